From an optimization exercise on the open Yosys and OpenROAD flow, aimed at small area and a short achievable clock period; shortcuts taken in it are not production practice. Only simulation tests tie the RTL to the original design; equivalence was not proved. Runs are listed by start time; runs that overlapped did not see each other's results, and the first one shown may already differ from the original design. Not every run is shown, and edits may drop behaviour that the tests do not exercise. In runs 11 to 16 the design's own scripts or RTL, not TritonCTS, make the clock network. The flow treats the clock pin as an ideal source. Dropping or thinning the clock tree relies on that and would not hold on a real chip.

==> flow/design.v <==
`timescale 1ns / 1ps
module Fdiv #(
    parameter [31:0] DIV = 32'd4
) (
    input  wire reset,
    input  wire clk_50ns,
    output wire tick_1s
);
  reg [31:0] counter;
  reg clk_1s;
  assign tick_1s = (counter == DIV) && !clk_1s;
  always @(posedge reset or posedge clk_50ns) begin
    if (reset) begin
      counter <= 32'd0;
      clk_1s  <= 1'b0;
    end else if (counter == DIV) begin
      counter <= 32'd0;
      clk_1s <= ~clk_1s;
    end else counter <= counter + 1'b1;
  end
endmodule
`timescale 1ns / 1ps
module Dis (
    input wire reset,
    input wire start,
    input wire pause,
    input wire waitt,
    input wire clk_50ns,
    input wire tick_1s,
    input wire [1:0] speedup,
    output reg [15:0] distance
);
  reg start_ff;
  always @(posedge reset or posedge clk_50ns) begin
    if (reset) begin
      distance <= 16'd0;
      start_ff <= 1'b0;
    end else if (tick_1s) begin
      if ((start || start_ff) && !pause && !waitt) begin
        case (speedup)
          2'b00: distance <= distance + 16'd1;
          2'b01: distance <= distance + 16'd2;
          2'b10: distance <= distance + 16'd4;
          2'b11: distance <= distance + 16'd6;
        endcase
        if (start) start_ff <= start;
      end
    end
  end
endmodule
`timescale 1ns / 1ps
module Traffic (
    input  wire reset,
    input  wire pause,
    input  wire waitt,
    input  wire clk_50ns,
    input  wire tick_1s,
    output reg  addition
);
  reg [3:0] count;
  always @(posedge reset or posedge clk_50ns) begin
    if (reset) begin
      count <= 4'd0;
      addition <= 1'b0;
    end else if (tick_1s) begin
      if (count == 4'd10) begin
        count <= 4'd0;
        addition <= 1'b1;
      end else if (!pause && waitt) begin
        count <= count + 4'd1;
        addition <= 1'b0;
      end
    end
  end
endmodule
`timescale 1ns / 1ps
module Fare (
    input wire reset,
    input wire start,
    input wire pause,
    input wire waitt,
    input wire clk_50ns,
    input wire tick_1s,
    input wire addition,
    input wire [15:0] distance,
    output reg [15:0] fare
);
  parameter s_fare = 16'd60;   
  reg start_ff;
  always @(posedge reset or posedge clk_50ns) begin
    if (reset) begin
      fare <= 16'd0;
      start_ff <= 1'b0;
    end else if (tick_1s) begin
      if ((start || start_ff) && !waitt && !pause) begin
        if (distance <= 16'd30) begin
          fare <= s_fare;
        end else if (fare <= 16'd200) begin
          fare <= s_fare + (12 * (distance - 30)) / 10;
        end else begin
          fare <= 16'd204 + (18 * (distance - 150)) / 10;
        end
        if (start) start_ff <= start;
      end else if (addition && waitt && !pause) begin
        fare <= fare + 16'd5;
      end
    end
  end
endmodule
`timescale 1ns / 1ps
module Delay #(
    parameter integer SCAN = 2
) (
    input wire reset,
    input wire clk_50ns,
    output reg [2:0] Bit_Sel
);
  integer cnt;
  always @(posedge reset or posedge clk_50ns) begin
    if (reset) begin
      cnt <= 0;
      Bit_Sel <= 3'b000;
    end else begin
      cnt <= cnt + 1;
      if (cnt == SCAN) begin
        Bit_Sel <= Bit_Sel + 3'b001;
        cnt <= 0;
      end
    end
  end
endmodule
`timescale 1ns / 1ps
module BcdCode (
    input  wire [15:0] bin,
    output reg  [15:0] bcd
);
  always @(*) begin
    bcd[3:0]   = bin % 10;
    bcd[7:4]   = bin / 10 % 10;
    bcd[11:8]  = bin / 100 % 10;
    bcd[15:12] = bin / 1000 % 10;
  end
endmodule
`timescale 1ns / 1ps
module SLed (
    input wire [15:0] distance_bcd,
    input wire [15:0] fare_bcd,
    input wire [2:0] Bit_Sel,
    output reg [3:0] AN,   
    output reg [7:0] Seg   
);
  reg [3:0] digit;
  always @(*) begin
    case (Bit_Sel)
      3'b000: AN <= 4'b1000;
      3'b001: AN <= 4'b1001;
      3'b010: AN <= 4'b1010;
      3'b011: AN <= 4'b1011;
      3'b100: AN <= 4'b1100;
      3'b101: AN <= 4'b1101;
      3'b110: AN <= 4'b1110;
      3'b111: AN <= 4'b1111;
    endcase
  end
  always @(*) begin
    case (Bit_Sel)
      3'b000: digit <= fare_bcd[15:12];
      3'b001: digit <= fare_bcd[11:8];
      3'b010: digit <= fare_bcd[7:4];
      3'b011: digit <= fare_bcd[3:0];
      3'b100: digit <= distance_bcd[15:12];
      3'b101: digit <= distance_bcd[11:8];
      3'b110: digit <= distance_bcd[7:4];
      3'b111: digit <= distance_bcd[3:0];
    endcase
  end
  always @(*) begin
    if (Bit_Sel == 3'b010 || Bit_Sel == 3'b110) begin
      case (digit)
        4'b0000: Seg <= 8'b0000_0010;
        4'b0001: Seg <= 8'b1001_1110;
        4'b0010: Seg <= 8'b0010_0100;
        4'b0011: Seg <= 8'b0000_1100;
        4'b0100: Seg <= 8'b1001_1000;
        4'b0101: Seg <= 8'b0100_1000;
        4'b0110: Seg <= 8'b0100_0000;
        4'b0111: Seg <= 8'b0001_1110;
        4'b1000: Seg <= 8'b0000_0000;
        4'b1001: Seg <= 8'b0000_1000;
        default: Seg <= 8'b1111_1110;
      endcase
    end else begin
      case (digit)
        4'b0000: Seg <= 8'b0000_0011;
        4'b0001: Seg <= 8'b1001_1111;
        4'b0010: Seg <= 8'b0010_0101;
        4'b0011: Seg <= 8'b0000_1101;
        4'b0100: Seg <= 8'b1001_1001;
        4'b0101: Seg <= 8'b0100_1001;
        4'b0110: Seg <= 8'b0100_0001;
        4'b0111: Seg <= 8'b0001_1111;
        4'b1000: Seg <= 8'b0000_0001;
        4'b1001: Seg <= 8'b0000_1001;
        default: Seg <= 8'b1111_1111;
      endcase
    end
  end
endmodule
`timescale 1ns / 1ps
module Top(reset,start,pause,waitt,clk_50ns,speedup,AN,Seg);
  input reset;
  input start;
  input pause;
  input waitt;
  input clk_50ns;
  input [1:0]speedup;
  output [3:0]AN;
  output [7:0]Seg;
  wire tick_1s;
  wire addition;
  wire [2:0]Bit_Sel;
  wire [15:0]fare;
  wire [15:0]fare_bcd;
  wire [15:0]distance;
  wire [15:0]distance_bcd;
  Fdiv u1(reset,clk_50ns,tick_1s);
  Dis  u2(reset,start,pause,waitt,clk_50ns,tick_1s,speedup,distance);
  Traffic u3(reset,pause,waitt,clk_50ns,tick_1s,addition);
  Fare u4(reset,start,pause,waitt,clk_50ns,tick_1s,addition,distance,fare);
  Delay u5(reset,clk_50ns,Bit_Sel);
  BcdCode u6(distance,distance_bcd);
  BcdCode u7(fare,fare_bcd);
  SLed  u8(distance_bcd,fare_bcd,Bit_Sel,AN,Seg);
endmodule
==> flow/run.sh <==
#!/bin/bash
# synth_recipe.tcl (not shown) runs the flow's synth.tcl, then flattens the netlist and writes it again
# the make line also repeats each setting of config.mk as NAME=value (left out here)
make -C /OpenROAD-flow-scripts/flow DESIGN_CONFIG=/design/flow/config.mk WORK_HOME=/design/flow/orfs CLKGATE_MAP_FILE= SYNTH_SCRIPT=/design/flow/synth_recipe.tcl finish
==> flow/config.mk <==
export PLATFORM = sky130hd
export DESIGN_NAME = Top
export DESIGN_NICKNAME = Top
export VERILOG_FILES = /design/flow/design.v
export SDC_FILE = /design/flow/constraint.sdc
export NUM_CORES = 4
export LEC_CHECK = 0
export CAP_MARGIN = 20
export CORE_MARGIN = 2
export CORE_UTILIZATION = 40
export SLEW_MARGIN = 20
==> flow/constraint.sdc <==
create_clock -name core_clock -period 120.0 [get_ports {clk_50ns}]
set_input_delay 24.0000 -clock core_clock [delete_from_list [all_inputs] [get_ports {clk_50ns}]]
set_output_delay 24.0000 -clock core_clock [all_outputs]
set_load 0.01 [all_outputs]
==> run summary, run 1 <==
PortBufs=17; vias in the first global route=65.13k; # setup viols final=0; CTS tree=yes; Reg clk slew, reported paths=90 ps; largest net degree at the start of global routing=59; RSZ-0062 raised after global routing=no; Worst-Margin Slew=1166 ps; antenna violations before repair=5; Yosys cell types=160; CTS Buffer Depth=2; Yosys reg bits=107; fillcell total=16.13k; Hold Fails Final Rpt=0; Finished Cell Area=64560 sq um; Hold Path Class=reg -> reg; setup TNS=0 ps; Final Max Slew Viols=0; share of post-route cells with drive strength above 1=0.06771; die width=396.9 microns; Mean Syn Cell Area=6.814 sq um; ys flop type=dfrtp_1; outcome=no timing/DRC/antenna violations; post-DP HPWL=179000 microns; Yosys warning count=7; drt drc=0; ys async rst share=1.000; data arrival time of the worst path=89190 ps; Crit Path Class=reg -> out; Core Area=153700 sq um; initial core utilization=0.4018; Critical Path Source Type=flip-flop; Skew-Pair Late Insertion Delay=390 ps; DR pass1 iterations=8; Synth area leader=ha_1; # Max-Cap Violations=0; number of top-level pins=19; total gr overflow=0; Post-Route Utilization=0.4200; Crit-path slowest cell=a2111oi_0; Worst EP required=96000 ps; GP Congestion=0.9865; Cells after Synth=9064; first-pass GRT wire length=355700 microns; minimum clock period=113190 ps; Worst Setup End Kind=output port; final net count=9433; DRT iter0 DRCs=6551; CTS H-tree depth=3; Slew headroom=0.2174; cell repeated most along the worst path=ha_1; DP Area=64160 sq um; synthesized area=61760 sq um; clock skew=23.76 ps; part of the Yosys area used for sequential elements=0.04335; die height=396.9 microns; Die ar.=157600 sq um; register area=2678 sq um; CTS root buffer=clkbuf_16; Area Overhead vs Synth=4.528%; vias per cell=6.443; CTS Hold Bufs=0; area of the multi-input gates=56950 sq um; CP peak stage delay=810 ps; CTS Buf Count=9; Yosys top cell area share=0.1031; routed wire length=223900 microns; Post-DRT Antenna Nets=0; Final Cycle Share=0.9433; Core Rows=144; crit path max fanout=27; wire per inst=20.42 microns; GRT Overall Usage=0.2689; number of synthesized flops with an enable pin=0; Max Freq=8.834 MHz; via count=70.65k; Clock Sinks=107; synth top area cells=ha_1 (10%), xnor2_1 (7.7%), nor2_1 (5.7%), nand2_1 (5.2%), a21oi_1 (4.9%)
==> final cells by class <==
cell class,count,share of cell area
clock inverters,7,0.001744
well taps,2044,0.03962
flip-flops and latches,107,0.04148
clock buffers,9,0.003489
inverters,257,0.01502
multi-input cells,8406,0.8823
diodes,1,0.00003876
repair buffers,134,0.01636
==> metal layers <==
layer,up-vias,routed length (microns),global-route usage,share of wire
met5,-,51,0,0.00023
met4,8,6885,0.07734,0.031
met3,392,13960,0.02265,0.062
met2,2475,100400,0.4426,0.45
met1,33594,102600,0.3723,0.46
li1,34180,-,-,-
==> path summary, 6_finish.rpt <==
path | from | endpoint | slack [ps] | cells past startpoint
setup / recovery | u5.Bit_Sel[1] | Seg[3] | 6810 | 322
hold / removal | u2.start_ff | u2.start_ff | 470 | 1
setup reg to reg | u2.distance[2] | u4.fare[0] | 81100 | 110
hold reg to reg | u2.start_ff | u2.start_ff | 470 | 1
max in group asynchronous | reset | u4.fare[4] | 94680 | 3
min in group asynchronous | reset | u1.counter[6] | 24090 | 2
==> worst max-delay path, delay by kind of cell (launching register included) <==
| family | cells | cell delay, ps |
|---|---|---|
| AOI/OAI and AO/OA | 136 | 36940 |
| and+or+nand+nor | 126 | 33640 |
| adders and majority gates | 31 | 10030 |
| muxes | 10 | 3680 |
| buffers and inverters | 15 | 2470 |
| xor gates and xnor gates | 4 | 1400 |
| DFF | 1 | 410 |
==> synthesized netlist by cell type, drive strengths merged, types with 34 or more instances <==
cell     instances
nor3           365
and3           140
o21a           159
a22oi           47
a211oi         127
nor2b          122
or3            110
a2111oi         54
a41oi           36
and2           124
o22ai           48
a311oi          37
a21o           196
xor2           241
nor3b           41
a211o           47
nand4          168
and4            52
o2111ai         45
o21bai          45
dfrtp          107
mux2i          128
nand2b         172
nand2          870
o31ai          101
inv            256
o211ai         117
a31oi          154
a21oi          618
nor4           131
nand3          350
or2            101
xnor2          547
clkbuf         223
nor2           945
ha             509
a31o            34
mux2            98
o31a            51
or4             58
a21boi          64
buf            102
o21ai          593
==> placed cells by master, fill, tap and decap left out, types with 126 or more instances in the layout <==
cell and instances:
a21o_1 195, a21oi_1 602, a31oi_1 148, and3_1 137, ha_1 509, inv_1 243
mux2i_1 126, nand2_1 861, nand2b_1 170, nand3_1 345, nand4_1 162, nor2_1 932
nor3_1 342, o21a_1 158, o21ai_0 500, xnor2_1 544, xor2_1 239
==> stage by stage <==
step | setup WS [ps] | cells | hold slack [ps]
floorplan | 25400 | 9095 | 435.5
global placement | 6486 | 10943 | 456.3
detailed placement | 6661 | 10944 | 455.1
CTS | 5934 | 10960 | 476.7
global route | 52.17 | 10964 | 501.8
finish | 6807 | 10965 | 471.9
==> cell families after synthesis <==
group | count (synthesis) | synth area share
buf+inv | 582 | 0.03825
other cells | 2 | 0.0001216
compound gates | 2952 | 0.3363
mux | 228 | 0.03947
simple gates | 3883 | 0.3247
xor+xnor | 788 | 0.1122
fa+ha+maj | 522 | 0.1056
flops | 107 | 0.04335
==> timing repair <==
action | CTS | global route
setup endpoints to repair | 0 | 7
gates resized for setup | 0 | 4
setup buffers | 0 | 3
==> state kept, by name, indices dropped and copies added, names as in the netlist <==
signal,cells
u1.clk_1s,1
u2.distance,16
u4.fare,16
u4.start_ff,1
u5.Bit_Sel,3
u3.addition,1
u1.counter,32
u2.start_ff,1
u3.count,4
u5.cnt,32
Power of run 1 is not shown: the default activity estimate is doubtful for this run.
==> run 2, diff against run 1 <==
==> flow/design.v (replaced) <==
`timescale 1ns / 1ps
module Fdiv (
    input  wire reset,
    input  wire clk_50ns,
    output reg  [3:0] phase,
    output wire tick_1s
);
  assign tick_1s = (phase == 4'd4);
  always @(posedge reset or posedge clk_50ns) begin
    if (reset) phase <= 4'd0;
    else if (phase == 4'd9) phase <= 4'd0;
    else phase <= phase + 4'd1;
  end
endmodule
`timescale 1ns / 1ps
module Dis (
    input wire reset,
    input wire start,
    input wire pause,
    input wire waitt,
    input wire clk_50ns,
    input wire tick_1s,
    input wire [1:0] speedup,
    output reg [18:0] distance,
    output wire drive
);
  reg start_ff;
  assign drive = (start || start_ff) && !pause && !waitt;
  wire en = tick_1s && drive;
  wire [3:0] d0 = distance[3:0];
  wire [3:0] d1 = distance[7:4];
  wire [3:0] d2 = distance[11:8];
  wire [3:0] d3 = distance[15:12];
  wire [2:0] d4 = distance[18:16];
  wire [3:0] inc = en ? {1'b0, speedup[1], speedup[0], ~(speedup[0] | speedup[1])} : 4'd0;
  wire [4:0] u = d0 + inc;
  wire c0 = (u >= 5'd10);
  wire [3:0] n0 = c0 ? u[3:0] - 4'd10 : u[3:0];
  wire c1 = c0 && (d1 == 4'd9);
  wire [3:0] n1 = c0 ? (c1 ? 4'd0 : d1 + 4'd1) : d1;
  wire c2 = c1 && (d2 == 4'd9);
  wire [3:0] n2 = c1 ? (c2 ? 4'd0 : d2 + 4'd1) : d2;
  wire c3 = c2 && (d3 == 4'd9);
  wire [3:0] n3 = c2 ? (c3 ? 4'd0 : d3 + 4'd1) : d3;
  wire [2:0] n4 = c3 ? d4 + 3'd1 : d4;
  wire wrap = (d4 == 3'd6) && (d3 == 4'd5) && (d2 == 4'd5) && (d1 == 4'd3) && (u >= 5'd6);
  wire [3:0] w0 = u[3:0] - 4'd6;
  always @(posedge reset or posedge clk_50ns) begin
    if (reset) begin
      distance <= 19'd0;
      start_ff <= 1'b0;
    end else begin
      distance <= wrap ? {15'd0, w0} : {n4, n3, n2, n1, n0};
      if (en && start) start_ff <= 1'b1;
    end
  end
endmodule
`timescale 1ns / 1ps
module Traffic (
    input  wire reset,
    input  wire pause,
    input  wire waitt,
    input  wire clk_50ns,
    input  wire tick_1s,
    output reg  addition
);
  reg [3:0] count;
  always @(posedge reset or posedge clk_50ns) begin
    if (reset) begin
      count <= 4'd0;
      addition <= 1'b0;
    end else if (tick_1s) begin
      if (count == 4'd10) begin
        count <= 4'd0;
        addition <= 1'b1;
      end else if (!pause && waitt) begin
        count <= count + 4'd1;
        addition <= 1'b0;
      end
    end
  end
endmodule
`timescale 1ns / 1ps
module Fare (
    input wire reset,
    input wire drive,
    input wire pause,
    input wire waitt,
    input wire clk_50ns,
    input wire tick_1s,
    input wire [3:0] phase,
    input wire addition,
    input wire [18:0] distance,
    output reg [18:0] fare
);
  wire [3:0] f0 = fare[3:0];
  wire [3:0] f1 = fare[7:4];
  wire [3:0] f2 = fare[11:8];
  wire [3:0] f3 = fare[15:12];
  wire [2:0] f4 = fare[18:16];
  wire le200 = (fare <= 19'h00200);   
  wire [18:0] calc;
  BcdCode u_calc (
      .reset(reset),
      .clk_50ns(clk_50ns),
      .phase(phase),
      .d(distance),
      .le200(le200),
      .fare_new(calc)
  );
  wire en5 = tick_1s && addition && waitt && !pause;
  wire [4:0] u = f0 + (en5 ? 4'd5 : 4'd0);
  wire c0 = (u >= 5'd10);
  wire [3:0] n0 = c0 ? u[3:0] - 4'd10 : u[3:0];
  wire c1 = c0 && (f1 == 4'd9);
  wire [3:0] n1 = c0 ? (c1 ? 4'd0 : f1 + 4'd1) : f1;
  wire c2 = c1 && (f2 == 4'd9);
  wire [3:0] n2 = c1 ? (c2 ? 4'd0 : f2 + 4'd1) : f2;
  wire c3 = c2 && (f3 == 4'd9);
  wire [3:0] n3 = c2 ? (c3 ? 4'd0 : f3 + 4'd1) : f3;
  wire [2:0] n4 = c3 ? f4 + 3'd1 : f4;
  wire wrap = en5 && (f4 == 3'd6) && (f3 == 4'd5) && (f2 == 4'd5) && (f1 == 4'd3) && (f0 != 4'd0);
  wire [3:0] w0 = f0 - 4'd1;
  always @(posedge reset or posedge clk_50ns) begin
    if (reset) fare <= 19'd0;
    else if (tick_1s && drive) fare <= calc;
    else fare <= wrap ? {15'd0, w0} : {n4, n3, n2, n1, n0};
  end
endmodule
`timescale 1ns / 1ps
module Delay (
    input wire reset,
    input wire clk_50ns,
    output reg [2:0] Bit_Sel
);
  reg [1:0] cnt;
  always @(posedge reset or posedge clk_50ns) begin
    if (reset) begin
      cnt <= 2'd0;
      Bit_Sel <= 3'b000;
    end else if (cnt == 2'd2) begin
      cnt <= 2'd0;
      Bit_Sel <= Bit_Sel + 3'b001;
    end else begin
      cnt <= cnt + 2'd1;
    end
  end
endmodule
`timescale 1ns / 1ps
module BcdCode (
    input  wire        reset,
    input  wire        clk_50ns,
    input  wire [3:0]  phase,
    input  wire [18:0] d,         
    input  wire        le200,     
    output wire [18:0] fare_new   
);
  wire le30 = (d <= 19'h00030);
  wire ge150 = (d >= 19'h00150);
  wire geA = (d >= 19'h54594);
  wire geB = (d >= 19'h36446);
  reg  [19:0] cst;   
  always @(*) begin
    if (le30) cst = 20'h00060;
    else if (le200) cst = geA ? 20'h34488 : 20'h00024;
    else if (ge150) cst = geB ? 20'h34398 : 20'h99934;
    else cst = 20'h39255;
  end
  wire k8 = !le200;   
  wire [4:0] c0 = (!le30 && !le200 && !ge150) ? 5'd6 : 5'd0;
  reg  [3:0] dj;   
  reg  [3:0] cj;   
  always @(*) begin
    case (phase)
      4'd9: begin dj = d[3:0];   cj = 4'd0; end
      4'd0: begin dj = d[7:4];   cj = cst[3:0]; end
      4'd1: begin dj = d[11:8];  cj = cst[7:4]; end
      4'd2: begin dj = d[15:12]; cj = cst[11:8]; end
      4'd3: begin dj = {1'b0, d[18:16]}; cj = cst[15:12]; end
      default: begin dj = 4'd0;  cj = cst[19:16]; end
    endcase
    if (le30) dj = 4'd0;
  end
  reg  [4:0] carry;
  wire [4:0] cin = (phase == 4'd9) ? c0 : carry;
  wire [6:0] t = (k8 ? {dj, 3'b000} : {2'b00, dj, 1'b0}) + cj + cin;   
  wire [3:0] tq = t / 7'd10;
  wire [3:0] q = t % 7'd10;
  wire [4:0] cout = dj + tq;
  reg  [15:0] sr;
  always @(posedge reset or posedge clk_50ns) begin
    if (reset) carry <= 5'd0;
    else carry <= cout;
  end
  always @(posedge clk_50ns) sr <= {q, sr[15:4]};
  assign fare_new = {q[2:0], sr};
endmodule
`timescale 1ns / 1ps
module SLed (
    input wire [15:0] distance_bcd,
    input wire [15:0] fare_bcd,
    input wire [2:0] Bit_Sel,
    output wire [3:0] AN,   
    output reg [7:0] Seg   
);
  reg [3:0] digit;
  assign AN = {1'b1, Bit_Sel};
  always @(*) begin
    case (Bit_Sel)
      3'b000: digit = fare_bcd[15:12];
      3'b001: digit = fare_bcd[11:8];
      3'b010: digit = fare_bcd[7:4];
      3'b011: digit = fare_bcd[3:0];
      3'b100: digit = distance_bcd[15:12];
      3'b101: digit = distance_bcd[11:8];
      3'b110: digit = distance_bcd[7:4];
      default: digit = distance_bcd[3:0];
    endcase
  end
  always @(*) begin
    case (digit)
      4'd0: Seg[7:1] = 7'b0000001;
      4'd1: Seg[7:1] = 7'b1001111;
      4'd2: Seg[7:1] = 7'b0010010;
      4'd3: Seg[7:1] = 7'b0000110;
      4'd4: Seg[7:1] = 7'b1001100;
      4'd5: Seg[7:1] = 7'b0100100;
      4'd6: Seg[7:1] = 7'b0100000;
      4'd7: Seg[7:1] = 7'b0001111;
      4'd8: Seg[7:1] = 7'b0000000;
      4'd9: Seg[7:1] = 7'b0000100;
      default: Seg[7:1] = 7'b1111111;
    endcase
    Seg[0] = (Bit_Sel[1:0] != 2'b10);
  end
endmodule
`timescale 1ns / 1ps
module Top(reset,start,pause,waitt,clk_50ns,speedup,AN,Seg);
  input reset;
  input start;
  input pause;
  input waitt;
  input clk_50ns;
  input [1:0]speedup;
  output [3:0]AN;
  output [7:0]Seg;
  wire tick_1s;
  wire [3:0]phase;
  wire addition;
  wire drive;
  wire [2:0]Bit_Sel;
  wire [18:0]fare;
  wire [18:0]distance;
  Fdiv u1(reset,clk_50ns,phase,tick_1s);
  Dis  u2(reset,start,pause,waitt,clk_50ns,tick_1s,speedup,distance,drive);
  Traffic u3(reset,pause,waitt,clk_50ns,tick_1s,addition);
  Fare u4(reset,drive,pause,waitt,clk_50ns,tick_1s,phase,addition,distance,fare);
  Delay u5(reset,clk_50ns,Bit_Sel);
  SLed  u8(distance[15:0],fare[15:0],Bit_Sel,AN,Seg);
endmodule
==> run 2 against run 1 <==
  * Global-route usage shrank 7.9 points
  * Routed wire length is 94% lower
  * Critical endpoint is now u2.distance[18]
  * Die area fell by 90%
  * Highest routed layer is now met4
  * Area after synthesis fell by 90%
  * Design area down 90%
  * Final cell count is 92% lower
  * Register-to-register slack improved by 31000 ps
  * Count of clock-buffer cells in the layout did not move
  * Clock skew down 14 ps
  * Sequential share of layout area up 23 points
==> run summary, run 2 <==
diodes inserted=0; hold path startpoint=u4.u_calc.sr[6]; setup TNS=0 ps; Area Overhead vs Synth=10.97%; Critical Path Source Type=primary input; Skew-Pair Late Insertion Delay=350 ps; number of top-level pins=19; vias in the first global route=4943; Mean Syn Cell Area=8.444 sq um; count leader, synth=ha_1; synthesized area=5953 sq um; crit path max fanout=9; number of synthesized flops with an enable pin=0; synth top area cells=dfrtp_1 (24%), ha_1 (12%), dfxtp_1 (5.4%), o21ai_0 (4.4%), nand2_1 (3.6%); Final Max Slew Viols=0; routed wire length=14440 microns; reg-to-reg setup timing slack=112450 ps; vias per cell=5.704; first-pass GRT wire length=24760 microns; CTS Buf Count=9; Max Freq=35.76 MHz; most frequent cells in the layout=ha_1 (59), dfrtp_1 (58), nand2_1 (57), nor2_1 (55), inv_1 (55); data arrival time of the worst path=28240 ps; Regs by FF count=u2.distance: 19 flops, u4.fare: 19 flops, u4.u_calc.sr: 16 flops; post-DP HPWL=10730 microns; final net count=773; die height=126.0 microns; CTS Hold Bufs=0; critical path, cell by cell=clkdlybuf4s50_1, or4_1, nor3_1, ha_1, fa_1, xnor2_1, ha_1, a21boi_0, o21a_1, nand2b_1, nor4_1, nand2_1, xor2_1, nor2_1; antenna violations before repair=0; Hold Fails Final Rpt=0; Crit-path slowest cell=nor4_1; Slew headroom=0.3294; # setup viols final=0; CTS tree=yes; Yosys reg bits=74; share of post-route cells with drive strength above 1=0.07365; worst hold path stage count=0; Die ar.=15870 sq um; Core Rows=44; Crit Path Class=in -> reg; ys async rst share=0.7838; CTS resizes=0; WHS Endpoint=u4.u_calc.sr[2]; Post-CTS Setup Bufs=0; CTS Buffer Depth=2; Synth area leader=dfrtp_1; Met1 Routed Length=6861 microns; Hold Path Class=reg -> reg; synth cell count leaders=ha_1 (59), dfrtp_1 (58), nand2_1 (57), inv_1 (56), nor2_1 (55); CTS H-tree depth=3; CTS root buffer=clkbuf_16; drt drc=0; die width=126.0 microns; # Max-Cap Violations=0; part of the Yosys area used for sequential elements=0.2976; PortBufs=17; routed wl met2=6836 microns; total gr overflow=0; fillcell total=1390; cell repeated most along the worst path=ha_1; initial core utilization=0.4096; highest metal used=met4; RSZ-0062 raised after global routing=no; outcome=no timing/DRC/antenna violations; register area=1772 sq um; via count=5077; RR Endpoint=u4.u_calc.carry[4]; Worst-Margin Slew=1002 ps; DR pass1 iterations=5; reg2reg path depth=27; DRT iter0 DRCs=281; Worst Setup End Kind=flip-flop; wire per inst=16.22 microns; Final Cycle Share=0.2330; Yosys top cell area share=0.2438; wire length on met3=500 microns; clock skew=9.508 ps; GRT Overall Usage=0.1901; CP peak stage delay=810 ps; ys flop type=dfrtp_1; Cells after Synth=705; minimum clock period=27960 ps; Core Area=14530 sq um; Yosys cell types=82; Yosys warning count=7; Clock Sinks=74; largest net degree at the start of global routing=59; Post-DRT Antenna Nets=0; GP Congestion=0.8535; Reg clk slew, reported paths=60 ps; area of the multi-input gates=3824 sq um; commonest non-fill, non-tap cell in the layout=ha_1; R2R Path Start=u4.fare[0]; Worst EP required=120280 ps
## run 2: changes by cell type after synthesis, sizes merged, moves of 232 or more
cell / previous run / this run
a21oi: 618 / 41
nor2: 945 / 55
o21ai: 593 / 57
xor2: 241 / 9
nand3: 350 / 16
ha: 509 / 59
nand2: 870 / 57
nor3: 365 / 18
xnor2: 547 / 19
## run 2: logic make-up after synthesis
family	synth area share
AO/OA/AOI/OAI	0.2026
XOR/XNOR	0.04498
adder cells (fa/ha/maj)	0.1459
buffers and inverters	0.06221
flip-flops	0.2976
multiplexers	0.03615
other	0.0006299
AND/OR/NAND/NOR	0.2100
## run 2: worst max path at each step
stage | slack [ps] | depth (start not counted) | from | endpoint
floorplan | 92650 | 16 | waitt | u2.distance[18]
global placement | 91870 | 14 | waitt | u2.distance[18]
detailed placement | 91660 | 14 | waitt | u2.distance[18]
CTS | 92040 | 14 | waitt | u2.distance[18]
global route | 91770 | 14 | waitt | u2.distance[18]
finish | 92040 | 14 | waitt | u2.distance[18]
## run 2: final cells by class
class	count	area share
multi-input combinational	539	0.5788
sequential	74	0.2682
tap	184	0.03485
clock buffer	9	0.03409
inverter	57	0.03239
timing repair buffer	20	0.02917
clock inverter	7	0.02254
## run 2: layer usage
layer,up-vias,global-route usage
met1,2455,0.2494
met5,-,0
met2,103,0.3147
li1,2503,-
met4,0,0.06787
met3,16,0.03483
## run 2: per-stage QoR
step	std cells	util	area (sq um)	setup slack (ps)	hold WS, ps
final	890	0.4545	6606	92040	352.6
after detailed placement	874	0.4288	6232	91660	339.6
after CTS	890	0.4545	6606	92040	352.8
after global routing	890	0.4545	6606	91770	359.4
after global placement	874	0.4288	6232	91870	340.4
after floorplan	705	-	5953	92650	330.6
## run 2: critical path: cells and delay by family
family,cells,cell delay (ps)
buf+inv,1,470
compound gates,2,420
xor+xnor,2,320
fa+ha+maj,3,680
simple gates,6,2350
Power of run 2 is not shown: the default activity estimate is doubtful for this run.
==> run 3, diff against run 2 <==
==> flow/flow/run.sh (new file) <==
#!/bin/bash
# Layout flow: the standard synthesis, then its combinational logic
# re-mapped by ABC with an area-oriented script (flip-flops kept as they
# are, same cells and names), then the standard ORFS flow from the
# floorplan on, with a leaner clock tree.  Each tool's output goes to a
# log file of its own in this folder.
set -euo pipefail
R=orfs/results/${FLOW_PLATFORM}/Top/base
LIB=${FLOW_HOME}/platforms/${FLOW_PLATFORM}/lib/sky130_fd_sc_hd__tt_025C_1v80.lib

bash standard.sh synth > 1_standard_synth.log 2>&1

cp ${R}/1_2_yosys.v ${R}/1_2_yosys_standard.v
FFS=$(grep -oE "sky130_fd_sc_hd__(df|edf|sdf|dl)[a-z0-9_]+" ${R}/1_2_yosys_standard.v | sort -u | tr '\n' ' ')
sed -e "s#@LIB@#${LIB}#g" -e "s#@FFS@#${FFS}#g" -e "s#@IN@#${R}/1_2_yosys_standard.v#g" \
    -e "s#@OUT@#${R}/1_2_yosys.v#g" flow/remap.ys > remap.ys
yosys -s remap.ys > 2_remap_yosys.log 2>&1
rm -f ${R}/1_synth.odb ${R}/1_synth.sdc
touch ${R}/1_2_yosys.v ${R}/1_2_yosys.sdc

bash standard.sh \
  "CTS_ARGS=-sink_clustering_enable -repair_clock_nets -dont_use_dummy_load" \
  finish > 3_standard_finish.log 2>&1
==> flow/flow/remap.ys (new file) <==
# Re-map the combinational logic of the standard synthesis netlist.  The
# flip-flop cells are black boxes, so every register keeps its cell and name.
read_liberty -ignore_miss_func @LIB@
blackbox @FFS@
read_verilog @IN@
hierarchy -check -top Top
flatten
opt_clean -purge
abc -script +strash;&get,-n;&deepsyn,-T,60;&dch,-f;&nf,-R,1000;&put -liberty @LIB@ -dont_use *probe* -dont_use *lpflow* -D 120000
opt_clean -purge
splitnets
opt_clean -purge
hilomap -singleton -hicell sky130_fd_sc_hd__conb_1 HI -locell sky130_fd_sc_hd__conb_1 LO
insbuf -buf sky130_fd_sc_hd__buf_4 A X
check
stat -liberty @LIB@
write_verilog -noattr -nohex -nodec @OUT@
==> flow/standard.sh (new file) <==
#!/bin/bash
# synth_recipe.tcl (not shown) runs the flow's synth.tcl, then flattens the netlist and writes it again
# the make line also repeats each setting of config.mk as NAME=value (left out here)
make -C /OpenROAD-flow-scripts/flow DESIGN_CONFIG=/design/flow/config.mk WORK_HOME=/design/flow/orfs CLKGATE_MAP_FILE= SYNTH_SCRIPT=/design/flow/synth_recipe.tcl "${@:-finish}"
removed: flow/run.sh
==> run 3 against run 2 <==
  * Utilization decreased by 0.28 points
  * Critical endpoint unchanged
  * Worst setup slack improved by 320 ps
  * First-iteration DRC count increased by 20%
  * Fmax increased by 1.2%
  * Area after synthesis decreased by 26%
  * Via count decreased by 19%
  * Sequential share of layout area increased by 9.4 points
  * Design area decreased by 26%
  * Die area decreased by 25%
  * Hold slack got worse by 19 ps
  * Highest routed layer unchanged
  * Critical path depth increased by 2
  * Clock skew increased by 24 ps
==> run summary, run 3 <==
area of the multi-input gates=2574 sq um; Cells after Synth=555; worst setup margin=92360 ps; initial core utilization=0.4086; final net count=589; fillcell total=1071; CTS Hold Bufs=0; Reg clk slew, reported paths=70 ps; Die ar.=11930 sq um; RR Endpoint=u4.u_calc.carry[3]; Crit-path slowest cell=clkdlybuf4s50_1; PortBufs=17; Yosys warning count=7; Area Overhead vs Synth=10.57%; RSZ-0062 raised after global routing=no; vias per cell=5.740; reg-to-reg setup timing slack=112720 ps; wire per inst=15.37 microns; Max Freq=36.18 MHz; die width=109.2 microns; Core Area=10840 sq um; Final Cycle Share=0.2303; critical path, cell by cell=clkdlybuf4s50_1, nor4_2, buf_4, a21oi_1, o21ai_0, and2_0, and3_1, and2_0, nand2_1, nor3_1, and2_0, a21oi_1, and4_1, nand2_1, nand2_1, mux2i_1; post-DP HPWL=7949 microns; WHS Endpoint=u4.u_calc.sr[4]; worst hold path stage count=0; register area=1772 sq um; CTS Buffer Depth=2; Post-CTS Setup Bufs=0; R2R Path Start=u1.phase[0]; CTS resizes=0; Critical Path Source Type=primary input; diodes inserted=0; Worst Setup End Kind=flip-flop; Core Rows=38; # setup viols final=0; antenna violations before repair=0; CTS H-tree depth=3; DR pass1 iterations=5; Skew-Pair Late Insertion Delay=350 ps; first-pass GRT wire length=18650 microns; outcome=no timing/DRC/antenna violations; crit path max fanout=30; pre-CTS setup slack=92040 ps; GP Congestion=0.8924; synthesized area=4429 sq um; GRT Overall Usage=0.1974; Clock Sinks=74; # Max-Cap Violations=0; Slew headroom=0.4486; minimum clock period=27640 ps; DRT iter0 DRCs=336; Hold Fails Final Rpt=0; data arrival time of the worst path=27900 ps; Post-DRT Antenna Nets=0; largest net degree at the start of global routing=54; Crit Path Class=in -> reg; Regs by FF count=u2.distance: 19 flops, u4.fare: 19 flops, u4.u_calc.sr: 16 flops; reg2reg path depth=24; hold path startpoint=u4.u_calc.sr[8]; Worst EP required=120260 ps; commonest non-fill, non-tap cell in the layout=nor2_1; clock skew=33.67 ps; setup TNS=0 ps; vias in the first global route=3898; Hold Path Class=reg -> reg; total gr overflow=0; routed wire length=11070 microns; CP peak stage delay=520 ps; CTS Buf Count=9; number of top-level pins=19; Final Max Slew Viols=0; share of post-route cells with drive strength above 1=0.02586; via count=4133; drt drc=0; CTS tree=yes; Worst-Margin Slew=821.2 ps; Mean Syn Cell Area=7.981 sq um; CTS root buffer=clkbuf_8; die height=109.2 microns; most frequent cells in the layout=nor2_1 (89), nand2_1 (64), dfrtp_1 (58), a21oi_1 (49), o21ai_0 (42)
[run 3: changes by cell type in the layout (fill, tap and decap cells not counted), moves of 14 or more]
cell / delta
ha_1: -59
clkinv_1: +15
inv_1: -55
nor2_1: +34
nor3_1: +14
[run 3: routing by layer]
| metal | GRT usage | part of all wire |
|---|---|---|
| met1 | 0.2605 | 0.47 |
| met2 | 0.3336 | 0.47 |
| met3 | 0.03228 | 0.052 |
| met4 | 0.05696 | 0.010 |
| met5 | 0 | 0 |
[run 3: layout make-up]
type | instances | area share
multi-input combinational | 461 | 0.5255
sequential | 74 | 0.3618
timing repair buffer | 20 | 0.03935
tap | 140 | 0.03577
clock buffer | 9 | 0.02529
inverter | 16 | 0.01226
[run 3: critical path: cells and delay by family]
kind | cells | cell delay (ps)
compound gates | 3 | 720
buf+inv | 2 | 860
mux | 1 | 140
simple gates | 10 | 2160
[run 3: worst max-delay path by stage]
stage	start	end	slack [ps]	cells after the start
finish	waitt	u2.distance[18]	92360	16
global placement	waitt	u2.distance[18]	92210	16
detailed placement	waitt	u2.distance[18]	92040	16
global route	waitt	u2.distance[18]	91970	16
CTS	waitt	u2.distance[18]	92370	16
floorplan	waitt	u2.distance[18]	91110	14
[run 3: through the flow]
stage / instance area, sq um / instances / utilization / hold WS (ps)
after floorplan: 4429 / 555 / - / 330.6
after CTS: 4897 / 720 / 0.4518 / 337.3
after global routing: 4897 / 720 / 0.4518 / 348.1
after global placement: 4773 / 711 / 0.4403 / 338.4
after detailed placement: 4773 / 711 / 0.4403 / 338.2
final: 4897 / 720 / 0.4518 / 334.0
Power of run 3 is not shown: the default activity estimate is doubtful for this run.
==> run 4, diff against run 3 <==
==> flow/design.v (replaced) <==
`timescale 1ns / 1ps
module Fdiv (
    input  wire reset,
    input  wire clk_50ns,
    output reg  [3:0] phase,
    output wire tick_1s
);
  assign tick_1s = phase[2] & ~phase[1] & phase[0];
  always @(posedge reset or posedge clk_50ns) begin
    if (reset) phase <= 4'd1;
    else begin
      phase[0] <= ~phase[0];
      phase[1] <= phase[1] ^ (phase[0] & ~phase[3]);
      phase[2] <= phase[2] ^ (phase[1] & phase[0]);
      phase[3] <= phase[3] ^ (phase[0] & (phase[3] | (phase[2] & phase[1])));
    end
  end
endmodule
`timescale 1ns / 1ps
module Dis (
    input wire reset,
    input wire start,
    input wire pause,
    input wire waitt,
    input wire clk_50ns,
    input wire tick_1s,
    input wire [1:0] speedup,
    output reg [18:0] distance,
    output wire drive
);
  reg start_ff;
  assign drive = (start | start_ff) & ~pause & ~waitt;
  wire en = tick_1s & drive;
  wire [3:0] x  = distance[3:0];
  wire [3:0] d1 = distance[7:4];
  wire [3:0] d2 = distance[11:8];
  wire [3:0] d3 = distance[15:12];
  wire [2:0] d4 = distance[18:16];
  wire W = d4[2] & d4[1] & d3[2] & ~d3[1] & d3[0] & d2[2] & ~d2[1] & d2[0] & ~d1[2] & d1[1] & d1[0];
  wire n9_1 = d1[3] & d1[0];
  wire n9_2 = d2[3] & d2[0];
  wire n9_3 = d3[3] & d3[0];
  function [5:0] addu;   
    input [3:0] x;
    input [2:0] k;
    input w;
    reg [4:0] u;
    begin
      u = x + k;
      if (w && u >= 5'd6) addu = {2'b10, u[3:0] - 4'd6};
      else if (u >= 5'd10) addu = {2'b01, u[3:0] - 4'd10};
      else addu = {2'b00, u[3:0]};
    end
  endfunction
  wire [5:0] a0 = addu(x, 3'd1, W);
  wire [5:0] a1 = addu(x, 3'd2, W);
  wire [5:0] a2 = addu(x, 3'd4, W);
  wire [5:0] a3 = addu(x, 3'd6, W);
  reg  [5:0] a;
  always @(*) begin
    case (speedup)
      2'd0: a = a0;
      2'd1: a = a1;
      2'd2: a = a2;
      default: a = a3;
    endcase
  end
  wire z = en & a[5];    
  wire cc = en & a[4];   
  function [3:0] inc;
    input [3:0] d;
    begin
      inc[0] = ~d[0];
      inc[1] = d[1] ^ (d[0] & ~d[3]);
      inc[2] = d[2] ^ (d[1] & d[0]);
      inc[3] = d[3] ^ (d[0] & (d[3] | (d[2] & d[1])));
    end
  endfunction
  wire [3:0] n0 = en ? a[3:0] : x;
  wire [3:0] n1 = cc ? inc(d1) : d1;
  wire [3:0] n2 = (cc & n9_1) ? inc(d2) : d2;
  wire [3:0] n3 = (cc & n9_1 & n9_2) ? inc(d3) : d3;
  wire [2:0] n4 = (cc & n9_1 & n9_2 & n9_3) ? d4 + 3'd1 : d4;
  always @(posedge reset or posedge clk_50ns) begin
    if (reset) begin
      distance <= 19'd0;
      start_ff <= 1'b0;
    end else begin
      distance <= z ? {15'd0, n0} : {n4, n3, n2, n1, n0};
      if (tick_1s & start & ~pause & ~waitt) start_ff <= 1'b1;
    end
  end
endmodule
`timescale 1ns / 1ps
module Traffic (
    input  wire reset,
    input  wire pause,
    input  wire waitt,
    input  wire clk_50ns,
    input  wire tick_1s,
    output wire addition
);
  reg [3:0] s;
  wire t = tick_1s;
  wire c = ~pause & waitt;
  assign addition = s[3] & s[1] & s[0];
  always @(posedge reset or posedge clk_50ns) begin
    if (reset) s <= 4'd0;
    else begin
      s[3] <= (~t & s[3]) | (~c & s[3]) | (s[3] & ~s[1]) | (s[3] & ~s[0]) | (t & c & s[2] & s[1] & s[0]);
      s[2] <= (~t & s[2]) | (~c & s[2]) | (t & c & ~s[3] & ~s[2] & s[1] & s[0]) | (s[2] & ~s[1]) | (s[2] & ~s[0]);
      s[1] <= (~t & s[1]) | (~c & s[1]) | (t & c & ~s[1] & s[0]) | (s[1] & ~s[0]);
      s[0] <= (~t & s[0]) | (~c & s[0]) | (t & s[3] & s[1]) | (t & c & ~s[0]);
    end
  end
endmodule
`timescale 1ns / 1ps
module Fare (
    input wire reset,
    input wire drive,
    input wire pause,
    input wire waitt,
    input wire clk_50ns,
    input wire tick_1s,
    input wire [3:0] phase,
    input wire addition,
    input wire [18:0] distance,
    output reg [18:0] fare
);
  wire [3:0] x  = fare[3:0];
  wire [3:0] f1 = fare[7:4];
  wire [3:0] f2 = fare[11:8];
  wire [3:0] f3 = fare[15:12];
  wire [2:0] f4 = fare[18:16];
  wire le200 = ~f4[2] & ~f4[1] & ~f4[0] & ~f3[3] & ~f3[2] & ~f3[1] & ~f3[0] & ~f2[3] & ~f2[2] &
               (~f2[1] | (~f2[0] & ~f1[3] & ~f1[2] & ~f1[1] & ~f1[0] & ~x[3] & ~x[2] & ~x[1] & ~x[0]));
  wire [18:0] calc;
  BcdCode u_calc (
      .reset(reset),
      .clk_50ns(clk_50ns),
      .phase(phase),
      .d(distance),
      .le200(le200),
      .fare_new(calc)
  );
  wire load = tick_1s & drive;
  wire e = tick_1s & addition & waitt & ~pause;
  wire W = f4[2] & f4[1] & f3[2] & ~f3[1] & f3[0] & f2[2] & ~f2[1] & f2[0] & ~f1[2] & f1[1] & f1[0];
  wire [3:0] n0;
  assign n0[3] = (~W & ~x[2] & x[1] & x[0]) | (~W & x[2] & ~x[1] & ~x[0]);
  assign n0[2] = (W & x[2] & x[0]) | (~W & ~x[3] & ~x[2] & ~x[1]) | (x[3] & x[0]) |
                 (W & ~x[2] & ~x[1] & ~x[0]) | (~W & ~x[2] & x[1] & ~x[0]);
  assign n0[1] = (~W & ~x[3] & ~x[2] & ~x[1] & x[0]) | (~W & ~x[2] & x[1] & ~x[0]) |
                 (x[3] & ~x[0]) | (W & x[1] & x[0]) | (W & x[2] & ~x[0]) | (x[2] & x[1] & x[0]);
  assign n0[0] = ~x[0];
  wire c0 = (x[2] & x[0]) | x[3] | (x[2] & x[1]);
  wire z = W & (x[0] | x[1] | x[2]);
  function [4:0] inc;   
    input [3:0] d;
    input c;
    begin
      inc[0] = d[0] ^ c;
      inc[1] = d[1] ^ (c & d[0] & ~d[3]);
      inc[2] = d[2] ^ (c & d[1] & d[0]);
      inc[3] = d[3] ^ (c & d[0] & (d[3] | (d[2] & d[1])));
      inc[4] = c & d[3] & d[0];
    end
  endfunction
  wire [4:0] n1 = inc(f1, c0);
  wire [4:0] n2 = inc(f2, n1[4]);
  wire [4:0] n3 = inc(f3, n2[4]);
  wire c3 = n3[4];
  wire [2:0] n4 = {f4[2] ^ (c3 & f4[1] & f4[0]), f4[1] ^ (c3 & f4[0]), f4[0] ^ c3};
  wire [18:0] plus5 = {n4 & {3{~z}}, n3[3:0] & {4{~z}}, n2[3:0] & {4{~z}}, n1[3:0] & {4{~z}}, n0};
  always @(posedge reset or posedge clk_50ns) begin
    if (reset) fare <= 19'd0;
    else fare <= load ? calc : (e ? plus5 : fare);
  end
endmodule
`timescale 1ns / 1ps
module Delay (
    input wire reset,
    input wire clk_50ns,
    output reg [2:0] Bit_Sel
);
  reg [1:0] cnt;   
  always @(posedge reset or posedge clk_50ns) begin
    if (reset) begin
      cnt <= 2'd0;
      Bit_Sel <= 3'b000;
    end else begin
      cnt <= {cnt[0], ~cnt[1] & ~cnt[0]};
      Bit_Sel <= Bit_Sel + {2'b00, cnt[1]};
    end
  end
endmodule
`timescale 1ns / 1ps
module BcdCode (
    input  wire        reset,
    input  wire        clk_50ns,
    input  wire [3:0]  phase,
    input  wire [18:0] d,         
    input  wire        le200,     
    output wire [18:0] fare_new   
);
  wire le30 = (d <= 19'h00030);
  wire ge150 = (d >= 19'h00150);
  wire geA = (d >= 19'h54594);
  wire geB = (d >= 19'h36446);
  reg  [19:0] cst;   
  always @(*) begin
    if (le30) cst = 20'h00060;
    else if (le200) cst = geA ? 20'h34488 : 20'h00024;
    else if (ge150) cst = geB ? 20'h34398 : 20'h99934;
    else cst = 20'h39255;
  end
  wire k8 = ~le200;   
  wire [4:0] c0 = (~le30 & ~le200 & ~ge150) ? 5'd6 : 5'd0;
  wire [2:0] j = phase[2:0];   
  reg  [3:0] dj;   
  reg  [3:0] cj;   
  always @(*) begin
    case (j)
      3'd0: begin dj = d[3:0];   cj = 4'd0; end
      3'd1: begin dj = d[7:4];   cj = cst[3:0]; end
      3'd2: begin dj = d[11:8];  cj = cst[7:4]; end
      3'd3: begin dj = d[15:12]; cj = cst[11:8]; end
      3'd4: begin dj = {1'b0, d[18:16]}; cj = cst[15:12]; end
      default: begin dj = 4'd0; cj = cst[19:16]; end
    endcase
    if (le30) dj = 4'd0;
  end
  reg  [4:0] carry;
  wire [4:0] cin = (j == 3'd0) ? c0 : carry;
  wire [6:0] t = (k8 ? {dj, 3'b000} : {2'b00, dj, 1'b0}) + cj + cin;   
  wire [3:0] tq = t / 7'd10;
  wire [3:0] q = t % 7'd10;
  wire [4:0] cout = dj + tq;
  reg  [15:0] sr;
  always @(posedge reset or posedge clk_50ns) begin
    if (reset) carry <= 5'd0;
    else carry <= cout;
  end
  always @(posedge clk_50ns) sr <= {q, sr[15:4]};
  assign fare_new = {q[2:0], sr};
endmodule
`timescale 1ns / 1ps
module SLed (
    input wire [15:0] distance_bcd,
    input wire [15:0] fare_bcd,
    input wire [2:0] Bit_Sel,
    output wire [3:0] AN,   
    output wire [7:0] Seg   
);
  reg [3:0] x;
  assign AN = {1'b1, Bit_Sel};
  always @(*) begin
    case (Bit_Sel)
      3'b000: x = fare_bcd[15:12];
      3'b001: x = fare_bcd[11:8];
      3'b010: x = fare_bcd[7:4];
      3'b011: x = fare_bcd[3:0];
      3'b100: x = distance_bcd[15:12];
      3'b101: x = distance_bcd[11:8];
      3'b110: x = distance_bcd[7:4];
      default: x = distance_bcd[3:0];
    endcase
  end
  assign Seg[7] = (~x[3] & ~x[2] & ~x[1] & x[0]) | (x[2] & ~x[1] & ~x[0]);
  assign Seg[6] = (x[2] & ~x[1] & x[0]) | (x[2] & x[1] & ~x[0]);
  assign Seg[5] = ~x[2] & x[1] & ~x[0];
  assign Seg[4] = (~x[3] & ~x[2] & ~x[1] & x[0]) | (x[2] & ~x[1] & ~x[0]) | (x[2] & x[1] & x[0]);
  assign Seg[3] = x[0] | (x[2] & ~x[1]);
  assign Seg[2] = (~x[3] & ~x[2] & x[0]) | (~x[2] & x[1]) | (x[1] & x[0]);
  assign Seg[1] = (~x[3] & ~x[2] & ~x[1]) | (x[2] & x[1] & x[0]);
  assign Seg[0] = ~(Bit_Sel[1] & ~Bit_Sel[0]);
endmodule
`timescale 1ns / 1ps
module Top(reset,start,pause,waitt,clk_50ns,speedup,AN,Seg);
  input reset;
  input start;
  input pause;
  input waitt;
  input clk_50ns;
  input [1:0]speedup;
  output [3:0]AN;
  output [7:0]Seg;
  wire tick_1s;
  wire [3:0]phase;
  wire addition;
  wire drive;
  wire [2:0]Bit_Sel;
  wire [18:0]fare;
  wire [18:0]distance;
  Fdiv u1(reset,clk_50ns,phase,tick_1s);
  Dis  u2(reset,start,pause,waitt,clk_50ns,tick_1s,speedup,distance,drive);
  Traffic u3(reset,pause,waitt,clk_50ns,tick_1s,addition);
  Fare u4(reset,drive,pause,waitt,clk_50ns,tick_1s,phase,addition,distance,fare);
  Delay u5(reset,clk_50ns,Bit_Sel);
  SLed  u8(distance[15:0],fare[15:0],Bit_Sel,AN,Seg);
endmodule
--- a/flow/flow/run.sh
+++ b/flow/flow/run.sh
@@ -2,7 +2,7 @@
 # Layout flow: the standard synthesis, then its combinational logic
 # re-mapped by ABC with an area-oriented script (flip-flops kept as they
 # are, same cells and names), then the standard ORFS flow from the
-# floorplan on, with a leaner clock tree.  Each tool's output goes to a
+# floorplan on, with a leaner clock tree and plain buffers on the ports.  Each tool's output goes to a
 # log file of its own in this folder.
 set -euo pipefail
 R=orfs/results/${FLOW_PLATFORM}/Top/base
@@ -19,5 +19,6 @@
 touch ${R}/1_2_yosys.v ${R}/1_2_yosys.sdc
 
 bash standard.sh \
-  "CTS_ARGS=-sink_clustering_enable -repair_clock_nets -dont_use_dummy_load" \
+  "CTS_ARGS=-sink_clustering_enable -repair_clock_nets -dont_use_dummy_load -sink_clustering_size 25 -sink_clustering_max_diameter 60 -buf_list sky130_fd_sc_hd__clkbuf_8" \
+  "BUFFER_PORTS_ARGS=-buffer_cell sky130_fd_sc_hd__buf_2" \
   finish > 3_standard_finish.log 2>&1
==> run 4 against run 3 <==
  * Register-to-register slack got worse by 300 ps
  * Area after synthesis decreased by 3.4%
  * Sequential cell count decreased by 1
  * Routed wire length increased by 0.38%
  * Critical path type is now reg -> out
==> run summary, run 4 <==
vias in the first global route=3701; via count=4116; CTS tree=yes; post-DP HPWL=7968 microns; CTS Buffer Depth=2; Max Freq=37.33 MHz; Core Rows=37; crit path max fanout=13; Crit-path slowest cell=dfrtp_1; Most flops, register=u4.fare; max reg flops=19; pre-CTS setup slack=92900 ps; CTS H-tree depth=3; commonest non-fill, non-tap cell in the layout=nor2_1; vias per cell=5.939; most frequent cells in the layout=nor2_1 (67), nand2_1 (64), dfrtp_1 (56), a21oi_1 (52), o21ai_0 (49); first-pass GRT wire length=18290 microns; data arrival time of the worst path=2790 ps; outcome=no timing/DRC/antenna violations; drt drc=0; GP Congestion=0.8908; Area Overhead vs Synth=8.862%; Hold Path Class=reg -> reg; Die ar.=11540 sq um; Mean Syn Cell Area=8.056 sq um; Hold Fails Final Rpt=0; Clock Sinks=73; # setup viols final=0; DRT iter0 DRCs=403; setup TNS=0 ps; critical path, cell by cell=nor2b_1, a222oi_1, and3_1, a21oi_1, xnor2_1, nor2_1, o21a_1, or2_0, buf_2; clock skew=29.31 ps; worst setup margin=93210 ps; Finished Layout Cells=693; die width=107.4 microns; CTS resizes=0; number of top-level pins=19; Final Cycle Share=0.2232; minimum clock period=26790 ps; Slew headroom=0.4875; CTS Buf Count=9; Core Area=10370 sq um; initial core utilization=0.4125; Post-CTS Setup Bufs=0; wire per inst=16.03 microns; Crit Path Class=reg -> out; RSZ-0062 raised after global routing=no; Finished Cell Area=4657 sq um; routed wire length=11110 microns; Final Max Slew Viols=0; Worst-Margin Slew=768.7 ps; Reg clk slew, reported paths=90 ps; largest net degree at the start of global routing=58; fillcell total=1058; Critical Path Source Type=flip-flop; Post-DRT Antenna Nets=0; PortBufs=17; DR pass1 iterations=5; Yosys warning count=7; final net count=566; die height=107.4 microns; Worst EP required=96000 ps; DP Area=4533 sq um; Skew-Pair Late Insertion Delay=370 ps; diodes inserted=0; # Max-Cap Violations=0; CP peak stage delay=550 ps; total gr overflow=0; share of post-route cells with drive strength above 1=0.05745; synthesized area=4278 sq um; Worst Setup End Kind=output port; Cells after Synth=531; antenna violations before repair=0; CTS root buffer=clkbuf_8; Regs by FF count=u4.fare: 19 flops, u2.distance: 18 flops, u4.u_calc.sr: 16 flops; GRT Overall Usage=0.2008; # placed instances=684; CTS Hold Bufs=0
-- run 4: critical path: cells and delay by family, from the launching register on --
| kind | cells | cell delay [ps] |
|---|---|---|
| buf+inv | 1 | 140 |
| flops | 1 | 550 |
| simple gates | 4 | 860 |
| xor+xnor | 1 | 210 |
| compound gates | 3 | 670 |
-- run 4: cell type report --
type                       instances  area [sq um]  area share
multi-input combinational        440          2447      0.5255
tap                              136         170.2     0.03654
timing repair buffer              21         115.1     0.02472
sequential                        73          1748      0.3753
inverter                          14         52.55     0.01128
clock buffer                       9         123.9     0.02660
-- run 4: final timing paths --
| check | from | endpoint | slack, ps | cells after the start |
|---|---|---|---|---|
| worst max-delay path | u5.Bit_Sel[2] | Seg[4] | 93210 | 9 |
| worst min-delay path | u4.u_calc.sr[10] | u4.u_calc.sr[6] | 320 | 0 |
| worst max register to register | u2.distance[14] | u4.u_calc.carry[3] | 112420 | 32 |
| worst min register to register | u4.u_calc.sr[10] | u4.u_calc.sr[6] | 320 | 0 |
| max in group asynchronous | reset | u2.distance[16] | 95630 | 3 |
| min in group asynchronous | reset | u4.fare[17] | 23850 | 3 |
-- run 4: through the flow --
stage	utilization	hold slack (ps)
2_1_floorplan	-	325.9
3_3_place_gp	0.4371	337.3
3_5_place_dp	0.4371	340.0
4_1_cts	0.4491	328.9
5_1_grt	0.4491	330.0
6_report	0.4491	325.0
-- run 4: per-layer routing --
| layer | wire length, microns | global-route usage | share of wire | vias to the layer above |
|---|---|---|---|---|
| met5 | 0 | 0 | 0 | - |
| met2 | 5073 | 0.3241 | 0.46 | 119 |
| met4 | 181 | 0.06044 | 0.016 | 0 |
| met1 | 5262 | 0.2702 | 0.47 | 1989 |
| li1 | - | - | - | 1996 |
| met3 | 590 | 0.04358 | 0.053 | 12 |
Power of run 4 is not shown: the default activity estimate is doubtful for this run.
==> run 5, diff against run 4 <==
--- a/flow/flow/run.sh
+++ b/flow/flow/run.sh
@@ -19,6 +19,6 @@
 touch ${R}/1_2_yosys.v ${R}/1_2_yosys.sdc
 
 bash standard.sh \
-  "CTS_ARGS=-sink_clustering_enable -repair_clock_nets -dont_use_dummy_load -sink_clustering_size 25 -sink_clustering_max_diameter 60 -buf_list sky130_fd_sc_hd__clkbuf_8" \
+  "CTS_ARGS=-sink_clustering_enable -repair_clock_nets -dont_use_dummy_load -sink_clustering_size 40 -sink_clustering_max_diameter 200 -buf_list {sky130_fd_sc_hd__clkbuf_8 sky130_fd_sc_hd__clkbuf_16}" \
   "BUFFER_PORTS_ARGS=-buffer_cell sky130_fd_sc_hd__buf_2" \
   finish > 3_standard_finish.log 2>&1
==> run 5 against run 4 <==
  * Still clean
  * Fmax is the same
  * Highest routed layer unchanged
  * Worst setup slack unchanged
  * Critical path type unchanged
  * Synthesized cell count unchanged
  * Critical endpoint unchanged
==> run summary, run 5 <==
Yosys warning count=7; Crit Path Class=reg -> out; diodes inserted=0; Critical Path Source Type=flip-flop; Post-CTS Setup Bufs=0; # Max-Cap Violations=0; via count=4116; total gr overflow=0; commonest non-fill, non-tap cell in the layout=nor2_1; Die ar.=11540 sq um; GRT Overall Usage=0.2008; largest net degree at the start of global routing=58; critical path, cell by cell=nor2b_1, a222oi_1, and3_1, a21oi_1, xnor2_1, nor2_1, o21a_1, or2_0, buf_2; Max Freq=37.33 MHz; Most flops, register=u4.fare; max reg flops=19; Core Area=10370 sq um; CTS Hold Bufs=0; CTS Buf Count=9; Hold Fails Final Rpt=0; vias in the first global route=3701; most frequent cells in the layout=nor2_1 (67), nand2_1 (64), dfrtp_1 (56), a21oi_1 (52), o21ai_0 (49); synthesized area=4278 sq um; CP peak stage delay=550 ps; CTS tree=yes; RSZ-0062 raised after global routing=no; outcome=no timing/DRC/antenna violations; Cells after Synth=531; Regs by FF count=u4.fare: 19 flops, u2.distance: 18 flops, u4.u_calc.sr: 16 flops; DRT iter0 DRCs=403; post-DP HPWL=7968 microns; antenna violations before repair=0; Hold Path Class=reg -> reg; initial core utilization=0.4125; CTS Buffer Depth=2; Post-DRT Antenna Nets=0; Slew headroom=0.4875; wire per inst=16.03 microns; worst hold path stage count=0; Top Family by Delay on Critical Path=simple AND/OR/NAND/NOR gates; Worst-Margin Slew=768.7 ps; drt drc=0; Core Rows=37; CTS root buffer=clkbuf_8; Area Overhead vs Synth=8.862%; Mean Syn Cell Area=8.056 sq um; reg2reg path depth=32; Clock Sinks=73; CTS resizes=0; DR pass1 iterations=5; routed wire length=11110 microns; minimum clock period=26790 ps; CTS H-tree depth=3; Worst EP required=96000 ps; crit path max fanout=13; number of top-level pins=19; share of post-route cells with drive strength above 1=0.05745; PortBufs=17; vias per cell=5.939; Crit-path slowest cell=dfrtp_1; setup TNS=0 ps; final net count=566; Worst Setup End Kind=output port; die width=107.4 microns; Skew-Pair Late Insertion Delay=370 ps; data arrival time of the worst path=2790 ps; first-pass GRT wire length=18290 microns; clock skew=29.31 ps; # setup viols final=0; Reg clk slew, reported paths=90 ps; crit path buf inv count=1; CP Depth=9; GP Congestion=0.8908; Final Cycle Share=0.2232; die height=107.4 microns; Final Max Slew Viols=0
run 5: cell counts in the layout (fill, tap and decap cells not counted):
Identical to the previous run, type by type.
run 5: cell type report:
class | instances | area, sq um
well taps | 136 | 170.2
fillers | 1058 | 5713
repair buffers | 21 | 115.1
flip-flops and latches | 73 | 1748
inverters | 14 | 52.55
clock buffers | 9 | 123.9
multi-input cells | 440 | 2447
run 5: path summary, 6_finish.rpt:
path	from	slack [ps]	to
worst max-delay path	u5.Bit_Sel[2]	93210	Seg[4]
worst min-delay path	u4.u_calc.sr[10]	320	u4.u_calc.sr[6]
worst max register to register	u2.distance[14]	112420	u4.u_calc.carry[3]
worst min register to register	u4.u_calc.sr[10]	320	u4.u_calc.sr[6]
max in group asynchronous	reset	95630	u2.distance[16]
min in group asynchronous	reset	23850	u4.fare[17]
run 5: routing by layer:
metal | part of all wire | global-route usage
met2 | 0.46 | 0.3241
met1 | 0.47 | 0.2702
met5 | 0 | 0
met3 | 0.053 | 0.04358
met4 | 0.016 | 0.06044
run 5: stage by stage:
step           setup slack, ps  cells  hold WS [ps]  instance area, sq um    util
6_report                 93210    693         325.0                  4657  0.4491
3_3_place_gp             93020    684         337.3                  4533  0.4371
4_1_cts                  93250    693         328.9                  4657  0.4491
2_1_floorplan            93150    531         325.9                  4278       -
3_5_place_dp             92900    684         340.0                  4533  0.4371
5_1_grt                  92910    693         330.0                  4657  0.4491
Power of run 5 is not shown: the default activity estimate is doubtful for this run.
==> run 6, diff against run 5 <==
--- a/flow/design.v
+++ b/flow/design.v
@@ -36,58 +36,51 @@
   wire [3:0] d2 = distance[11:8];
   wire [3:0] d3 = distance[15:12];
   wire [2:0] d4 = distance[18:16];
+  wire s1 = speedup[1];
+  wire s0 = speedup[0];
   wire W = d4[2] & d4[1] & d3[2] & ~d3[1] & d3[0] & d2[2] & ~d2[1] & d2[0] & ~d1[2] & d1[1] & d1[0];
-  wire n9_1 = d1[3] & d1[0];
-  wire n9_2 = d2[3] & d2[0];
-  wire n9_3 = d3[3] & d3[0];
-  function [5:0] addu;   
-    input [3:0] x;
-    input [2:0] k;
-    input w;
-    reg [4:0] u;
+  wire [3:0] n0;
+  assign n0[3] = (en & s1 & ~s0 & ~W & x[2] & ~x[1]) | (en & s1 & s0 & ~W & ~x[2] & x[1]) |
+                 (en & ~s1 & s0 & x[2] & x[1]) | (en & ~s1 & x[2] & x[1] & x[0]) | (~en & x[3]) |
+                 (~s1 & ~s0 & x[3] & ~x[0]);
+  assign n0[2] = (~en & x[2]) | (~s1 & ~W & x[2] & ~x[1]) | (~s1 & ~s0 & x[2] & ~x[0]) |
+                 (en & ~s1 & s0 & ~x[2] & x[1]) | (s1 & s0 & W & x[2]) |
+                 (en & s1 & ~s0 & ~W & ~x[3] & ~x[2]) | (en & s1 & s0 & ~W & ~x[2] & ~x[1]) |
+                 (en & ~s1 & ~x[2] & x[1] & x[0]) | (en & s1 & ~s0 & ~x[3] & ~x[2] & ~x[1]);
+  assign n0[1] = (~en & x[1]) | (~s1 & ~s0 & x[1] & ~x[0]) | (s1 & ~s0 & ~W & ~x[2] & x[1]) |
+                 (en & s1 & ~s0 & x[3]) | (en & s0 & ~W & ~x[3] & ~x[2] & ~x[1]) | (s1 & s0 & x[2] & x[1]) |
+                 (s1 & s0 & W & x[1]) | (en & s1 & ~s0 & W & x[2]) | (en & ~s1 & ~W & ~x[3] & ~x[1] & x[0]) |
+                 (en & ~s1 & W & ~x[2] & ~x[1] & x[0]) | (en & ~s1 & s0 & ~W & x[2] & ~x[1]) |
+                 (en & ~s1 & s0 & W & ~x[2] & ~x[1]);
+  assign n0[0] = (~en & x[0]) | (en & ~s1 & ~s0 & ~x[0]) | (s0 & x[0]) | (s1 & x[0]);
+  wire c0 = (en & s1 & s0 & ~W & x[2]) | (en & s1 & x[2] & x[1]) | (en & s0 & x[3]) | (en & s1 & x[3]) | (en & x[3] & x[0]);
+  wire z = (en & s1 & s0 & W) | (en & s1 & W & x[1]) | (en & s1 & W & x[2]) | (en & s0 & W & x[2]) | (en & W & x[2] & x[0]);
+  function [4:0] inc;   
+    input [3:0] d;
+    input c;
     begin
-      u = x + k;
-      if (w && u >= 5'd6) addu = {2'b10, u[3:0] - 4'd6};
-      else if (u >= 5'd10) addu = {2'b01, u[3:0] - 4'd10};
-      else addu = {2'b00, u[3:0]};
+      inc[0] = d[0] ^ c;
+      inc[1] = d[1] ^ (c & d[0] & ~d[3]);
+      inc[2] = d[2] ^ (c & d[1] & d[0]);
+      inc[3] = d[3] ^ (c & d[0] & (d[3] | (d[2] & d[1])));
+      inc[4] = c & d[3] & d[0];
     end
   endfunction
-  wire [5:0] a0 = addu(x, 3'd1, W);
-  wire [5:0] a1 = addu(x, 3'd2, W);
-  wire [5:0] a2 = addu(x, 3'd4, W);
-  wire [5:0] a3 = addu(x, 3'd6, W);
-  reg  [5:0] a;
-  always @(*) begin
-    case (speedup)
-      2'd0: a = a0;
-      2'd1: a = a1;
-      2'd2: a = a2;
-      default: a = a3;
-    endcase
-  end
-  wire z = en & a[5];    
-  wire cc = en & a[4];   
-  function [3:0] inc;
-    input [3:0] d;
-    begin
-      inc[0] = ~d[0];
-      inc[1] = d[1] ^ (d[0] & ~d[3]);
-      inc[2] = d[2] ^ (d[1] & d[0]);
-      inc[3] = d[3] ^ (d[0] & (d[3] | (d[2] & d[1])));
-    end
-  endfunction
-  wire [3:0] n0 = en ? a[3:0] : x;
-  wire [3:0] n1 = cc ? inc(d1) : d1;
-  wire [3:0] n2 = (cc & n9_1) ? inc(d2) : d2;
-  wire [3:0] n3 = (cc & n9_1 & n9_2) ? inc(d3) : d3;
-  wire [2:0] n4 = (cc & n9_1 & n9_2 & n9_3) ? d4 + 3'd1 : d4;
+  wire [4:0] n1 = inc(d1, c0);
+  wire [4:0] n2 = inc(d2, n1[4]);
+  wire [4:0] n3 = inc(d3, n2[4]);
+  wire c3 = n3[4];
+  wire [2:0] n4 = {d4[2] ^ (c3 & d4[1] & d4[0]), d4[1] ^ (c3 & d4[0]), d4[0] ^ c3};
   always @(posedge reset or posedge clk_50ns) begin
     if (reset) begin
       distance <= 19'd0;
       start_ff <= 1'b0;
     end else begin
-      distance <= z ? {15'd0, n0} : {n4, n3, n2, n1, n0};
-      if (tick_1s & start & ~pause & ~waitt) start_ff <= 1'b1;
+      distance <= {n4[2] & ~z, n4[1] & ~z, n4[0],
+                   n3[3], n3[2] & ~z, n3[1], n3[0] & ~z,
+                   n2[3], n2[2] & ~z, n2[1], n2[0] & ~z,
+                   n1[3], n1[2], n1[1] & ~z, n1[0] & ~z, n0};
+      if (en && start) start_ff <= 1'b1;
     end
   end
 endmodule
@@ -147,14 +140,14 @@
   wire e = tick_1s & addition & waitt & ~pause;
   wire W = f4[2] & f4[1] & f3[2] & ~f3[1] & f3[0] & f2[2] & ~f2[1] & f2[0] & ~f1[2] & f1[1] & f1[0];
   wire [3:0] n0;
-  assign n0[3] = (~W & ~x[2] & x[1] & x[0]) | (~W & x[2] & ~x[1] & ~x[0]);
-  assign n0[2] = (W & x[2] & x[0]) | (~W & ~x[3] & ~x[2] & ~x[1]) | (x[3] & x[0]) |
-                 (W & ~x[2] & ~x[1] & ~x[0]) | (~W & ~x[2] & x[1] & ~x[0]);
-  assign n0[1] = (~W & ~x[3] & ~x[2] & ~x[1] & x[0]) | (~W & ~x[2] & x[1] & ~x[0]) |
-                 (x[3] & ~x[0]) | (W & x[1] & x[0]) | (W & x[2] & ~x[0]) | (x[2] & x[1] & x[0]);
-  assign n0[0] = ~x[0];
-  wire c0 = (x[2] & x[0]) | x[3] | (x[2] & x[1]);
-  wire z = W & (x[0] | x[1] | x[2]);
+  assign n0[3] = (~e & x[3]) | (e & ~W & ~x[2] & x[1] & x[0]) | (e & ~W & x[2] & ~x[1] & ~x[0]);
+  assign n0[2] = (~e & x[2]) | (W & x[2] & x[0]) | (e & ~W & ~x[3] & ~x[2] & ~x[1]) | (e & x[3] & x[0]) |
+                 (e & W & ~x[2] & ~x[1] & ~x[0]) | (e & ~W & ~x[2] & x[1] & ~x[0]);
+  assign n0[1] = (e & ~W & ~x[3] & ~x[2] & ~x[1] & x[0]) | (~e & x[1]) | (~W & ~x[2] & x[1] & ~x[0]) |
+                 (e & x[3] & ~x[0]) | (W & x[1] & x[0]) | (e & W & x[2] & ~x[0]) | (x[2] & x[1] & x[0]);
+  assign n0[0] = x[0] ^ e;
+  wire c0 = (e & ~W & x[2] & x[0]) | (e & x[3]) | (e & x[2] & x[1]);
+  wire z = (e & W & x[0]) | (e & W & x[1]) | (e & W & x[2]);
   function [4:0] inc;   
     input [3:0] d;
     input c;
@@ -171,10 +164,13 @@
   wire [4:0] n3 = inc(f3, n2[4]);
   wire c3 = n3[4];
   wire [2:0] n4 = {f4[2] ^ (c3 & f4[1] & f4[0]), f4[1] ^ (c3 & f4[0]), f4[0] ^ c3};
-  wire [18:0] plus5 = {n4 & {3{~z}}, n3[3:0] & {4{~z}}, n2[3:0] & {4{~z}}, n1[3:0] & {4{~z}}, n0};
+  wire [18:0] plus5 = {n4[2] & ~z, n4[1] & ~z, n4[0],
+                       n3[3], n3[2] & ~z, n3[1], n3[0] & ~z,
+                       n2[3], n2[2] & ~z, n2[1], n2[0] & ~z,
+                       n1[3], n1[2], n1[1] & ~z, n1[0] & ~z, n0};
   always @(posedge reset or posedge clk_50ns) begin
     if (reset) fare <= 19'd0;
-    else fare <= load ? calc : (e ? plus5 : fare);
+    else fare <= load ? calc : plus5;
   end
 endmodule
 `timescale 1ns / 1ps
--- a/flow/flow/run.sh
+++ b/flow/flow/run.sh
@@ -19,6 +19,6 @@
 touch ${R}/1_2_yosys.v ${R}/1_2_yosys.sdc
 
 bash standard.sh \
-  "CTS_ARGS=-sink_clustering_enable -repair_clock_nets -dont_use_dummy_load -sink_clustering_size 40 -sink_clustering_max_diameter 200 -buf_list {sky130_fd_sc_hd__clkbuf_8 sky130_fd_sc_hd__clkbuf_16}" \
+  "CTS_ARGS=-sink_clustering_enable -repair_clock_nets -dont_use_dummy_load -sink_clustering_size 25 -sink_clustering_max_diameter 60 -buf_list sky130_fd_sc_hd__clkbuf_8" \
   "BUFFER_PORTS_ARGS=-buffer_cell sky130_fd_sc_hd__buf_2" \
   finish > 3_standard_finish.log 2>&1
==> run 6 against run 5 <==
  * Non-clock buffer count unchanged
  * Design area shrank 0.54%
  * Worst setup slack improved by 71 ps
  * Utilization about the same
  * Critical path type unchanged
==> run summary, run 6 <==
outcome=no timing/DRC/antenna violations; Worst EP required=96000 ps; DRT iter0 DRCs=299; reg2reg path depth=36; Area Overhead vs Synth=9.043%; Crit Path Class=reg -> out; largest net degree at the start of global routing=58; Crit-path slowest cell=dfrtp_1; total gr overflow=0; R2R Path Start=u4.fare[1]; Hold Path Class=reg -> reg; Reg clk slew, reported paths=80 ps; Final Cycle Share=0.2226; vias in the first global route=3776; die height=107.1 microns; DR pass1 iterations=5; CTS root buffer=clkbuf_8; Worst Setup End Kind=output port; critical path, cell by cell=clkinv_1, nor2_1, clkinv_1, o211a_1, a21oi_1, xnor2_1, nand2b_1, a21oi_1, buf_2; die width=107.1 microns; Top Family by Delay on Critical Path=compound AO/OA/AOI/OAI gates; antenna violations before repair=0; reg-to-reg setup timing slack=111890 ps; crit path buf inv count=3; CTS Hold Bufs=0; CTS tree=yes; Regs by FF count=u2.distance: 19 flops, u4.fare: 19 flops, u4.u_calc.sr: 16 flops; Post-CTS Setup Bufs=0; # setup viols final=0; crit path max fanout=9; post-DP HPWL=7738 microns; Yosys warning count=7; commonest non-fill, non-tap cell in the layout=nor2_1; Critical Path Source Type=flip-flop; Final Max Slew Viols=0; setup TNS=0 ps; CTS Buf Count=9; data arrival time of the worst path=2720 ps; wire per inst=15.59 microns; number of top-level pins=19; GRT Overall Usage=0.1990; Slew headroom=0.4448; RR Endpoint=u4.u_calc.carry[4]; Core Rows=37; final net count=551; most frequent cells in the layout=nor2_1 (69), nand2_1 (61), dfrtp_1 (56), a21oi_1 (54), nor3_1 (29); Worst-Margin Slew=825.8 ps; drt drc=0; CP peak stage delay=490 ps; minimum clock period=26720 ps; PortBufs=17; WHS Endpoint=u4.u_calc.sr[5]; Skew-Pair Late Insertion Delay=370 ps; synthesized area=4248 sq um; worst hold path stage count=0; CTS H-tree depth=3; GP Congestion=0.9240; Clock Sinks=73; Hold Fails Final Rpt=0; vias per cell=5.823; share of post-route cells with drive strength above 1=0.06458; Post-DRT Antenna Nets=0; diodes inserted=0; Core Area=10320 sq um; CTS Buffer Depth=2; Max Freq=37.43 MHz; clock skew=27.17 ps; routed wire length=10570 microns; Die ar.=11460 sq um; hold path startpoint=u4.u_calc.sr[9]; via count=3948; # Max-Cap Violations=0; CTS resizes=0; initial core utilization=0.4115; Mean Syn Cell Area=8.232 sq um; first-pass GRT wire length=18260 microns; RSZ-0062 raised after global routing=no; Cells after Synth=516
## run 6: worst max-delay path by stage
stage | start | endpoint | slack (ps) | depth (start not counted)
finish | u5.Bit_Sel[1] | Seg[7] | 93280 | 9
global route | u5.Bit_Sel[1] | Seg[7] | 93020 | 9
CTS | u5.Bit_Sel[1] | Seg[7] | 93310 | 9
detailed placement | pause | u4.fare[18] | 93260 | 11
global placement | pause | u4.fare[17] | 93380 | 12
floorplan | pause | u2.distance[16] | 92390 | 9
## run 6: through the flow
| step | setup slack [ps] | hold WS [ps] | util | std cells | cell area, sq um |
|---|---|---|---|---|---|
| after floorplan | 92390 | 330.6 | - | 516 | 4248 |
| after global placement | 93380 | 334.6 | 0.4362 | 668 | 4503 |
| after detailed placement | 93260 | 340.2 | 0.4362 | 668 | 4503 |
| after CTS | 93310 | 343.2 | 0.4482 | 677 | 4627 |
| after global routing | 93020 | 347.4 | 0.4487 | 678 | 4632 |
| final | 93280 | 339.0 | 0.4487 | 678 | 4632 |
## run 6: layout make-up
cell class,count,area [sq um]
fill,1019,5692
multi-input combinational,420,2406
sequential,73,1748
tap,136,170.2
clock buffer,9,123.9
timing repair buffer,21,112.6
inverter,19,71.32
## run 6: layer usage
layer	share of wire	vias up	GRT usage
met5	0	-	0
met4	0.014	0	0.07328
met3	0.056	10	0.04802
met2	0.45	120	0.3106
met1	0.48	1877	0.2677
li1	-	1941	-
Power of run 6 is not shown: the default activity estimate is doubtful for this run.
==> run 7, diff against run 6 <==
--- a/flow/flow/run.sh
+++ b/flow/flow/run.sh
@@ -21,4 +21,5 @@
 bash standard.sh \
   "CTS_ARGS=-sink_clustering_enable -repair_clock_nets -dont_use_dummy_load -sink_clustering_size 25 -sink_clustering_max_diameter 60 -buf_list sky130_fd_sc_hd__clkbuf_8" \
   "BUFFER_PORTS_ARGS=-buffer_cell sky130_fd_sc_hd__buf_2" \
+  "SETUP_SLACK_MARGIN=94" \
   finish > 3_standard_finish.log 2>&1
==> run 7 against run 6 <==
  * Worst setup slack improved by 460 ps
  * Critical path depth down 1
  * Hold slack got worse by 10 ps
  * Largest cell class unchanged
  * First-iteration DRC count rose by 20%
  * Sequential share of layout area down 1.6 points
  * Via count is 2.1% higher
  * Final cell count grew 1.8%
==> run summary, run 7 <==
outcome=no timing/DRC/antenna violations; # setup viols final=0; Post-DRT Antenna Nets=0; antenna violations before repair=0; die height=107.1 microns; via count=4031; Reg clk slew, reported paths=90 ps; CTS tree=yes; commonest non-fill, non-tap cell in the layout=nor2_1; Regs by FF count=u2.distance: 19 flops, u4.fare: 19 flops, u4.u_calc.sr: 16 flops; # Max-Cap Violations=0; CP peak stage delay=450 ps; first-pass GRT wire length=18770 microns; Hold Path Class=reg -> reg; Cells after Synth=516; CTS Buffer Depth=2; vias in the first global route=3849; number of top-level pins=19; synthesized area=4248 sq um; PortBufs=17; largest net degree at the start of global routing=58; data arrival time of the worst path=2250 ps; post-DP HPWL=7871 microns; Final Cycle Share=0.2188; Max Freq=38.09 MHz; DRT iter0 DRCs=358; WHS Endpoint=u4.u_calc.sr[4]; Worst EP required=96000 ps; Core Rows=37; worst hold path stage count=0; hold path startpoint=u4.u_calc.sr[8]; final net count=563; crit path buf inv count=1; wire per inst=16.31 microns; CTS Buf Count=9; Worst-Margin Slew=779.1 ps; clock skew=26.58 ps; Top Family by Delay on Critical Path=compound AO/OA/AOI/OAI gates; Core Area=10320 sq um; Hold Fails Final Rpt=0; most frequent cells in the layout=nor2_1 (65), nand2_1 (60), a21oi_1 (52), dfrtp_1 (51), nor3_1 (29); CTS Hold Bufs=0; total gr overflow=0; Area Overhead vs Synth=14.37%; Skew-Pair Late Insertion Delay=360 ps; Crit Path Class=reg -> out; share of post-route cells with drive strength above 1=0.1336; drt drc=0; Slew headroom=0.4806; die width=107.1 microns; GP Congestion=0.8861; CTS H-tree depth=3; Clock Sinks=73; Crit-path slowest cell=dfrtp_2; GRT Overall Usage=0.2046; minimum clock period=26250 ps; RSZ-0062 raised after global routing=yes; Critical Path Source Type=flip-flop; Mean Syn Cell Area=8.232 sq um; Final Max Slew Viols=0; CTS root buffer=clkbuf_8; RR Endpoint=u4.u_calc.carry[4]; crit path max fanout=6; Die ar.=11460 sq um; reg-to-reg setup timing slack=111930 ps; initial core utilization=0.4115; Yosys warning count=7; routed wire length=11250 microns; setup TNS=0 ps; Worst Setup End Kind=output port; reg2reg path depth=36; DR pass1 iterations=5; vias per cell=5.842; R2R Path Start=u4.fare[1]; diodes inserted=0; critical path, cell by cell=and2_4, a222oi_1, o211a_1, a21oi_4, xnor2_2, nand2b_1, a21oi_1, buf_2
## run 7: metrics by stage
step	worst slack, ps	instances	instance area [sq um]	hold slack (ps)	util
after floorplan	93850	516	4307	330.6	-
after global placement	93670	668	4556	343.7	0.4413
after detailed placement	93640	668	4556	342.8	0.4413
after CTS	93790	685	4797	331.1	0.4647
after global routing	93670	690	4858	341.2	0.4706
final	93750	690	4858	329.0	0.4706
## run 7: cell type report
cell class,count,area [sq um]
clock buffer,9,123.9
fill,1026,5465
inverter,19,73.82
multi-input combinational,420,2535
sequential,73,1754
tap,136,170.2
timing repair buffer,33,201.4
## run 7: worst reg2reg max path, delay by kind of cell, from the launching register on
family / cells / cell delay [ps]
AND/OR/NAND/NOR: 13 / 2310
adder cells (fa/ha/maj): 3 / 1090
buffers and inverters: 4 / 530
flip-flops: 1 / 470
XOR/XNOR: 1 / 320
AO/OA/AOI/OAI: 15 / 3330
## run 7: per-layer routing
layer,wire [microns],vias to the layer above,track usage,part of all wire
li1,-,1957,-,-
met3,531,18,0.05775,0.047
met2,5144,117,0.3250,0.46
met4,156,0,0.06865,0.014
met5,0,-,0,0
met1,5420,1939,0.2676,0.48
## run 7: worst max path at each step
stage / startpoint / to / slack (ps) / cells after the start
floorplan: waitt / u2.distance[16] / 93850 / 9
global placement: u5.Bit_Sel[1] / Seg[7] / 93670 / 9
detailed placement: u5.Bit_Sel[1] / Seg[7] / 93640 / 9
CTS: u5.Bit_Sel[1] / Seg[7] / 93790 / 8
global route: u5.Bit_Sel[1] / Seg[7] / 93670 / 8
finish: u5.Bit_Sel[1] / Seg[7] / 93750 / 8
## run 7: what timing repair did
item,CTS,global route
buffers inserted,8,5
endpoints found under the setup margin,7,9
pin swaps,7,9
resized for setup,23,5
Power of run 7 is not shown: the default activity estimate is doubtful for this run.
==> run 8, diff against run 7 <==
--- a/flow/flow/run.sh
+++ b/flow/flow/run.sh
@@ -21,5 +21,5 @@
 bash standard.sh \
   "CTS_ARGS=-sink_clustering_enable -repair_clock_nets -dont_use_dummy_load -sink_clustering_size 25 -sink_clustering_max_diameter 60 -buf_list sky130_fd_sc_hd__clkbuf_8" \
   "BUFFER_PORTS_ARGS=-buffer_cell sky130_fd_sc_hd__buf_2" \
-  "SETUP_SLACK_MARGIN=94" \
+  "SETUP_SLACK_MARGIN=95" \
   finish > 3_standard_finish.log 2>&1
==> run 8 against run 7 <==
  * Still clean
  * Critical path depth decreased by 2
  * Non-clock buffer count increased by 43
  * Synthesized cell count unchanged
  * Worst setup slack got worse by 25 ps
  * Routed wire length increased by 11%
  * First-iteration DRC count decreased by 19%
  * Design area increased by 17%
  * Sequential cell count unchanged
  * Critical endpoint is now Seg[4]
  * Hold slack improved by 3.4 ps
  * Fmax about the same
  * Clock skew decreased by 8.1 ps
  * Critical path type unchanged
  * Largest cell class unchanged
==> run summary, run 8 <==
die width=107.1 microns; most frequent cells in the layout=nand2_1 (58), nor2_1 (55), dfrtp_1 (52), a21oi_1 (41), buf_4 (32); PortBufs=17; data arrival time of the worst path=2280 ps; worst hold path stage count=0; Core Rows=37; CTS H-tree depth=3; Worst EP required=96000 ps; drt drc=0; post-DP HPWL=7937 microns; outcome=no timing/DRC/antenna violations; initial core utilization=0.4115; wire per inst=17.10 microns; Hold Path Class=reg -> reg; Skew-Pair Late Insertion Delay=370 ps; Area Overhead vs Synth=33.84%; Reg clk slew, reported paths=80 ps; die height=107.1 microns; routed wire length=12530 microns; final net count=606; number of top-level pins=19; DP Area=4707 sq um; CP peak stage delay=520 ps; Final Max Slew Viols=0; Post-DRT Antenna Nets=0; Core Area=10320 sq um; Yosys warning count=7; total gr overflow=0; Worst-Margin Slew=768.4 ps; CTS root buffer=clkbuf_8; reg2reg path depth=36; Top Family by Delay on Critical Path=multiplexers; diodes inserted=0; Mean Syn Cell Area=8.232 sq um; largest net degree at the start of global routing=58; clock skew=18.51 ps; crit path max fanout=5; GRT Overall Usage=0.2256; commonest non-fill, non-tap cell in the layout=nand2_1; Max Freq=38.06 MHz; CTS Buffer Depth=2; R2R Path Start=u4.fare[1]; CTS tree=yes; RSZ-0062 raised after global routing=yes; Finished Cell Area=5685 sq um; crit path buf inv count=2; Clock Sinks=73; vias in the first global route=4240; synthesized area=4248 sq um; Worst Setup End Kind=output port; GP Congestion=0.9234; Slew headroom=0.4877; Regs by FF count=u2.distance: 19 flops, u4.fare: 19 flops, u4.u_calc.sr: 16 flops; via count=4294; # setup viols final=0; DR pass1 iterations=5; CTS Buf Count=9; DRT iter0 DRCs=290; Crit Path Class=reg -> out; WHS Endpoint=u4.u_calc.sr[5]; first-pass GRT wire length=20660 microns; setup TNS=0 ps; reg-to-reg setup timing slack=111730 ps; critical path, cell by cell=buf_6, mux4_2, a211oi_4, nand4_1, o21ai_2, buf_2; # Max-Cap Violations=0; Die ar.=11460 sq um; Hold Fails Final Rpt=0; fillcell total=929; WHS=332.4 ps; hold path startpoint=u4.u_calc.sr[9]; Cells after Synth=516; Critical Path Source Type=flip-flop; Crit-path slowest cell=mux4_2; RR Endpoint=u4.u_calc.carry[4]; Final Cycle Share=0.2190; antenna violations before repair=0; minimum clock period=26280 ps; vias per cell=5.858; share of post-route cells with drive strength above 1=0.2998
-- run 8: cell types whose count changed in the layout (fill, tap and decap cells not counted), sizes merged --
cell    previous run  this run
inv                1         2
buf               33        76
clkinv            18        17
-- run 8: what timing repair did --
action	in CTS	in global routing
gates cloned	1	0
gates resized for setup	61	43
setup buffers	44	11
endpoints found under the setup margin	41	44
hold buffers	0	0
pin swaps	40	28
-- run 8: metal layers --
metal | GRT usage | vias to the layer above | routed length (microns)
li1 | - | 2053 | -
met1 | 0.3021 | 2086 | 5605
met2 | 0.3526 | 131 | 6001
met3 | 0.05410 | 24 | 645
met4 | 0.08627 | 0 | 279
met5 | 0 | - | 0
-- run 8: final cells by class --
type / count / area [sq um] / area share
sequential: 73 / 1753 / 0.3083
clock buffer: 9 / 123.9 / 0.02179
tap: 136 / 170.2 / 0.02993
multi-input combinational: 420 / 2887 / 0.5077
timing repair buffer: 76 / 676.9 / 0.1191
inverter: 19 / 75.07 / 0.01320
-- run 8: worst max-delay path by stage --
stage,from,end,depth (start not counted)
2_1_floorplan,waitt,u2.distance[16],9
6_report,u5.Bit_Sel[0],Seg[4],6
3_5_place_dp,waitt,u2.distance[16],11
5_1_grt,u5.Bit_Sel[0],Seg[4],6
3_3_place_gp,waitt,u2.distance[16],11
4_1_cts,u5.Bit_Sel[1],Seg[7],8
-- run 8: worst reg2reg max path, delay by kind of cell, from the launching register on --
kind | cells | cell delay, ps
AO/OA/AOI/OAI | 15 | 3260
AND/OR/NAND/NOR | 13 | 2510
adder cells (fa/ha/maj) | 3 | 1100
buffers and inverters | 4 | 520
flip-flops | 1 | 480
XOR/XNOR | 1 | 330
-- run 8: stage by stage --
| stage | worst slack, ps | utilization | std cells |
|---|---|---|---|
| 2_1_floorplan | 93850 | - | 516 |
| 3_3_place_gp | 93880 | 0.4559 | 668 |
| 3_5_place_dp | 93840 | 0.4559 | 668 |
| 4_1_cts | 93730 | 0.5256 | 722 |
| 5_1_grt | 93620 | 0.5507 | 733 |
| 6_report | 93720 | 0.5507 | 733 |
Power of run 8 is not shown: the default activity estimate is doubtful for this run.
==> run 9, diff against run 8 <==
--- a/flow/flow/run.sh
+++ b/flow/flow/run.sh
@@ -21,5 +21,5 @@
 bash standard.sh \
   "CTS_ARGS=-sink_clustering_enable -repair_clock_nets -dont_use_dummy_load -sink_clustering_size 25 -sink_clustering_max_diameter 60 -buf_list sky130_fd_sc_hd__clkbuf_8" \
   "BUFFER_PORTS_ARGS=-buffer_cell sky130_fd_sc_hd__buf_2" \
-  "SETUP_SLACK_MARGIN=95" \
+  "SETUP_SLACK_MARGIN=94" "SETUP_MOVE_SEQUENCE=sizeup,swap" "SKIP_GATE_CLONING=1" "SKIP_LAST_GASP=1" \
   finish > 3_standard_finish.log 2>&1
==> run 9 against run 8 <==
  * Routed wire length is 11% lower
  * Critical path depth is 2 higher
  * Still clean on timing, DRC and antenna
  * Synthesized cell count stayed put
  * Non-clock buffer count is 56 lower
  * Fmax is 0.13% lower
  * Largest cell class unchanged
==> run summary, run 9 <==
CTS Buf Count=9; antenna violations before repair=0; Hold Path Class=reg -> reg; Final Max Slew Viols=0; Worst-Margin Slew=777.8 ps; area of the multi-input gates=2521 sq um; CP peak stage delay=500 ps; Slew headroom=0.4815; drt drc=0; data arrival time of the worst path=2310 ps; Area Overhead vs Synth=11.78%; die width=107.1 microns; diodes inserted=0; DR pass1 iterations=5; fillcell total=1043; clock skew=27.07 ps; PortBufs=17; # setup viols final=0; Worst Setup End Kind=output port; Reg clk slew, reported paths=90 ps; GP Congestion=0.8861; Core Rows=37; setup TNS=0 ps; first-pass GRT wire length=18640 microns; CTS H-tree depth=3; Regs by FF count=u2.distance: 19 flops, u4.fare: 19 flops, u4.u_calc.sr: 16 flops; Post-CTS Setup Bufs=0; WHS=328.3 ps; # Max-Cap Violations=0; CTS root buffer=clkbuf_8; Worst EP required=96000 ps; crit path max fanout=12; Die ar.=11460 sq um; Skew-Pair Late Insertion Delay=360 ps; Cells after Synth=516; commonest non-fill, non-tap cell in the layout=nor2_1; reg-to-reg setup timing slack=111920 ps; worst setup margin=93690 ps; minimum clock period=26310 ps; largest net degree at the start of global routing=58; GRT Overall Usage=0.2034; Yosys warning count=7; synthesized area=4248 sq um; final net count=550; Top Family by Delay on Critical Path=simple AND/OR/NAND/NOR gates; total gr overflow=0; most frequent cells in the layout=nor2_1 (66), nand2_1 (60), dfrtp_1 (54), a21oi_1 (52), nor3_1 (29); register area=1750 sq um; pre-CTS setup slack=93640 ps; vias in the first global route=3816; outcome=no timing/DRC/antenna violations; crit path buf inv count=1; Hold Fails Final Rpt=0; CTS tree=yes; Mean Syn Cell Area=8.232 sq um; Crit Path Class=reg -> out; Crit-path slowest cell=dfrtp_2; critical path, cell by cell=nor2_1, a222oi_1, and3_1, a21oi_2, xnor2_2, nand2b_1, a21oi_1, buf_2; share of post-route cells with drive strength above 1=0.1054; Max Freq=38.01 MHz; die height=107.1 microns; Core Area=10320 sq um; DRT iter0 DRCs=370; wire per inst=16.42 microns; initial core utilization=0.4115; Clock Sinks=73; routed wire length=11110 microns; vias per cell=5.832; RSZ-0062 raised after global routing=yes; Final Cycle Share=0.2193; Critical Path Source Type=flip-flop; post-DP HPWL=7871 microns; CTS Buffer Depth=2; number of top-level pins=19; via count=3948; Post-DRT Antenna Nets=0
-- run 9: through the flow --
step | instances | area, sq um | utilization
CTS | 677 | 4735 | 0.4586
finish | 677 | 4748 | 0.4599
global placement | 668 | 4556 | 0.4413
detailed placement | 668 | 4556 | 0.4413
global route | 677 | 4748 | 0.4599
floorplan | 516 | 4307 | -
-- run 9: worst reg2reg max path, delay by kind of cell (launching register included) --
family	cells	cell delay [ps]
XOR/XNOR	1	320
adder cells (fa/ha/maj)	3	1090
AND/OR/NAND/NOR	13	2320
buffers and inverters	4	530
AO/OA/AOI/OAI	15	3330
flip-flops	1	470
-- run 9: timing repair --
action,CTS,global route
gates resized for setup,19,3
setup endpoints to repair,7,9
cloned,0,0
endpoints found under the hold margin,0,0
pin swaps,8,4
hold buffers,0,0
-- run 9: worst paths after layout --
check | startpoint | to | depth (start not counted)
setup / recovery | u5.Bit_Sel[0] | Seg[7] | 8
hold / removal | u4.u_calc.sr[8] | u4.u_calc.sr[4] | 0
setup reg to reg | u4.fare[1] | u4.u_calc.carry[4] | 36
hold reg to reg | u4.u_calc.sr[8] | u4.u_calc.sr[4] | 0
max in group asynchronous | reset | u5.Bit_Sel[1] | 3
min in group asynchronous | reset | u4.fare[0] | 3
-- run 9: cell type report --
type                            instances  share of cell area
Multi-Input combinational cell        420              0.5310
Tap cell                              136             0.03584
Clock buffer                            9             0.02609
Sequential cell                        73              0.3686
Inverter                               19             0.01581
Timing Repair Buffer                   20             0.02266
-- run 9: routing by layer --
metal / global-route usage / vias up / part of all wire
li1: - / 1932 / -
met1: 0.2672 / 1886 / 0.48
met2: 0.3214 / 116 / 0.45
met3: 0.05775 / 14 / 0.051
met4: 0.06865 / 0 / 0.013
met5: 0 / - / 0
Power of run 9 is not shown: the default activity estimate is doubtful for this run.
==> run 10, diff against run 9 <==
--- a/flow/flow/run.sh
+++ b/flow/flow/run.sh
@@ -21,5 +21,5 @@
 bash standard.sh \
   "CTS_ARGS=-sink_clustering_enable -repair_clock_nets -dont_use_dummy_load -sink_clustering_size 25 -sink_clustering_max_diameter 60 -buf_list sky130_fd_sc_hd__clkbuf_8" \
   "BUFFER_PORTS_ARGS=-buffer_cell sky130_fd_sc_hd__buf_2" \
-  "SETUP_SLACK_MARGIN=94" "SETUP_MOVE_SEQUENCE=sizeup,swap" "SKIP_GATE_CLONING=1" "SKIP_LAST_GASP=1" \
+  "SETUP_SLACK_MARGIN=93.7" "SETUP_MOVE_SEQUENCE=sizeup,swap" "SKIP_GATE_CLONING=1" "SKIP_LAST_GASP=1" \
   finish > 3_standard_finish.log 2>&1
==> run 10 against run 9 <==
  * Global-route usage down 0.65 points
  * Area after synthesis unchanged
  * First-iteration DRC count down 30%
  * Worst setup slack better by 13 ps
  * Die area unchanged
  * Final cell count unchanged
  * Design area down 0.76%
  * Still clean
  * Non-clock buffer count unchanged
  * Critical endpoint unchanged
  * Synthesized cell count unchanged
  * Fmax about the same
  * Clock skew down 6.7 ps
  * Sequential share of layout area up 0.28 points
==> run summary, run 10 <==
# Max-Cap Violations=0; vias in the first global route=3670; die height=107.1 microns; Critical Path Source Type=flip-flop; critical path, cell by cell=and2_4, a222oi_1, and3_1, a21oi_2, xnor2_2, nand2b_1, a21oi_1, buf_2; Worst EP required=96000 ps; Crit Path Class=reg -> out; RSZ-0062 raised after global routing=yes; CTS tree=yes; Max Freq=38.03 MHz; Core Area=10320 sq um; routed wire length=10710 microns; Crit-path slowest cell=dfrtp_2; post-DP HPWL=7769 microns; Core Rows=37; share of post-route cells with drive strength above 1=0.09427; Cells after Synth=516; Die ar.=11460 sq um; Finished Layout Cells=677; wire per inst=15.81 microns; Hold Fails Final Rpt=0; commonest non-fill, non-tap cell in the layout=nor2_1; antenna violations before repair=0; Mean Syn Cell Area=8.232 sq um; data arrival time of the worst path=2300 ps; crit path max fanout=9; via count=3883; Hold Path Class=reg -> reg; final net count=550; Post-DRT Antenna Nets=0; Worst-Margin Slew=772.2 ps; Final Cycle Share=0.2192; GRT Overall Usage=0.1969; CTS H-tree depth=3; diodes inserted=0; # setup viols final=0; CTS Buffer Depth=2; CTS root buffer=clkbuf_8; Yosys warning count=7; synthesized area=4248 sq um; drt drc=0; CTS Hold Bufs=0; setup TNS=0 ps; clock skew=20.33 ps; minimum clock period=26300 ps; Slew headroom=0.4852; DRT iter0 DRCs=259; Regs by FF count=u2.distance: 19 flops, u4.fare: 19 flops, u4.u_calc.sr: 16 flops; most frequent cells in the layout=nor2_1 (67), nand2_1 (61), dfrtp_1 (54), a21oi_1 (52), nor3_1 (29); DR pass1 iterations=5; # placed instances=668; first-pass GRT wire length=18170 microns; Worst Setup End Kind=output port; PortBufs=17; initial core utilization=0.4115; CTS Buf Count=9; number of top-level pins=19; largest net degree at the start of global routing=58; die width=107.1 microns; total gr overflow=0; CP peak stage delay=490 ps; Clock Sinks=73; Area Overhead vs Synth=10.93%; Final Max Slew Viols=0; outcome=no timing/DRC/antenna violations; Skew-Pair Late Insertion Delay=360 ps; Reg clk slew, reported paths=80 ps; vias per cell=5.736; Post-CTS Setup Bufs=0; GP Congestion=0.9255
## run 10: critical path: cells and delay by family (launching register included)
kind | cells | cell delay (ps)
flops | 1 | 490
xor+xnor | 1 | 210
simple gates | 3 | 560
compound gates | 3 | 560
buf+inv | 1 | 140
## run 10: final cells by class
type	instances	area (sq um)
fill	1018	5612
multi-input combinational	420	2484
sequential	73	1750
tap	136	170.2
clock buffer	9	123.9
timing repair buffer	20	111.4
inverter	19	72.57
## run 10: what timing repair did
item,CTS,global route
resized for setup,13,10
endpoints found under the setup margin,9,12
pin swaps,1,5
gates cloned,0,0
## run 10: metrics by stage
step | area (sq um) | util | worst slack (ps) | hold slack [ps]
after CTS | 4677 | 0.4530 | 93670 | 347.6
after detailed placement | 4517 | 0.4375 | 93290 | 336.3
final | 4712 | 0.4564 | 93700 | 344.5
after global routing | 4712 | 0.4564 | 93540 | 358.3
after global placement | 4517 | 0.4375 | 93370 | 335.4
after floorplan | 4268 | - | 93700 | 330.6
## run 10: metal layers
| metal | wire, microns | track usage | vias to the layer above |
|---|---|---|---|
| met5 | 0 | 0 | - |
| met4 | 162 | 0.06215 | 0 |
| met3 | 497 | 0.03708 | 16 |
| met2 | 4866 | 0.3088 | 95 |
| met1 | 5179 | 0.2743 | 1842 |
| li1 | - | - | 1930 |
## run 10: worst paths after layout
check                                      from            endpoint  slack (ps)  depth (start not counted)
worst max-delay path              u5.Bit_Sel[1]              Seg[7]       93700                          8
worst min-delay path            u4.u_calc.sr[9]     u4.u_calc.sr[5]         340                          0
worst max register to register       u4.fare[1]  u4.u_calc.carry[4]      111890                         36
worst min register to register  u4.u_calc.sr[9]     u4.u_calc.sr[5]         340                          0
max in group asynchronous                 reset       u5.Bit_Sel[0]       95570                          3
min in group asynchronous                 reset  u4.u_calc.carry[4]       23830                          3
Power of run 10 is not shown: the default activity estimate is doubtful for this run.
==> run 11, diff against run 10 <==
==> flow/flow/run.sh (replaced) <==
#!/bin/bash
# Layout flow: the standard synthesis, then its combinational logic
# re-mapped by ABC with an area-oriented script (flip-flops kept as they
# are, same cells and names), then the standard ORFS flow, with plain
# buffers on the ports and a small two-level clock tree built by cts.tcl
# in place of ORFS's clock tree synthesis.  Each tool's output goes to a
# log file of its own in this folder.
set -euo pipefail
R=orfs/results/${FLOW_PLATFORM}/Top/base
LIB=${FLOW_HOME}/platforms/${FLOW_PLATFORM}/lib/sky130_fd_sc_hd__tt_025C_1v80.lib

bash standard.sh synth > 1_standard_synth.log 2>&1

cp ${R}/1_2_yosys.v ${R}/1_2_yosys_standard.v
FFS=$(grep -oE "sky130_fd_sc_hd__(df|edf|sdf|dl)[a-z0-9_]+" ${R}/1_2_yosys_standard.v | sort -u | tr '\n' ' ')
sed -e "s#@LIB@#${LIB}#g" -e "s#@FFS@#${FFS}#g" -e "s#@IN@#${R}/1_2_yosys_standard.v#g" \
    -e "s#@OUT@#${R}/1_2_yosys.v#g" flow/remap.ys > remap.ys
yosys -s remap.ys > 2_remap_yosys.log 2>&1
rm -f ${R}/1_synth.odb ${R}/1_synth.sdc
touch ${R}/1_2_yosys.v ${R}/1_2_yosys.sdc

bash standard.sh "BUFFER_PORTS_ARGS=-buffer_cell sky130_fd_sc_hd__buf_2" place > 3_standard_place.log 2>&1

RESULTS=${R} CLK_PORT=clk_50ns NLEAF=5 ROOT_BUF=sky130_fd_sc_hd__clkbuf_8 LEAF_BUF=sky130_fd_sc_hd__clkbuf_8 \
  openroad -no_init -exit flow/cts.tcl > 4_cts_openroad.log 2>&1

bash standard.sh "BUFFER_PORTS_ARGS=-buffer_cell sky130_fd_sc_hd__buf_2" finish > 5_standard_finish.log 2>&1
==> flow/flow/cts.tcl (new file) <==
# Clock tree: one root buffer at the clock port's side of the core feeding a
# few leaf buffers, each leaf driving the flip-flops of one cluster (k-means
# on the flip-flop positions).  All flip-flops are two buffers from the port.
set P $::env(FLOW_HOME)/platforms/$::env(FLOW_PLATFORM)
set R $::env(RESULTS)
read_lef $P/lef/sky130_fd_sc_hd.tlef
read_lef $P/lef/sky130_fd_sc_hd_merged.lef
read_liberty $P/lib/sky130_fd_sc_hd__tt_025C_1v80.lib
read_db $R/3_place.odb
read_sdc $R/3_place.sdc
source $P/setRC.tcl

set db [ord::get_db]
set blk [ord::get_db_block]
set clknet [$blk findNet $::env(CLK_PORT)]
set nleaf $::env(NLEAF)
set rootm [$db findMaster $::env(ROOT_BUF)]
set leafm [$db findMaster $::env(LEAF_BUF)]

set sinks {}
foreach it [$clknet getITerms] {
  set inst [$it getInst]
  set loc [$inst getLocation]
  lappend sinks [list [lindex $loc 0] [lindex $loc 1] $it]
}
set n [llength $sinks]
puts "clock sinks: $n"

# k-means with deterministic seeds spread along x
set sorted [lsort -integer -index 0 $sinks]
set cent {}
for {set k 0} {$k < $nleaf} {incr k} {
  set e [lindex $sorted [expr {int(($k + 0.5) * $n / $nleaf)}]]
  lappend cent [list [lindex $e 0] [lindex $e 1]]
}
for {set iter 0} {$iter < 50} {incr iter} {
  set assign {}
  foreach s $sinks {
    set best 0; set bd 1e30
    for {set k 0} {$k < $nleaf} {incr k} {
      set c [lindex $cent $k]
      set d [expr {abs([lindex $s 0] - [lindex $c 0]) + abs([lindex $s 1] - [lindex $c 1])}]
      if {$d < $bd} { set bd $d; set best $k }
    }
    lappend assign $best
  }
  set new {}
  for {set k 0} {$k < $nleaf} {incr k} {
    set sx 0; set sy 0; set m 0
    foreach s $sinks a $assign {
      if {$a == $k} { incr sx [lindex $s 0]; incr sy [lindex $s 1]; incr m }
    }
    if {$m > 0} { lappend new [list [expr {$sx / $m}] [expr {$sy / $m}]] } else { lappend new [lindex $cent $k] }
  }
  set cent $new
}

set rnet [odb::dbNet_create $blk clknet_root]
$rnet setSigType CLOCK
set root [odb::dbInst_create $blk $rootm clkbuf_root]
set rx 0; set ry 0
foreach c $cent { incr rx [lindex $c 0]; incr ry [lindex $c 1] }
$root setLocation [expr {$rx / $nleaf}] [expr {$ry / $nleaf}]
$root setPlacementStatus PLACED
[$root findITerm A] connect $clknet
[$root findITerm X] connect $rnet
for {set k 0} {$k < $nleaf} {incr k} {
  set lnet [odb::dbNet_create $blk clknet_leaf_$k]
  $lnet setSigType CLOCK
  set leaf [odb::dbInst_create $blk $leafm clkbuf_leaf_$k]
  set c [lindex $cent $k]
  $leaf setLocation [lindex $c 0] [lindex $c 1]
  $leaf setPlacementStatus PLACED
  [$leaf findITerm A] connect $rnet
  [$leaf findITerm X] connect $lnet
  set m 0
  foreach s $sinks a $assign {
    if {$a == $k} { set it [lindex $s 2]; $it disconnect; $it connect $lnet; incr m }
  }
  puts "leaf $k: $m sinks at $c"
}
$clknet setSigType CLOCK

set_placement_padding -global -left 0 -right 0
detailed_placement
set_propagated_clock [all_clocks]
estimate_parasitics -placement
report_clock_skew
set worst 0
foreach pin [get_pins -hierarchical */CLK] {
  set s [get_property $pin slew_max]
  if {$s > $worst} { set worst $s }
}
puts "worst clock pin slew (placement estimate): $worst"
repair_timing -hold -verbose
detailed_placement
check_placement -verbose
report_worst_slack -max
report_worst_slack -min
write_db $R/4_1_cts.odb
exec cp $R/4_1_cts.odb $R/4_cts.odb
write_sdc -no_timestamp $R/4_cts.sdc
==> run 11 against run 10 <==
  * Register-to-register slack gained 30 ps
  * Global-route usage fell by 0.94 points
  * Routed wire length decreased by 1.6%
  * Critical endpoint unchanged
  * Critical path depth rose by 1
  * Synthesized cell count is the same
  * Hold slack improved by 8.2 ps
  * Highest routed layer unchanged
==> run summary, run 11 <==
share of post-route cells with drive strength above 1=0.05937; Skew-Pair Late Insertion Delay=370 ps; Top Family by Delay on Critical Path=compound AO/OA/AOI/OAI gates; Hold Fails Final Rpt=0; pre-CTS setup slack=93260 ps; Cells after Synth=516; Worst EP required=96000 ps; crit path max fanout=9; data arrival time of the worst path=2750 ps; Yosys warning count=7; diodes inserted=0; vias in the first global route=3715; RSZ-0062 raised after global routing=no; DRT iter0 DRCs=332; worst hold path stage count=0; crit path buf inv count=3; drt drc=0; minimum clock period=26750 ps; Final Cycle Share=0.2229; critical path, cell by cell=clkinv_1, nor2_1, clkinv_1, o211a_1, a21oi_1, xnor2_1, nand2b_1, a21oi_1, buf_2; CP peak stage delay=510 ps; die height=107.1 microns; die width=107.1 microns; Core Rows=37; Core Area=10320 sq um; Max Freq=37.38 MHz; Worst-Margin Slew=773.3 ps; # setup viols final=0; post-DP HPWL=7738 microns; Reg clk slew, reported paths=120 ps; outcome=no timing/DRC/antenna violations; commonest non-fill, non-tap cell in the layout=nor2_1; first-pass GRT wire length=18200 microns; setup TNS=0 ps; number of top-level pins=19; Area Overhead vs Synth=8.071%; synthesized area=4248 sq um; most frequent cells in the layout=nor2_1 (69), nand2_1 (61), dfrtp_1 (56), a21oi_1 (54), nor3_1 (29); CP Depth=9; clock skew=41.05 ps; antenna violations before repair=0; GP Congestion=0.9240; Die ar.=11460 sq um; worst setup margin=93250 ps; Post-Route Utilization=0.4447; wire per inst=15.61 microns; Crit-path slowest cell=dfrtp_1; initial core utilization=0.4115; reg2reg path depth=36; Hold Path Class=reg -> reg; DR pass1 iterations=5; PortBufs=17; vias per cell=5.815; Mean Syn Cell Area=8.232 sq um; via count=3925; Crit Path Class=reg -> out; GRT Overall Usage=0.1876; largest net degree at the start of global routing=58; Slew headroom=0.4800; Regs by FF count=u2.distance: 19 flops, u4.fare: 19 flops, u4.u_calc.sr: 16 flops; Worst Setup End Kind=output port; Final Max Slew Viols=0; Critical Path Source Type=flip-flop; final net count=548; # Max-Cap Violations=0; Post-DRT Antenna Nets=0; routed wire length=10530 microns; total gr overflow=0
run 11: worst paths after layout:
check / startpoint / end / slack [ps]
setup / recovery: u5.Bit_Sel[1] / Seg[7] / 93250
hold / removal: u4.u_calc.sr[6] / u4.u_calc.sr[2] / 350
setup reg to reg: u4.fare[1] / u4.u_calc.carry[4] / 111920
hold reg to reg: u4.u_calc.sr[6] / u4.u_calc.sr[2] / 350
max in group asynchronous: reset / u4.fare[5] / 95630
min in group asynchronous: reset / u2.distance[12] / 23840
run 11: area by class of cell:
class / count / area [sq um]
flip-flops and latches: 73 / 1748
well taps: 136 / 170.2
repair buffers: 21 / 112.6
fillers: 1022 / 5733
multi-input cells: 420 / 2406
plain buffers: 6 / 82.58
inverters: 19 / 71.32
run 11: metrics by stage:
step | hold WS (ps) | cells | area [sq um]
final | 352.7 | 675 | 4591
after floorplan | 330.6 | 516 | 4248
after detailed placement | 340.2 | 668 | 4503
after global placement | 334.6 | 668 | 4503
after global routing | 349.5 | 675 | 4591
run 11: metal layers:
metal,up-vias,wire length [microns],GRT usage
li1,1933,-,-
met1,1876,5091,0.2727
met2,107,4790,0.3101
met3,9,519,0.01581
met4,0,133,0.02876
met5,-,0,0
Power of run 11 is not shown: the default activity estimate is doubtful for this run.
==> run 12, diff against run 11 <==
--- a/flow/flow/run.sh
+++ b/flow/flow/run.sh
@@ -21,7 +21,7 @@
 
 bash standard.sh "BUFFER_PORTS_ARGS=-buffer_cell sky130_fd_sc_hd__buf_2" place > 3_standard_place.log 2>&1
 
-RESULTS=${R} CLK_PORT=clk_50ns NLEAF=5 ROOT_BUF=sky130_fd_sc_hd__clkbuf_8 LEAF_BUF=sky130_fd_sc_hd__clkbuf_8 \
+RESULTS=${R} CLK_PORT=clk_50ns NLEAF=5 LEAF_CAP=15 ROOT_BUF=sky130_fd_sc_hd__clkbuf_8 LEAF_BUF=sky130_fd_sc_hd__clkbuf_8 \
   openroad -no_init -exit flow/cts.tcl > 4_cts_openroad.log 2>&1
 
 bash standard.sh "BUFFER_PORTS_ARGS=-buffer_cell sky130_fd_sc_hd__buf_2" finish > 5_standard_finish.log 2>&1
--- a/flow/flow/cts.tcl
+++ b/flow/flow/cts.tcl
@@ -1,6 +1,6 @@
-# Clock tree: one root buffer at the clock port's side of the core feeding a
-# few leaf buffers, each leaf driving the flip-flops of one cluster (k-means
-# on the flip-flop positions).  All flip-flops are two buffers from the port.
+# Clock tree: one root buffer feeding a few leaf buffers, each leaf driving
+# the flip-flops of one cluster (k-means on the flip-flop positions, at most
+# LEAF_CAP flip-flops per leaf).  All flip-flops are two buffers from the port.
 set P $::env(FLOW_HOME)/platforms/$::env(FLOW_PLATFORM)
 set R $::env(RESULTS)
 read_lef $P/lef/sky130_fd_sc_hd.tlef
@@ -33,16 +33,26 @@
   set e [lindex $sorted [expr {int(($k + 0.5) * $n / $nleaf)}]]
   lappend cent [list [lindex $e 0] [lindex $e 1]]
 }
-for {set iter 0} {$iter < 50} {incr iter} {
-  set assign {}
+# capacitated k-means: each leaf drives at most CAP flip-flops
+set cap $::env(LEAF_CAP)
+for {set iter 0} {$iter < 30} {incr iter} {
+  set pairs {}
+  set i 0
   foreach s $sinks {
-    set best 0; set bd 1e30
     for {set k 0} {$k < $nleaf} {incr k} {
       set c [lindex $cent $k]
-      set d [expr {abs([lindex $s 0] - [lindex $c 0]) + abs([lindex $s 1] - [lindex $c 1])}]
-      if {$d < $bd} { set bd $d; set best $k }
+      lappend pairs [list [expr {abs([lindex $s 0] - [lindex $c 0]) + abs([lindex $s 1] - [lindex $c 1])}] $i $k]
     }
-    lappend assign $best
+    incr i
+  }
+  set pairs [lsort -integer -index 0 $pairs]
+  set assign [lrepeat $n -1]
+  set used [lrepeat $nleaf 0]
+  foreach p $pairs {
+    lassign $p d i k
+    if {[lindex $assign $i] >= 0 || [lindex $used $k] >= $cap} { continue }
+    lset assign $i $k
+    lset used $k [expr {[lindex $used $k] + 1}]
   }
   set new {}
   for {set k 0} {$k < $nleaf} {incr k} {
==> run 12 against run 11 <==
  * Utilization did not move
  * Still clean
  * Critical endpoint unchanged
  * Sequential cell count unchanged
  * Global-route usage grew 0.12 points
  * Design area is the same
  * Area after synthesis is the same
  * Hold slack improved by 2.9 ps
==> run summary, run 12 <==
Area Overhead vs Synth=8.071%; Die ar.=11460 sq um; pre-CTS setup slack=93260 ps; data arrival time of the worst path=2730 ps; Slew headroom=0.4709; die height=107.1 microns; PortBufs=17; Reg clk slew, reported paths=100 ps; number of top-level pins=19; Yosys warning count=7; minimum clock period=26730 ps; initial core utilization=0.4115; reg-to-reg setup timing slack=111930 ps; Skew-Pair Late Insertion Delay=360 ps; Mean Syn Cell Area=8.232 sq um; Hold Fails Final Rpt=0; Final Max Slew Viols=0; Core Area=10320 sq um; fillcell total=1018; worst setup margin=93270 ps; # Max-Cap Violations=0; Hold Path Class=reg -> reg; DR pass1 iterations=4; wire per inst=15.75 microns; synthesized area=4248 sq um; worst hold path stage count=0; Worst EP required=96000 ps; vias in the first global route=3727; Regs by FF count=u2.distance: 19 flops, u4.fare: 19 flops, u4.u_calc.sr: 16 flops; Core Rows=37; setup TNS=0 ps; GP Congestion=0.9240; vias per cell=5.782; most frequent cells in the layout=nor2_1 (69), nand2_1 (61), dfrtp_1 (56), a21oi_1 (54), nor3_1 (29); Crit Path Class=reg -> out; Max Freq=37.41 MHz; Final Cycle Share=0.2228; final net count=548; routed wire length=10630 microns; area of the multi-input gates=2406 sq um; Worst-Margin Slew=786.9 ps; crit path max fanout=9; drt drc=0; Critical Path Source Type=flip-flop; RSZ-0062 raised after global routing=no; diodes inserted=0; antenna violations before repair=0; share of post-route cells with drive strength above 1=0.05937; Post-DRT Antenna Nets=0; commonest non-fill, non-tap cell in the layout=nor2_1; post-DP HPWL=7738 microns; reg2reg path depth=36; clock skew=26.97 ps; register area=1748 sq um; GRT Overall Usage=0.1887; via count=3903; first-pass GRT wire length=18290 microns; total gr overflow=0; Worst Setup End Kind=output port; outcome=no timing/DRC/antenna violations; Post-Route Utilization=0.4447; # setup viols final=0; DRT iter0 DRCs=318; Cells after Synth=516; largest net degree at the start of global routing=58; die width=107.1 microns
[run 12: cell counts in the layout (fill, tap and decap cells not counted)]
No cell type changed its count.
[run 12: path summary, 6_finish.rpt]
check,to,from
min in group asynchronous,u4.u_calc.carry[3],reset
max,Seg[7],u5.Bit_Sel[1]
min,u4.u_calc.sr[3],u4.u_calc.sr[7]
max in group asynchronous,u3.s[1],reset
max reg2reg,u4.u_calc.carry[4],u4.fare[1]
min reg2reg,u4.u_calc.sr[3],u4.u_calc.sr[7]
[run 12: area by class of cell]
| type | instances | share of cell area |
|---|---|---|
| Sequential cell | 73 | 0.3808 |
| Inverter | 19 | 0.01554 |
| Buffer | 6 | 0.01799 |
| Timing Repair Buffer | 21 | 0.02453 |
| Multi-Input combinational cell | 420 | 0.5241 |
| Tap cell | 136 | 0.03707 |
[run 12: per-layer routing]
metal	vias to the layer above	wire, microns	GRT usage	share of wire
li1	1932	-	-	-
met1	1872	5227	0.2762	0.49
met2	86	4793	0.3083	0.45
met3	13	432	0.01216	0.041
met4	0	177	0.03803	0.017
met5	-	0	0	0
[run 12: worst max-delay path: stages (launching register included)]
cell and delay (ps):
dfrtp_1 500, clkinv_1 160, nor2_1 340, clkinv_1 180
o211a_1 240, a21oi_1 360, xnor2_1 190, nand2b_1 110
a21oi_1 150, buf_2 150
[run 12: through the flow]
| step | cells | hold WS, ps | cell area, sq um |
|---|---|---|---|
| floorplan | 516 | 330.6 | 4248 |
| global placement | 668 | 334.6 | 4503 |
| detailed placement | 668 | 340.2 | 4503 |
| global route | 675 | 364.3 | 4591 |
| finish | 675 | 355.6 | 4591 |
Power of run 12 is not shown: the default activity estimate is doubtful for this run.
==> run 13, diff against run 12 <==
--- a/flow/flow/run.sh
+++ b/flow/flow/run.sh
@@ -19,9 +19,9 @@
 rm -f ${R}/1_synth.odb ${R}/1_synth.sdc
 touch ${R}/1_2_yosys.v ${R}/1_2_yosys.sdc
 
-bash standard.sh "BUFFER_PORTS_ARGS=-buffer_cell sky130_fd_sc_hd__buf_2" place > 3_standard_place.log 2>&1
+bash standard.sh "BUFFER_PORTS_ARGS=-buffer_cell sky130_fd_sc_hd__buf_2" "CORE_UTILIZATION=60" "PLACE_DENSITY=0.7" place > 3_standard_place.log 2>&1
 
 RESULTS=${R} CLK_PORT=clk_50ns NLEAF=5 LEAF_CAP=15 ROOT_BUF=sky130_fd_sc_hd__clkbuf_8 LEAF_BUF=sky130_fd_sc_hd__clkbuf_8 \
   openroad -no_init -exit flow/cts.tcl > 4_cts_openroad.log 2>&1
 
-bash standard.sh "BUFFER_PORTS_ARGS=-buffer_cell sky130_fd_sc_hd__buf_2" finish > 5_standard_finish.log 2>&1
+bash standard.sh "BUFFER_PORTS_ARGS=-buffer_cell sky130_fd_sc_hd__buf_2" "CORE_UTILIZATION=60" "PLACE_DENSITY=0.7" finish > 5_standard_finish.log 2>&1
==> run 13 against run 12 <==
  * Sequential cell count unchanged
  * Critical path depth unchanged
  * Utilization increased by 22 points
  * First-iteration DRC count increased by 12%
  * Routed wire length decreased by 2.7%
  * Area after synthesis unchanged
  * Die area decreased by 32%
  * Fmax about the same
  * Hold slack got worse by 1.9 ps
  * Worst setup slack got worse by 24 ps
  * Design area decreased by 1.1%
  * Via count increased by 2.7%
  * Still clean
==> run summary, run 13 <==
Worst Setup End Kind=output port; reg2reg path depth=36; final net count=547; Cells after Synth=516; worst setup path end=Seg[7]; outcome=no timing/DRC/antenna violations; Regs by FF count=u2.distance: 19 flops, u4.fare: 19 flops, u4.u_calc.sr: 16 flops; M2 GR Usage=0.4421; diodes inserted=0; Core Area=6832 sq um; Yosys warning count=7; GRT busiest layer=met2; Reg clk slew, reported paths=90 ps; most frequent cells in the layout=nor2_1 (69), nand2_1 (61), dfrtp_1 (56), a21oi_1 (54), nor3_1 (29); Hold Path Class=reg -> reg; Mean Syn Cell Area=8.232 sq um; vias per cell=6.320; pre-CTS setup slack=93280 ps; data arrival time of the worst path=2760 ps; Skew-Pair Late Insertion Delay=340 ps; Die ar.=7769 sq um; routed wire length=10350 microns; commonest non-fill, non-tap cell in the layout=nor2_1; wire per inst=16.32 microns; Core Rows=30; DR pass1 iterations=5; # Max-Cap Violations=0; Max Freq=37.38 MHz; Area Overhead vs Synth=6.892%; R2R Path Start=u4.fare[1]; worst setup margin=93240 ps; reg-to-reg setup timing slack=112070 ps; die width=88.14 microns; crit path max fanout=9; DRT iter0 DRCs=357; Crit-path slowest cell=dfrtp_1; clock skew=16.44 ps; via count=4007; vias in the first global route=3530; Hold Fails Final Rpt=0; hold path startpoint=u4.u_calc.sr[8]; Post-DRT Antenna Nets=0; Slew headroom=0.4876; Final Cycle Share=0.2230; synthesized area=4248 sq um; PortBufs=17; met3 Track Usage GR=0.02922; post-DP HPWL=7364 microns; number of top-level pins=19; Final Max Slew Viols=0; drt drc=0; CP peak stage delay=490 ps; share of post-route cells with drive strength above 1=0.05948; Worst-Margin Slew=762.1 ps; setup TNS=0 ps; minimum clock period=26760 ps; RSZ-0062 raised after global routing=no; # setup viols final=0; RR Endpoint=u4.u_calc.carry[4]; critical path, cell by cell=clkinv_1, nor2_1, clkinv_1, o211a_1, a21oi_1, xnor2_1, nand2b_1, a21oi_1, buf_2; largest net degree at the start of global routing=58; initial core utilization=0.6218; antenna violations before repair=0; Crit. Startpoint=u5.Bit_Sel[1]; Worst EP required=96000 ps; GP Congestion=0.8568; Critical Path Source Type=flip-flop; die height=88.14 microns; total gr overflow=0; met1 global-route usage=0.4004; first-pass GRT wire length=17240 microns; Crit Path Class=reg -> out; GRT Overall Usage=0.2731
-- run 13: cell type report --
cell class	instances	area (sq um)
sequential	73	1748
fill	592	2291
buffer	6	82.58
multi-input combinational	420	2411
timing repair buffer	20	107.6
tap	96	120.1
inverter	19	71.32
-- run 13: per-layer routing --
metal | up-vias | wire [microns]
li1 | 1944 | -
met1 | 1902 | 4584
met3 | 19 | 658
met2 | 142 | 4887
met4 | 0 | 215
met5 | - | 0
-- run 13: through the flow --
stage,instances,util,hold slack (ps),instance area [sq um]
after global placement,628,0.6518,335.6,4453
after detailed placement,628,0.6518,337.2,4453
final,634,0.6647,353.7,4541
after global routing,634,0.6647,360.1,4541
after floorplan,516,-,330.6,4248
-- run 13: worst min-delay path by stage --
stage                       to  slack [ps]  cells after the start
3_5_place_dp   u4.u_calc.sr[0]         340                      0
6_report       u4.u_calc.sr[4]         350                      0
5_1_grt        u4.u_calc.sr[4]         360                      0
3_3_place_gp   u4.u_calc.sr[4]         340                      0
2_1_floorplan  u4.u_calc.sr[0]         330                      0
-- run 13: worst max-delay path: cells and delay by family (launching register included) --
family / cells / cell delay, ps
AOI/OAI and AO/OA: 3 / 770
xor gates and xnor gates: 1 / 200
buffers and inverters: 3 / 500
DFF: 1 / 490
and+or+nand+nor: 2 / 450
Power of run 13 is not shown: the default activity estimate is doubtful for this run.
==> run 14, diff against run 13 <==
--- a/flow/flow/run.sh
+++ b/flow/flow/run.sh
@@ -19,9 +19,9 @@
 rm -f ${R}/1_synth.odb ${R}/1_synth.sdc
 touch ${R}/1_2_yosys.v ${R}/1_2_yosys.sdc
 
-bash standard.sh "BUFFER_PORTS_ARGS=-buffer_cell sky130_fd_sc_hd__buf_2" "CORE_UTILIZATION=60" "PLACE_DENSITY=0.7" place > 3_standard_place.log 2>&1
+bash standard.sh "BUFFER_PORTS_ARGS=-buffer_cell sky130_fd_sc_hd__buf_2" "CORE_UTILIZATION=75" "PLACE_DENSITY=0.85" place > 3_standard_place.log 2>&1
 
 RESULTS=${R} CLK_PORT=clk_50ns NLEAF=5 LEAF_CAP=15 ROOT_BUF=sky130_fd_sc_hd__clkbuf_8 LEAF_BUF=sky130_fd_sc_hd__clkbuf_8 \
   openroad -no_init -exit flow/cts.tcl > 4_cts_openroad.log 2>&1
 
-bash standard.sh "BUFFER_PORTS_ARGS=-buffer_cell sky130_fd_sc_hd__buf_2" "CORE_UTILIZATION=60" "PLACE_DENSITY=0.7" finish > 5_standard_finish.log 2>&1
+bash standard.sh "BUFFER_PORTS_ARGS=-buffer_cell sky130_fd_sc_hd__buf_2" "CORE_UTILIZATION=75" "PLACE_DENSITY=0.85" finish > 5_standard_finish.log 2>&1
==> run 14 against run 13 <==
  * Still clean
  * Fmax is 0.39% lower
  * Area after synthesis is the same
  * Worst setup slack worse by 100 ps
  * Sequential cell count did not move
  * Hold slack got worse by 23 ps
  * Utilization up 16 points
  * Synthesized cell count is the same
  * Sequential share of layout area rose by 0.30 points
  * Die area is 19% lower
==> run summary, run 14 <==
Worst Setup End Kind=output port; Finished Cell Area=4506 sq um; Hold Fails Final Rpt=0; final net count=547; wire per inst=17.54 microns; Regs by FF count=u2.distance: 19 flops, u4.fare: 19 flops, u4.u_calc.sr: 16 flops; largest net degree at the start of global routing=58; Area Overhead vs Synth=6.068%; GRT Overall Usage=0.3450; Crit Path Class=reg -> out; GP Congestion=0.9714; WHS=330.8 ps; minimum clock period=26860 ps; critical path, cell by cell=clkinv_1, nor2_1, clkinv_1, o211a_1, a21oi_1, xnor2_1, nand2b_1, a21oi_1, buf_2; DR pass1 iterations=5; total gr overflow=0; # Max-Cap Violations=0; Skew-Pair Late Insertion Delay=350 ps; Cells after Synth=516; Core Area=5473 sq um; data arrival time of the worst path=2860 ps; vias in the first global route=3744; diodes inserted=0; Crit-path slowest cell=dfrtp_1; first-pass GRT wire length=17600 microns; Reg clk slew, reported paths=120 ps; crit path max fanout=9; outcome=no timing/DRC/antenna violations; Slew headroom=0.3022; Yosys warning count=7; die width=79.26 microns; CP peak stage delay=530 ps; via count=4176; Core Rows=27; die height=79.26 microns; # setup viols final=0; Top Family by Delay on Critical Path=compound AO/OA/AOI/OAI gates; vias per cell=6.846; post-DP HPWL=7487 microns; Die ar.=6281 sq um; Post-DRT Antenna Nets=0; Worst EP required=96000 ps; crit path buf inv count=3; routed wire length=10700 microns; Final Cycle Share=0.2238; drt drc=0; Mean Syn Cell Area=8.232 sq um; number of top-level pins=19; setup TNS=0 ps; antenna violations before repair=0; reg-to-reg setup timing slack=111980 ps; initial core utilization=0.7762; RSZ-0062 raised after global routing=no; Worst-Margin Slew=1038 ps; Critical Path Source Type=flip-flop; share of post-route cells with drive strength above 1=0.05762; DP Area=4423 sq um; Max Freq=37.23 MHz; most frequent cells in the layout=nor2_1 (69), nand2_1 (61), dfrtp_1 (56), a21oi_1 (54), nor3_1 (29); DRT iter0 DRCs=462; Hold Path Class=reg -> reg; PortBufs=17; commonest non-fill, non-tap cell in the layout=nor2_1; Final Max Slew Viols=0; synthesized area=4248 sq um; clock skew=29.38 ps
[run 14: cell types whose count changed in the layout (fill, tap and decap cells not counted)]
| cell | before | now |
|---|---|---|
| o31ai_1 | 5 | 6 |
| o31ai_2 | 1 | 0 |
[run 14: layer usage]
layer  track usage  wire length (microns)
met5             0                      0
met4       0.09138                    253
met3       0.03295                    862
met2        0.5949                   5339
met1        0.4701                   4243
[run 14: cell type report]
class,count,area [sq um]
plain buffers,6,82.58
flip-flops and latches,73,1748
multi-input cells,420,2406
well taps,72,90.09
inverters,19,71.32
fillers,378,967.2
repair buffers,20,107.6
[run 14: worst reg2reg max path: cells and delay by family (launching register included)]
family,cells,cell delay (ps)
AO/OA/AOI/OAI,15,3240
flip-flops,1,490
adder cells (fa/ha/maj),3,1100
XOR/XNOR,1,340
buffers and inverters,4,510
AND/OR/NAND/NOR,13,2300
[run 14: path summary, 6_finish.rpt]
path                                       from            endpoint  depth (start not counted)
worst max-delay path              u5.Bit_Sel[1]              Seg[7]                          9
worst min-delay path            u4.u_calc.sr[5]     u4.u_calc.sr[1]                          0
worst max register to register       u4.fare[1]  u4.u_calc.carry[4]                         36
worst min register to register  u4.u_calc.sr[5]     u4.u_calc.sr[1]                          0
max in group asynchronous                 reset     u2.distance[13]                          3
min in group asynchronous                 reset  u4.u_calc.carry[4]                          3
[run 14: through the flow]
step | setup slack [ps] | utilization | cells
3_3_place_gp | 93420 | 0.8082 | 604
2_1_floorplan | 92390 | - | 516
5_1_grt | 92870 | 0.8233 | 610
6_report | 93140 | 0.8233 | 610
3_5_place_dp | 93260 | 0.8082 | 604
Power of run 14 is not shown: the default activity estimate is doubtful for this run.
==> run 15, diff against run 14 <==
--- a/flow/flow/run.sh
+++ b/flow/flow/run.sh
@@ -19,9 +19,9 @@
 rm -f ${R}/1_synth.odb ${R}/1_synth.sdc
 touch ${R}/1_2_yosys.v ${R}/1_2_yosys.sdc
 
-bash standard.sh "BUFFER_PORTS_ARGS=-buffer_cell sky130_fd_sc_hd__buf_2" "CORE_UTILIZATION=75" "PLACE_DENSITY=0.85" place > 3_standard_place.log 2>&1
+bash standard.sh "BUFFER_PORTS_ARGS=-buffer_cell sky130_fd_sc_hd__buf_2" place > 3_standard_place.log 2>&1
 
 RESULTS=${R} CLK_PORT=clk_50ns NLEAF=5 LEAF_CAP=15 ROOT_BUF=sky130_fd_sc_hd__clkbuf_8 LEAF_BUF=sky130_fd_sc_hd__clkbuf_8 \
   openroad -no_init -exit flow/cts.tcl > 4_cts_openroad.log 2>&1
 
-bash standard.sh "BUFFER_PORTS_ARGS=-buffer_cell sky130_fd_sc_hd__buf_2" "CORE_UTILIZATION=75" "PLACE_DENSITY=0.85" finish > 5_standard_finish.log 2>&1
+bash standard.sh "BUFFER_PORTS_ARGS=-buffer_cell sky130_fd_sc_hd__buf_2" finish > 5_standard_finish.log 2>&1
--- a/flow/flow/remap.ys
+++ b/flow/flow/remap.ys
@@ -6,7 +6,7 @@
 hierarchy -check -top Top
 flatten
 opt_clean -purge
-abc -script +strash;&get,-n;&deepsyn,-T,60;&dch,-f;&nf,-R,1000;&put -liberty @LIB@ -dont_use *probe* -dont_use *lpflow* -D 120000
+abc -script +strash;&get,-n;&deepsyn,-T,180;&dch,-f;&nf,-R,1000;&put -liberty @LIB@ -dont_use *probe* -dont_use *lpflow* -D 120000
 opt_clean -purge
 splitnets
 opt_clean -purge
==> run 15 against run 14 <==
  * Critical path type unchanged
  * Final cell count grew 8.9%
  * First-iteration DRC count decreased by 29%
  * Critical endpoint unchanged
  * Global-route usage shrank 16 points
==> run summary, run 15 <==
reg-to-reg setup timing slack=111890 ps; antenna violations before repair=0; initial core utilization=0.4094; crit path max fanout=8; Crit. Startpoint=u5.Bit_Sel[1]; drt drc=0; largest net degree at the start of global routing=58; Finished Cell Area=4542 sq um; Worst EP required=96000 ps; setup TNS=0 ps; clock skew=11.47 ps; Final Max Slew Viols=0; fillcell total=1030; DP Area=4454 sq um; Cells after Synth=507; number of top-level pins=19; register area=1748 sq um; Slew headroom=0.4498; Post-Route Utilization=0.4419; Yosys warning count=7; Reg clk slew, reported paths=100 ps; vias per cell=5.905; R2R Path Start=u2.distance[11]; vias in the first global route=3647; GP Congestion=0.8738; routed wire length=10690 microns; hold path startpoint=u4.u_calc.sr[12]; # Max-Cap Violations=0; die width=106.6 microns; RR Endpoint=u4.u_calc.carry[3]; Max Freq=37.13 MHz; Post-DRT Antenna Nets=0; Worst Setup End Kind=output port; WHS Endpoint=u4.u_calc.sr[8]; Core Area=10280 sq um; die height=106.6 microns; minimum clock period=26930 ps; first-pass GRT wire length=18000 microns; RSZ-0062 raised after global routing=no; via count=3921; synthesized area=4208 sq um; Worst-Margin Slew=825.3 ps; outcome=no timing/DRC/antenna violations; GRT Overall Usage=0.1887; Regs by FF count=u2.distance: 19 flops, u4.fare: 19 flops, u4.u_calc.sr: 16 flops; Skew-Pair Late Insertion Delay=350 ps; Mean Syn Cell Area=8.299 sq um; data arrival time of the worst path=2930 ps; final net count=537; most frequent cells in the layout=nand2_1 (60), nor2_1 (57), dfrtp_1 (56), a21oi_1 (46), o21ai_0 (45); Final Cycle Share=0.2244; Critical Path Source Type=flip-flop; diodes inserted=0; post-DP HPWL=7596 microns; wire per inst=16.10 microns; commonest non-fill, non-tap cell in the layout=nand2_1; WHS=356.2 ps; PortBufs=17; share of post-route cells with drive strength above 1=0.05492; reg2reg path depth=33; DR pass1 iterations=5; total gr overflow=0; # setup viols final=0; Hold Path Class=reg -> reg; Core Rows=37; Die ar.=11360 sq um; area of the multi-input gates=2400 sq um; Crit Path Class=reg -> out; Area Overhead vs Synth=7.939%; Hold Fails Final Rpt=0; worst hold path stage count=0; DRT iter0 DRCs=326
-- run 15: cell types whose count changed in the layout (fill, tap and decap cells not counted), moves of 7 or more --
cell | before | now
nand3_1 | 20 | 12
o21ai_0 | 27 | 45
nand2b_1 | 5 | 14
clkinv_1 | 18 | 10
nor2_1 | 69 | 57
o22ai_1 | 4 | 16
a21oi_1 | 54 | 46
a211oi_1 | 9 | 2
nor3_1 | 29 | 21
-- run 15: worst max path at each step --
stage,endpoint,cells after the start
2_1_floorplan,u2.distance[18],9
3_3_place_gp,u2.distance[18],11
3_5_place_dp,u2.distance[17],11
5_1_grt,Seg[7],10
6_report,Seg[7],10
-- run 15: layout make-up --
type / count / share of cell area
multi-input cells: 419 / 0.5284
flip-flops and latches: 73 / 0.3848
repair buffers: 19 / 0.02204
inverters: 11 / 0.009091
plain buffers: 6 / 0.01818
well taps: 136 / 0.03747
-- run 15: critical path: stages (launching register included) --
cell and delay (ps):
dfrtp_1 480, or2_0 390, o22ai_1 160, or4_1 430, o31ai_1 160, clkinv_1 200, o22ai_1 220, and2_0 170
nand2b_1 90, a21oi_1 130, buf_2 150
-- run 15: metrics by stage --
stage          std cells  setup WS, ps
5_1_grt              664         92760
2_1_floorplan        507         92220
3_3_place_gp         658         93320
3_5_place_dp         658         93250
6_report             664         93070
-- run 15: per-layer routing --
metal / share of wire / vias up / GRT usage
li1: - / 1902 / -
met1: 0.48 / 1900 / 0.2721
met2: 0.45 / 100 / 0.3112
met3: 0.049 / 19 / 0.01839
met4: 0.018 / 0 / 0.03340
met5: 0 / - / 0
Power of run 15 is not shown: the default activity estimate is doubtful for this run.
==> run 16, diff against run 15 <==
--- a/flow/flow/remap.ys
+++ b/flow/flow/remap.ys
@@ -6,7 +6,7 @@
 hierarchy -check -top Top
 flatten
 opt_clean -purge
-abc -script +strash;&get,-n;&deepsyn,-T,180;&dch,-f;&nf,-R,1000;&put -liberty @LIB@ -dont_use *probe* -dont_use *lpflow* -D 120000
+abc -script +strash;&get,-n;&deepsyn,-T,600;&dch,-f;&nf,-R,1000;&put -liberty @LIB@ -dont_use *probe* -dont_use *lpflow* -D 120000
 opt_clean -purge
 splitnets
 opt_clean -purge
==> run 16 against run 15 <==
  * Hold slack did not move
  * Critical path depth unchanged
  * Critical path type unchanged
  * Highest routed layer unchanged
  * Still clean on timing, DRC and antenna
  * Register-to-register slack barely moved
  * Area after synthesis did not move
  * Critical endpoint unchanged
  * Routed wire length did not move
==> run summary, run 16 <==
total gr overflow=0; WHS Endpoint=u4.u_calc.sr[8]; final net count=537; Reg clk slew, reported paths=100 ps; Final Max Slew Viols=0; post-DP HPWL=7596 microns; Regs by FF count=u2.distance: 19 flops, u4.fare: 19 flops, u4.u_calc.sr: 16 flops; GRT Overall Usage=0.1887; Worst-Margin Slew=825.3 ps; first-pass GRT wire length=18000 microns; Post-DRT Antenna Nets=0; vias in the first global route=3647; Hold Fails Final Rpt=0; worst hold path stage count=0; routed wire length=10690 microns; RSZ-0062 raised after global routing=no; Cells after Synth=507; antenna violations before repair=0; die height=106.6 microns; initial core utilization=0.4094; Yosys warning count=7; die width=106.6 microns; commonest non-fill, non-tap cell in the layout=nand2_1; Max Freq=37.13 MHz; Hold Path Class=reg -> reg; Area Overhead vs Synth=7.939%; Critical Path Source Type=flip-flop; share of post-route cells with drive strength above 1=0.05492; RR Endpoint=u4.u_calc.carry[3]; Core Area=10280 sq um; reg2reg path depth=33; Worst EP required=96000 ps; via count=3921; drt drc=0; crit path max fanout=8; vias per cell=5.905; largest net degree at the start of global routing=58; Crit Path Class=reg -> out; synthesized area=4208 sq um; Mean Syn Cell Area=8.299 sq um; reg-to-reg setup timing slack=111890 ps; R2R Path Start=u2.distance[11]; Worst Setup End Kind=output port; PortBufs=17; hold path startpoint=u4.u_calc.sr[12]; Die ar.=11360 sq um; clock skew=11.47 ps; outcome=no timing/DRC/antenna violations; Skew-Pair Late Insertion Delay=350 ps; most frequent cells in the layout=nand2_1 (60), nor2_1 (57), dfrtp_1 (56), a21oi_1 (46), o21ai_0 (45); number of top-level pins=19; DRT iter0 DRCs=326; # Max-Cap Violations=0; DR pass1 iterations=5; minimum clock period=26930 ps; setup TNS=0 ps; data arrival time of the worst path=2930 ps; GP Congestion=0.8738; wire per inst=16.10 microns; # setup viols final=0; Final Cycle Share=0.2244; Slew headroom=0.4498; diodes inserted=0; Core Rows=37
==> run 16: cell counts in the layout (fill, tap and decap cells not counted) <==
No cell type changed its count.
==> run 16: per-stage QoR <==
step,area [sq um],util,worst slack (ps),instances,hold WS (ps)
after floorplan,4208,-,92220,507,325.9
after global placement,4454,0.4334,93320,658,343.4
after detailed placement,4454,0.4334,93250,658,339.9
after global routing,4542,0.4419,92760,664,361.9
final,4542,0.4419,93070,664,356.2
==> run 16: layout make-up <==
| class | instances | area [sq um] |
|---|---|---|
| flip-flops and latches | 73 | 1748 |
| repair buffers | 19 | 100.1 |
| inverters | 11 | 41.29 |
| multi-input cells | 419 | 2400 |
| fillers | 1030 | 5736 |
| plain buffers | 6 | 82.58 |
| well taps | 136 | 170.2 |
==> run 16: critical path, cell delays in order, from the launching register on <==
cell      delay [ps]
dfrtp_1          480
or2_0            390
o22ai_1          160
or4_1            430
o31ai_1          160
clkinv_1         200
o22ai_1          220
and2_0           170
nand2b_1          90
a21oi_1          130
buf_2            150
==> run 16: worst max-delay path by stage <==
stage	endpoint	start	slack, ps	cells after the start
2_1_floorplan	u2.distance[18]	pause	92220	9
3_3_place_gp	u2.distance[18]	pause	93320	11
3_5_place_dp	u2.distance[17]	pause	93250	11
5_1_grt	Seg[7]	u5.Bit_Sel[1]	92760	10
6_report	Seg[7]	u5.Bit_Sel[1]	93070	10
==> run 16: per-layer routing <==
metal | up-vias | GRT usage | wire length (microns)
li1 | 1902 | - | -
met1 | 1900 | 0.2721 | 5121
met2 | 100 | 0.3112 | 4858
met3 | 19 | 0.01839 | 522
met4 | 0 | 0.03340 | 188
met5 | - | 0 | 0
Power of run 16 is not shown: the default activity estimate is doubtful for this run.

re-timing with driven ports:
In the flow no input, the clock included, has a driving cell. The finished layouts below were timed again as built, in two steps. Step 1, drivers: a clkbuf_16 drives clk_50ns and a buf_2 each remaining input, both assumed. Step 2 also shifts input and output timing later by t, the mid clock arrival at the registers, as if the neighbouring blocks saw the same clock. Three values: ideal, step 1, step 2; two values: the first two.
run	t, ns	setup slack, ns	worst setup path after step 2	clock arrival spread, ns	worst data-port slew with drivers (ns)
run 1	0.436	6.807 / 6.752 / 7.188	register to output	0.024 / 0.024	0.08
run 2	0.387	92.036 / 92.050 / 91.663	input to register	0.010 / 0.009	0.03
run 3	0.367	92.360 / 92.369 / 92.002	input to register	0.033 / 0.034	0.03
run 4	0.384	93.213 / 93.181 / 92.861	input to register	0.030 / 0.029	0.03
run 5	0.384	93.213 / 93.181 / 92.861	input to register	0.030 / 0.029	0.03
run 6	0.386	93.284 / 93.250 / 93.215	input to register	0.027 / 0.027	0.03
run 7	0.383	93.748 / 93.715 / 93.786	input to register	0.027 / 0.026	0.03
run 8	0.389	93.723 / 93.690 / 93.942	input to register	0.021 / 0.021	0.05
run 9	0.383	93.689 / 93.656 / 93.791	input to register	0.027 / 0.028	0.03
run 10	0.378	93.702 / 93.669 / 93.541	input to register	0.022 / 0.023	0.03
run 11	0.380	93.251 / 93.220 / 93.222	input to register	0.043 / 0.042	0.03
run 12	0.376	93.268 / 93.236 / 93.223	input to register	0.028 / 0.027	0.03
run 13	0.363	93.244 / 93.216 / 93.199	input to register	0.016 / 0.016	0.03
run 14	0.368	93.140 / 93.110 / 93.135	input to register	0.030 / 0.030	0.03
run 15	0.378	93.071 / 93.038 / 93.166	input to register	0.011 / 0.012	0.03
run 16	0.378	93.071 / 93.038 / 93.166	input to register	0.011 / 0.012	0.03
After both steps every run listed still meets setup and hold. The setup slack of run 2, which loses most, moves by +0.014 ns with the drivers and by -0.373 ns with both steps.
